From an optimization exercise on the open Yosys and OpenROAD flow, aimed at small area; shortcuts taken in it are not production practice.
The RTL was checked by simulation tests, not by an equivalence proof against the original design.
Runs are listed by start time; runs that overlapped did not see each other's results, and the first one shown may already differ from the original design.
The series may have gaps, and a smaller design here may also do less where the tests do not look.
The clock port is modelled as an ideal driver; clocking choices that lean on that would not hold on a real chip.
Power and IR drop assume default switching activity.

==> flow/design.v <==
module clmul_top (
    input  wire         clk,
    input  wire [63:0]  a,
    input  wire [63:0]  b,
    output wire [127:0] p
);
reg  [63:0]  a_q;
reg  [63:0]  b_q;
reg  [127:0] p_q;
wire [127:0] prod;
Multiplier #(.n(64)) u_mul (
    .A(a_q),
    .B(b_q),
    .result(prod)
);
always @(posedge clk) begin
    a_q <= a;
    b_q <= b;
    p_q <= prod;
end
assign p = p_q;
endmodule

module Multiplier #(
    parameter n = 64
)(
    input wire signed [n-1:0] A,
    input wire signed [n-1:0] B,
    output reg signed [2*n-1:0] result
);
integer i, j;
always @(A or B) begin
    result = 0;
    for (i = 0; i < n; i = i + 1) begin
        for (j = 0; j < n; j = j + 1) begin
            if (i + j < 2*n) begin
                result[i + j] = result[i + j] + (A[i] & B[j]);
            end
        end
    end
end
endmodule
==> flow/run.sh <==
#!/bin/bash
# synth_recipe.tcl (not shown) runs the flow's synth.tcl, then flattens the netlist and writes it again
# the make line also repeats each setting of config.mk as NAME=value (left out here)
make -C /OpenROAD-flow-scripts/flow DESIGN_CONFIG=/design/flow/config.mk WORK_HOME=/design/flow/orfs CLKGATE_MAP_FILE= SYNTH_SCRIPT=/design/flow/synth_recipe.tcl finish
==> flow/config.mk <==
export PLATFORM = sky130hd
export DESIGN_NAME = clmul_top
export DESIGN_NICKNAME = clmul_top
export VERILOG_FILES = /design/flow/design.v
export SDC_FILE = /design/flow/constraint.sdc
export NUM_CORES = 4
export LEC_CHECK = 0
export CAP_MARGIN = 20
export CORE_MARGIN = 2
export CORE_UTILIZATION = 45
export SLEW_MARGIN = 20
==> flow/constraint.sdc <==
create_clock -name core_clock -period 5.0 [get_ports {clk}]
set_input_delay 1.0000 -clock core_clock [delete_from_list [all_inputs] [get_ports {clk}]]
set_output_delay 1.0000 -clock core_clock [all_outputs]
set_load 0.01 [all_outputs]
==> notes.md, run 1 <==
* Status: no timing/DRC/antenna violations
* Critical Path Slowest Stage Cell: dfxtp_4
* Total congestion overflow at 0
* Clk root buf: clkbuf_16
* WL final at 311.5 mm
* Slew headroom at 11.43%
* Row count at 137
* CTS Buffer Depth at 3
* Final worst path period need at 3305 ps
* Reg2Reg Capture Point: p_q[68]
* Area of the multi-input gates at 50150 um2
* RSZ-0062 raised after global routing: no
* CP most frequent cell: xnor2_1
* Seq/Total Area, Yosys at 8.118%
* Main area contributors after synthesis: xnor2_1 (43%), nand2_1 (24%), xor2_1 (13%), dfxtp_1 (8.1%), buf_6 (5.7%)
* Synthesized flop and latch total at 255
* Mean Syn Cell Area at 6.822 um2
* TNS Setup at 0 ps
* Initial core utilization at 45.23%
* Leading area contributor after synthesis: xnor2_1
* Syn Std Cell Area at 62880 um2
* Crit-path cells: buf_4 -> nand2_1 -> xor2_1 -> xnor2_1 -> xnor2_1 -> xnor2_1 -> xnor2_1 -> xnor2_1
* Final net count at 8980
* Routed Antenna Nets at 0
* Boundary Pins at 257
* Worst Setup EP: p_q[68]
* Worst Tran Pin Value at 1329 ps
* Hold_buf cts at 0
* Worst setup startpoint: b_q[31]
* Total CTS buffers at 41
* Max Clock Freq at 0.3025 GHz
* CP arrival at 3830 ps
* R2R cell count at 8
* Synth unique cells at 9
* Die Area at 142700 um2
* Setup CP Type: reg2reg
* Core Area at 139000 um2
* Mapped Cells at 9218
* Share of layout cells above drive strength 1 at 4.774%
* Final setup fails at 0
* Vias in the first global route at 61350
* CP top delay family: XOR/XNOR gates
* Final hold vios at 0
* PortBufs at 255
* Drt wl/cell at 28.92 um
* Gpl congestion at 0.9286
* Worst Path Required at 5530 ps
* Reg2reg start: b_q[31]
* Worst hold path type: in2reg
* Leak at 23.42 nW
* CP Buf/Inv Count at 1
* Yosys warning count at 2
* Via density at 6.005
* Post-cts sizing count at 0
* First-pass GRT wire length at 440.1 mm
* Post-route setup slack at 1695 ps
* Reg2Reg Setup Slack at 1690 ps
* Die width at 377.8 um
* Synth Net Count at 9347
* Clock sink count at 255
* CTS H-tree depth at 2
* CP max FO at 49
* Cell depth of the worst setup path at 8
* DRC at 0
* Initial DRC count at 12520
* Dpl ws at 1992 ps
* DP Wirelength at 163.7 mm
* Layout Area Growth over Synthesis at 1.643%
* Post-CTS Setup Bufs at 0
* Final period utilization at 66.11%
* Via count at 64670
* Pwr dens at 328.3 nW/um2
* Max Clock Skew at 63.32 ps
* Maxcap violations at 0
* Die height at 377.8 um
* Top-area cell type share of the netlist area at 42.57%
* First-pass iteration count of the detailed router at 6
* Worst skew pair latency at 700 ps
* Overall routing resource usage at 42.04%
* Register area at 5475 um2
* CP peak stage delay at 1130 ps
* Fill cell count at 14220
* CTS tree: done
* CP Launch Type: flip-flop
* Largest net degree at the start of global routing at 63
* Worst Setup End Kind: flip-flop
* Initial antenna violation count at 18
* Final slew viol count at 0
* Clock transition at path regs at 70 ps
* Worst vdd ir at 0.0003056 V
power by group:
part	total [mW]	switching, mW	internal (mW)
Clock	3.07	1.40	1.67
Combinational	13.6	6.74	6.82
Sequential	4.35	1.62	2.73
how the worst min path moves through the flow:
stage | startpoint | to | slack [ps] | cells after the start
floorplan | a_q[23] | p_q[32] | 1010 | 6
global placement | a_q[61] | p_q[110] | 1080 | 3
detailed placement | a_q[61] | p_q[110] | 1080 | 3
CTS | a[63] | a_q[63] | 740 | 1
global route | a[63] | a_q[63] | 750 | 1
finish | a[63] | a_q[63] | 730 | 1
layout make-up:
class / count / share of cell area (%)
antenna: 12 / 0.04698
clock buffer: 51 / 1.713
clock inverter: 22 / 0.3367
multi-input combinational: 8066 / 78.46
sequential: 255 / 8.566
tap: 1876 / 3.672
timing repair buffer: 487 / 7.208
cell usage after synthesis:
master and count:
dfxtp_1 255, buf_2 123, xor2_1 913, buf_4 453
nand2_1 4094, conb_1 1, and2_1 2, xnor2_1 3056
buf_6 321
logic make-up (layout without fill, tap and decap cells):
logic type	Yosys count	count (layout)	synth area share, %
buffers and inverters	897	560	12.14
other	1	13	0.005964
DFF	255	255	8.118
xor gates and xnor gates	3969	3969	55.28
and+or+nand+nor	4096	4096	24.46
flip-flops by register name, summed over array words and instances (netlist names):
signal,flops
a_q,64
p_q,127
b_q,64
cell usage in the layout, fill, tap and decap left out:
master,count
dfxtp_2,44
xor2_1,913
buf_4,207
diode_2,12
buf_12,25
inv_8,1
clkbuf_1,8
clkbuf_16,42
xnor2_1,3056
and2_1,2
clkinv_4,3
clkdlybuf4s50_1,255
clkbuf_8,1
clkinv_8,1
dfxtp_4,84
clkinv_1,1
inv_6,4
clkinv_2,5
conb_1,1
dfxtp_1,127
clkinvlp_4,5
bufinv_16,2
nand2_1,4094
metrics by stage:
stage,cell area [um2],cells,hold slack (ps),utilization (%),power [mW]
2_1_floorplan,62880,9218,1011,-,13.78
3_3_place_gp,62540,10680,1079,44.99,17.38
3_5_place_dp,62550,10680,1076,45.00,17.49
4_1_cts,63860,10760,744.4,45.94,20.62
5_1_grt,63890,10760,747.0,45.95,21.79
6_report,63920,10770,731.9,45.98,20.98
metal layers:
layer	global-route usage, %	vias to the layer above	part of all wire, %
met5	0	-	0.057
met4	27.85	28	8.9
met3	15.40	2339	18
met2	59.15	6961	38
met1	53.16	29240	35
li1	-	26100	-
## Run 2: large edit since run 1, in outline
flow/design.v: 42 -> 3884 lines; modules unchanged: 1
  Multiplier: edited, 19 -> 3861 lines, shown in part
==> module Multiplier, changes in run 2, first 68 of 3871 lines <==
@@ -4,16 +4,3858 @@
     input wire signed [n-1:0] A,
     input wire signed [n-1:0] B,
-    output reg signed [2*n-1:0] result
+    output wire signed [2*n-1:0] result
 );
-integer i, j;
-always @(A or B) begin
-    result = 0;
-    for (i = 0; i < n; i = i + 1) begin
-        for (j = 0; j < n; j = j + 1) begin
-            if (i + j < 2*n) begin
-                result[i + j] = result[i + j] + (A[i] & B[j]);
-            end
-        end
-    end
-end
+wire w128 = A[0] & B[0];
+wire w129 = A[0] & B[1];
+wire w130 = A[1] & B[0];
+wire w131 = w129 ^ w130;
+wire w132 = A[0] & B[2];
+wire w133 = A[1] & B[1];
+wire w134 = A[2] & B[0];
+wire w135 = w132 ^ w133;
+wire w136 = w135 ^ w134;
+wire w137 = A[0] & B[3];
+wire w138 = A[1] & B[2];
+wire w139 = A[2] & B[1];
+wire w140 = A[3] & B[0];
+wire w141 = w137 ^ w138;
+wire w142 = w139 ^ w140;
+wire w143 = w141 ^ w142;
+wire w144 = A[1] & B[3];
+wire w145 = A[2] & B[2];
+wire w146 = A[3] & B[1];
+wire w147 = w144 ^ w145;
+wire w148 = w147 ^ w146;
+wire w149 = A[2] & B[3];
+wire w150 = A[3] & B[2];
+wire w151 = w149 ^ w150;
+wire w152 = A[3] & B[3];
+wire w153 = A[4] & B[4];
+wire w154 = A[4] & B[5];
+wire w155 = A[5] & B[4];
+wire w156 = w154 ^ w155;
+wire w157 = A[4] & B[6];
+wire w158 = A[5] & B[5];
+wire w159 = A[6] & B[4];
+wire w160 = w157 ^ w158;
+wire w161 = w160 ^ w159;
+wire w162 = A[4] & B[7];
+wire w163 = A[5] & B[6];
+wire w164 = A[6] & B[5];
+wire w165 = A[7] & B[4];
+wire w166 = w162 ^ w163;
+wire w167 = w164 ^ w165;
+wire w168 = w166 ^ w167;
+wire w169 = A[5] & B[7];
+wire w170 = A[6] & B[6];
+wire w171 = A[7] & B[5];
+wire w172 = w169 ^ w170;
+wire w173 = w172 ^ w171;
+wire w174 = A[6] & B[7];
+wire w175 = A[7] & B[6];
+wire w176 = w174 ^ w175;
+wire w177 = A[7] & B[7];
+wire w178 = A[0] ^ A[4];
==> run 2 against run 1 <==
Compared with the run above:
- die area shrank 44%
- global-route usage is 5.3 points lower
- core utilization increased by 7.0 points
- setup slack got worse by 1400 ps
- highest routed layer unchanged
==> notes.md, run 2 <==
* Status: no timing/DRC/antenna violations
* R2R cell count at 11 (+3)
* Worst Setup End Kind: flip-flop
* Most used DFF post-synth: dfxtp_1
* Routed Antenna Nets at 0 (unchanged)
* Area of the multi-input gates at 28710 um2 (-43%)
* First-pass iteration count of the detailed router at 5 (-1)
* Hold_buf cts at 0 (unchanged)
* Reg2Reg Capture Point: p_q[62]
* Final setup fails at 0 (unchanged)
* CP arrival at 5250 ps (+1420 ps)
* Top-area cell type share of the netlist area at 43.30% (+0.73 points)
* Worst Path Required at 5500 ps (-30 ps)
* Clk root buf: clkbuf_16
* Initial antenna violation count at 3 (-15)
* CP max FO at 17 (-65%)
* Mean Syn Cell Area at 8.296 um2 (+22%)
* Row count at 101 (-26%)
* Top reg by flops: p_q
* Max Clock Freq at 0.2105 GHz (-30%)
* Final core occ at 52.99% (+7.0 points)
* Synth Net Count at 4323 (-54%)
* PortBufs at 255 (unchanged)
* Share of layout cells above drive strength 1 at 11.74% (+7.0 points)
* Die width at 282.1 um (-25%)
* Setup CP Type: reg2reg
* Via density at 5.211 (-13%)
* CTS tree: done
* Overall routing resource usage at 36.72% (-5.3 points)
* WL final at 149.0 mm (-52%)
* Maxcap violations at 0 (unchanged)
* Ant diodes at 0 (-12)
* Final period utilization at 95.01% (+29 points)
* Final hold vios at 0 (unchanged)
* Layout Area Growth over Synthesis at 16.05%
* Worst Setup EP: p_q[62]
* Initial DRC count at 3475 (-72%)
* Crit-path cells: nand2_1 -> xor2_1 -> xnor2_2 -> xnor2_1 -> xnor2_2 -> xnor2_1 -> xnor2_1 -> xnor2_1 -> xnor2_1 -> xnor2_1 -> xnor2_1
* CP peak stage delay at 910 ps (-220 ps)
* Main area contributors after synthesis: xnor2_1 (43%), dfxtp_1 (15%), nor2_1 (11%), xor2_1 (9.6%), xnor2_2 (8.6%)
* Initial core utilization at 45.66% (+0.42 points)
* Largest regs: p_q (127), a_q (64), b_q (64)
* Max reg flops at 127 (unchanged)
* Drt wl/cell at 26.54 um (-8.2%)
* Critical Path Slowest Stage Cell: dfxtp_1
* Worst Tran Pin Value at 1186 ps (-142.7 ps)
* Ys async rst share at 0% (unchanged)
* Highest-count cells in the layout ignoring fill and taps: xnor2_1 (1716), nor2_1 (993), xor2_1 (381)
* Worst hold path type: reg2reg
* Max Clock Skew at 34.65 ps (-28.67 ps)
* Clock transition at path regs at 70 ps (about the same)
* Largest net degree at the start of global routing at 18 (-71%)
* Vias in the first global route at 27500 (-55%)
* Leading area contributor after synthesis: xnor2_1
* Final net count at 4689 (-48%)
* Area post-placement at 39340 um2 (-37%)
* Via count at 29250 (-55%)
* Register area at 5105 um2 (-6.8%)
* Gpl congestion at 1.073 (+16%)
* First-pass GRT wire length at 206.0 mm (-53%)
* Die height at 282.1 um (-25%)
* CTS H-tree depth at 1 (-1)
* Reg2Reg Setup Slack at 250 ps (-1450 ps)
* Total congestion overflow at 0 (unchanged)
* Most common cell in the netlist: xnor2_1
* Post-synth top cells: xnor2_1 (1720), nor2_1 (993), xor2_1 (381)
* Total CTS buffers at 30 (-27%)
* Synthesized flop and latch total at 255 (unchanged)
* Final slew viol count at 0 (unchanged)
* Clock sink count at 255 (unchanged)
* Die Area at 79560 um2 (-44%)
* Syn Std Cell Area at 34790 um2 (-45%)
* TNS Setup at 0 ps (unchanged)
* Reg2reg start: b_q[0]
* Hold path start: a_q[63]
* CTS Buffer Depth at 3 (unchanged)
* DRC at 0 (unchanged)
* RSZ-0062 raised after global routing: no
* Final worst path period need at 4751 ps (+1445 ps)
* Slew headroom at 20.38% (+8.9 points)
* Worst skew pair latency at 640 ps (-60 ps)
* Mapped Cells at 4194 (-55%)
* Core Area at 76200 um2 (-45%)
* WHS at 740.0 ps (+8.048 ps)
* CP Launch Type: flip-flop
* Seq/Total Area, Yosys at 14.67% (+6.6 points)
* Commonest non-fill, non-tap cell in the layout: xnor2_1
* Fill cell count at 7293 (-49%)
* Yosys warning count at 1 (-1)
* Post-cts sizing count at 0 (unchanged)
* Worst setup startpoint: b_q[0]
* Post-synth EDFFs at 0 (unchanged)
* CP most frequent cell: xnor2_1
* Boundary Pins at 257 (unchanged)
* Synth unique cells at 37 (+28)
* Finished Cell Area at 40380 um2 (-37%)
* Post-CTS Setup Bufs at 0 (unchanged)
* DP Wirelength at 125.4 mm (-23%)
## run 2: cell count changes after synthesis, moves of 34 or more
cell	before	now
buf_4	453	79
buf_2	123	49
mux2_2	0	39
nor2_1	0	993
buf_6	321	12
nand2_1	4094	287
xnor2_2	0	185
xnor2_1	3056	1720
xnor2_4	0	34
xor2_1	913	381
## run 2: cell type report
| class | count | share of cell area [%] |
|---|---|---|
| Multi-Input combinational cell | 3788 | 71.12 |
| Inverter | 10 | 0.09297 |
| Tap cell | 1030 | 3.192 |
| Sequential cell | 255 | 12.64 |
| Timing Repair Buffer | 475 | 10.41 |
| Clock inverter | 19 | 0.5268 |
| Clock buffer | 36 | 2.017 |
## run 2: through the flow
stage / std cells / setup WS (ps)
finish: 5613 / 249.3
global route: 5613 / 191.8
CTS: 5612 / 330.6
detailed placement: 5557 / 341.4
global placement: 5557 / 376.4
floorplan: 4194 / 2134
## run 2: layer usage
layer  share of wire [%]  GRT usage [%]
met2                  42          54.93
met4                 5.9          18.51
met5              0.0094              0
met3                  10          6.410
met1                  42          50.53
## run 2: cells by family after synthesis
family / count (synthesis) / share of synthesized area [%]
XOR/XNOR: 2328 / 64.71
AND/OR/NAND/NOR: 1342 / 14.92
flip-flops: 255 / 14.67
buffers and inverters: 151 / 2.917
AO/OA/AOI/OAI: 76 / 1.446
multiplexers: 41 / 1.320
other: 1 / 0.01078
## run 2: worst min-delay path by stage
stage	slack (ps)	depth (start not counted)	end
4_1_cts	740	2	p_q[126]
3_3_place_gp	720	2	p_q[126]
2_1_floorplan	690	2	p_q[0]
5_1_grt	770	2	p_q[126]
6_report	740	2	p_q[126]
3_5_place_dp	730	2	p_q[126]
## run 2: critical path, delay by kind of cell, from the launching register on
family                    cells  cell delay (ps)
xor gates and xnor gates     10             3550
DFF                           1              910
and+or+nand+nor               1              150
Power of run 2 is not shown: default switching activity piles up to over one toggle a cycle in this logic, so the estimate is an artifact.
==> run 3: too many edits to list; what changed since run 2 <==
flow/design.v: 3884 -> 3802 lines; modules unchanged: 1
  Multiplier: edited, 3861 -> 3779 lines, shown in part
==> module Multiplier as of run 3, first 69 of 3779 lines <==
module Multiplier #(
    parameter n = 64
)(
    input wire signed [n-1:0] A,
    input wire signed [n-1:0] B,
    output wire signed [2*n-1:0] result
);
wire w128 = A[0] ^ A[32];
wire w129 = A[1] ^ A[33];
wire w130 = A[2] ^ A[34];
wire w131 = A[3] ^ A[35];
wire w132 = A[4] ^ A[36];
wire w133 = A[5] ^ A[37];
wire w134 = A[6] ^ A[38];
wire w135 = A[7] ^ A[39];
wire w136 = A[8] ^ A[40];
wire w137 = A[9] ^ A[41];
wire w138 = A[10] ^ A[42];
wire w139 = A[11] ^ A[43];
wire w140 = A[12] ^ A[44];
wire w141 = A[13] ^ A[45];
wire w142 = A[14] ^ A[46];
wire w143 = A[15] ^ A[47];
wire w144 = A[16] ^ A[48];
wire w145 = A[17] ^ A[49];
wire w146 = A[18] ^ A[50];
wire w147 = A[19] ^ A[51];
wire w148 = A[20] ^ A[52];
wire w149 = A[21] ^ A[53];
wire w150 = A[22] ^ A[54];
wire w151 = A[23] ^ A[55];
wire w152 = A[24] ^ A[56];
wire w153 = A[25] ^ A[57];
wire w154 = A[26] ^ A[58];
wire w155 = A[27] ^ A[59];
wire w156 = A[28] ^ A[60];
wire w157 = A[29] ^ A[61];
wire w158 = A[30] ^ A[62];
wire w159 = A[31] ^ A[63];
wire w160 = A[0] ^ A[16];
wire w161 = A[1] ^ A[17];
wire w162 = A[2] ^ A[18];
wire w163 = A[3] ^ A[19];
wire w164 = A[4] ^ A[20];
wire w165 = A[5] ^ A[21];
wire w166 = A[6] ^ A[22];
wire w167 = A[7] ^ A[23];
wire w168 = A[8] ^ A[24];
wire w169 = A[9] ^ A[25];
wire w170 = A[10] ^ A[26];
wire w171 = A[11] ^ A[27];
wire w172 = A[12] ^ A[28];
wire w173 = A[13] ^ A[29];
wire w174 = A[14] ^ A[30];
wire w175 = A[15] ^ A[31];
wire w176 = A[0] ^ A[8];
wire w177 = A[1] ^ A[9];
wire w178 = A[2] ^ A[10];
wire w179 = A[3] ^ A[11];
wire w180 = A[4] ^ A[12];
wire w181 = A[5] ^ A[13];
wire w182 = A[6] ^ A[14];
wire w183 = A[7] ^ A[15];
wire w184 = A[0] ^ A[4];
wire w185 = A[1] ^ A[5];
wire w186 = A[2] ^ A[6];
wire w187 = A[3] ^ A[7];
wire w188 = w176 ^ w180;
wire w189 = w177 ^ w181;
==> run 3 against run 2 <==
Compared with the run above:
- routed wire length shrank 1.8%
- register-to-register slack gained 40 ps
- count of clock-buffer cells in the layout grew 4
- critical path type unchanged
- critical endpoint is now p_q[64]
==> notes.md, run 3 <==
* Status: no timing/DRC/antenna violations
* Post-cts sizing count at 0 (unchanged)
* Hold_buf cts at 0 (unchanged)
* Most common cell in the netlist: xnor2_1
* Most used DFF post-synth: dfxtp_1
* Seq/Total Area, Yosys at 14.69% (+0.018 points)
* Max reg flops at 127 (unchanged)
* Overall routing resource usage at 35.94% (-0.78 points)
* Commonest non-fill, non-tap cell in the layout: xnor2_1
* Slew headroom at 24.14% (+3.8 points)
* Reg2Reg Capture Point: p_q[64]
* Crit-path cells: xnor2_1 -> nor2_1 -> xor2_1 -> xnor2_1 -> xnor2_1 -> xnor2_1 -> xnor2_2 -> xnor2_1 -> xnor2_1 -> xnor2_1 -> xnor2_1
* Hold path start: a_q[63]
* Fill cell count at 7314 (+0.29%)
* Final hold vios at 0 (unchanged)
* Routed Antenna Nets at 0 (unchanged)
* Row count at 101 (unchanged)
* Drt wl/cell at 26.49 um (-0.19%)
* Max Clock Skew at 24.88 ps (-9.775 ps)
* Setup CP Type: reg2reg
* R2R cell count at 11 (unchanged)
* Layout Area Growth over Synthesis at 15.22%
* Post-synth EDFFs at 0 (unchanged)
* Mapped Cells at 4126 (-1.6%)
* WL met1 at 60.62 mm (-2.7%)
* CTS tree: done
* Die height at 281.9 um (about the same)
* Synth Net Count at 4255 (-1.6%)
* Via density at 5.233 (+0.43%)
* CTS Buffer Depth at 3 (unchanged)
* Via count at 28890 (-1.2%)
* Boundary Pins at 257 (unchanged)
* Synth unique cells at 35 (-5.4%)
* DRC at 0 (unchanged)
* Post-CTS Setup Bufs at 0 (unchanged)
* Uppermost layer routed: met5
* Final worst path period need at 4710 ps (-40.92 ps)
* Worst Tran Pin Value at 1130 ps (-56.03 ps)
* Main area contributors after synthesis: xnor2_1 (43%), dfxtp_1 (15%), nor2_1 (11%), xor2_1 (9.2%), xnor2_2 (8.4%)
* DP Wirelength at 123.7 mm (-1.4%)
* WL met3 at 13.42 mm (-13%)
* Critical Path Slowest Stage Cell: xnor2_1
* First-pass GRT wire length at 202.3 mm (-1.8%)
* Met2 WL at 62.27 mm (-0.28%)
* Max Clock Freq at 0.2123 GHz (+0.87%)
* WL final at 146.3 mm (-1.8%)
* Reg2Reg Setup Slack at 290 ps (+40 ps)
* CP max FO at 8 (-9)
* Initial core utilization at 45.60% (-0.056 points)
* Initial antenna violation count at 2 (-1)
* Finished Cell Area at 40040 um2 (-0.84%)
* Total CTS buffers at 30 (unchanged)
* Clk root buf: clkbuf_16
* Hold path depth at 3 (+1)
* Final period utilization at 94.20% (-0.82 points)
* Largest net degree at the start of global routing at 15 (-3)
* Reg2reg start: b_q[49]
* Total congestion overflow at 0 (unchanged)
* Yosys warning count at 1 (unchanged)
* Maxcap violations at 0 (unchanged)
* Worst Setup End Kind: flip-flop
* Share of layout cells above drive strength 1 at 11.14% (-0.60 points)
* Area of the multi-input gates at 28550 um2 (-0.57%)
* CP Launch Type: flip-flop
* Ys async rst share at 0% (unchanged)
* Core Area at 76200 um2 (unchanged)
* Highest-count cells in the layout ignoring fill and taps: xnor2_1 (1707), nor2_1 (997), xor2_1 (365)
* Die Area at 79460 um2 (-0.12%)
* Gpl congestion at 1.058 (-1.4%)
* Top-area cell type share of the netlist area at 43.05% (-0.25 points)
* Worst hold path type: reg2reg
* CP most frequent cell: xnor2_1
* TNS Setup at 0 ps (unchanged)
* Worst skew pair latency at 630 ps (about the same)
* Largest regs: p_q (127), a_q (64), b_q (64)
* Syn Std Cell Area at 34750 um2 (-0.12%)
* Final setup fails at 0 (unchanged)
* Top reg by flops: p_q
* Worst Path Required at 5490 ps (about the same)
* Clock sink count at 255 (unchanged)
* Clock transition at path regs at 70 ps (about the same)
* WHS Endpoint: p_q[126]
* Register area at 5105 um2 (unchanged)
* Synthesized flop and latch total at 255 (unchanged)
* Mean Syn Cell Area at 8.422 um2 (+1.5%)
* Vias in the first global route at 27080 (-1.5%)
* Initial DRC count at 3759 (+8.2%)
* CP arrival at 5200 ps (-50 ps)
* Die width at 281.9 um (about the same)
* Final slew viol count at 0 (unchanged)
* PortBufs at 255 (unchanged)
* RSZ-0062 raised after global routing: no
* CTS H-tree depth at 1 (unchanged)
* First-pass iteration count of the detailed router at 5 (unchanged)
* Area post-placement at 38930 um2 (-1.0%)
* CP peak stage delay at 840 ps (-70 ps)
* Final net count at 4596 (-2.0%)
* Post-synth top cells: xnor2_1 (1708), nor2_1 (997), xor2_1 (365)
* Leading area contributor after synthesis: xnor2_1
[run 3: changes by cell type in the layout (fill, tap and decap cells not counted), sizes merged, moves of 5 or more]
cell    before   now
xor2       383   368
a22oi        8     2
buf        220   187
nand2b      23    16
nand2      287   278
mux2        39    23
xnor3        6    11
o21ai       13     5
a32oi        6     0
nor2       995  1000
[run 3: area by class of cell]
cell class	instances	share of cell area, %
inverter	11	0.1031
multi-input combinational	3727	71.31
clock buffer	40	2.147
antenna	1	0.006250
clock inverter	15	0.5844
tap	1030	3.219
sequential	255	12.75
timing repair buffer	442	9.881
[run 3: how the worst max path moves through the flow]
stage	from	to	depth (start not counted)
after floorplan	a_q[48]	p_q[63]	11
after global placement	b_q[49]	p_q[64]	11
after detailed placement	b_q[49]	p_q[64]	11
after CTS	b_q[49]	p_q[64]	11
after global routing	b_q[49]	p_q[64]	11
final	b_q[49]	p_q[64]	11
[run 3: kinds of logic (layout without fill, tap and decap cells)]
logic type,after synthesis,count (layout),synth area share [%]
other,1,2,0.01079
and+or+nand+nor,1329,1329,14.76
buffers and inverters,144,508,3.169
xor gates and xnor gates,2318,2318,65.56
muxes,25,25,0.8029
AOI/OAI and AO/OA,54,54,1.015
DFF,255,255,14.69
[run 3: routing by layer]
layer / global-route usage, % / up-vias
met5: 0 / -
met4: 20.20 / 2
met3: 5.991 / 378
met2: 54.43 / 1626
met1: 48.26 / 13730
li1: - / 13150
[run 3: through the flow]
stage | cells | util, % | hold WS (ps) | setup WS [ps]
finish | 5521 | 52.54 | 727.1 | 290.2
global route | 5520 | 52.54 | 752.7 | 255.4
CTS | 5520 | 52.53 | 728.0 | 81.34
detailed placement | 5465 | 51.09 | 705.9 | 98.69
global placement | 5465 | 51.09 | 699.9 | 60.65
floorplan | 4126 | - | 639.7 | 2110
[run 3: critical path, delay by kind of cell, from the launching register on]
kind          cells  cell delay, ps
flops             1             590
simple gates      1             130
xor+xnor         10            3840
Power of run 3 is left out for the same reason.
==> inputs of run 4 (changes only) <==
==> flow/flow/run.sh (new file) <==
#!/bin/bash
# Standard synthesis, then every gate set back to its smallest drive strength
# (the layout's timing repair upsizes only what it must), then the standard
# layout with the ports buffered by buf_1 cells.
set -euo pipefail
bash standard.sh synth > synth.log 2>&1
openroad -no_init -exit flow/downsize.tcl > downsize.log 2>&1
export BUFFER_PORTS_ARGS="-buffer_cell sky130_fd_sc_hd__buf_1"
bash standard.sh > layout.log 2>&1
==> flow/flow/downsize.tcl (new file) <==
# Set every combinational gate of the synthesized netlist to drive strength 1
# and remove the synthesis buffers. Registers keep their cells.
set res orfs/results/$::env(FLOW_PLATFORM)/clmul_top/base
read_liberty $::env(FLOW_HOME)/platforms/sky130hd/lib/sky130_fd_sc_hd__tt_025C_1v80.lib
read_db $res/1_synth.odb
set bufs {}
foreach inst [get_cells *] {
  set m [get_property $inst ref_name]
  if {[regexp {^sky130_fd_sc_hd__(buf|clkbuf)_\d+$} $m]} { lappend bufs $inst }
}
puts "removing [llength $bufs] buffers"
remove_buffers $bufs
set n 0
foreach inst [get_cells *] {
  set m [get_property $inst ref_name]
  if {[regexp {^(sky130_fd_sc_hd__\w+)_(\d+)$} $m -> base sz] && $sz > 1
      && ![string match *df* $base] && ![string match *conb* $base]} {
    set lc [get_lib_cells -quiet ${base}_1]
    if {$lc ne ""} {
      replace_cell $inst $lc
      incr n
    }
  }
}
puts "downsized $n cells"
write_db $res/1_synth.odb
==> flow/standard.sh (new file) <==
#!/bin/bash
# synth_recipe.tcl (not shown) runs the flow's synth.tcl, then flattens the netlist and writes it again
# the make line also repeats each setting of config.mk as NAME=value (left out here)
make -C /OpenROAD-flow-scripts/flow DESIGN_CONFIG=/design/flow/config.mk WORK_HOME=/design/flow/orfs CLKGATE_MAP_FILE= SYNTH_SCRIPT=/design/flow/synth_recipe.tcl "${@:-finish}"
removed: flow/run.sh
==> run 4 against run 3 <==
Compared with the run above:
- critical path type unchanged
- synthesized area shrank 9.7%
- largest cell class unchanged
- first-iteration DRC count shrank 6.8%
- sequential share of layout area rose by 1.3 points
==> notes.md, run 4 <==
* Status: no timing/DRC/antenna violations
* Final net count at 4666 (+1.5%)
* Met2 Use GR at 55.71% (+1.3 points)
* Via density at 5.225 (-0.15%)
* Total CTS buffers at 29 (-3.3%)
* Via count at 28690 (-0.71%)
* Final slew viol count at 0 (unchanged)
* Boundary Pins at 257 (unchanged)
* WL final at 136.9 mm (-6.4%)
* Vias in the first global route at 26730 (-1.3%)
* Clock sink count at 255 (unchanged)
* Max Clock Skew at 23.64 ps (-1.240 ps)
* Row count at 96 (-5.0%)
* Initial antenna violation count at 1 (-1)
* Core Area at 68830 um2 (-9.7%)
* Max Clock Freq at 0.2207 GHz (+3.9%)
* Top reg by flops: p_q
* Ant diodes at 0 (-1)
* DRC at 0 (unchanged)
* CP top delay family: XOR/XNOR gates
* Die height at 268.0 um (-4.9%)
* Setup CP Type: reg2reg
* CTS H-tree depth at 1 (unchanged)
* Final worst path period need at 4532 ps (-178.1 ps)
* CP Launch Type: flip-flop
* Share of layout cells above drive strength 1 at 6.778% (-4.4 points)
* CP peak stage delay at 950 ps (+110 ps)
* Total congestion overflow at 0 (unchanged)
* CP most frequent cell: xnor2_1
* CTS tree: done
* Worst Setup End Kind: flip-flop
* Clk root buf: clkbuf_16
* Syn Std Cell Area at 31370 um2 (-9.7%)
* Clock transition at path regs at 70 ps (about the same)
* Worst Tran Pin Value at 1170 ps (+40.40 ps)
* Gr busiest metal: met2
* Final period utilization at 90.63% (-3.6 points)
* Die width at 268.0 um (-4.9%)
* Final setup fails at 0 (unchanged)
* Post-CTS Setup Bufs at 0 (unchanged)
* Hold_buf cts at 0 (unchanged)
* CP max FO at 8 (unchanged)
* Crit-path cells: xnor2_1 -> nor2_1 -> xnor2_1 -> xnor2_1 -> xnor2_1 -> xnor2_1 -> xnor2_1 -> xnor2_1 -> buf_4 -> xnor2_1 -> xnor3_1
* Gpl congestion at 1.071 (+1.2%)
* PortBufs at 255 (unchanged)
* CP arrival at 5030 ps (-170 ps)
* Initial core utilization at 45.57% (about the same)
* Critical Path Slowest Stage Cell: xnor2_1
* Highest-count cells in the layout ignoring fill and taps: xnor2_1 (1938), nor2_1 (1000), xor2_1 (368)
* Overall routing resource usage at 37.19% (+1.2 points)
* RSZ-0062 raised after global routing: no
* Max reg flops at 127 (unchanged)
* Initial DRC count at 3503 (-6.8%)
* Worst Path Required at 5500 ps (about the same)
* CP Buf/Inv Count at 1 (+1)
* Met3 Resource Use GR at 5.929% (-0.062 points)
* Routed Antenna Nets at 0 (unchanged)
* Largest regs: p_q (127), a_q (64), b_q (64)
* First-pass GRT wire length at 191.1 mm (-5.6%)
* Mean Syn Cell Area at 7.855 um2 (-6.7%)
* Worst skew pair latency at 620 ps (about the same)
* Synth Net Count at 4122 (-3.1%)
* Worst hold path type: in2reg
* Slew headroom at 21.43% (-2.7 points)
* CTS Buffer Depth at 3 (unchanged)
* DP Wirelength at 114.2 mm (-7.6%)
* Final hold vios at 0 (unchanged)
* Post-cts sizing count at 0 (unchanged)
* Reg2Reg Setup Slack at 470 ps (+180 ps)
* Largest net degree at the start of global routing at 15 (unchanged)
* Drt wl/cell at 24.94 um (-5.9%)
* Maxcap violations at 0 (unchanged)
* Layout Area Growth over Synthesis at 15.97%
* Die Area at 71830 um2 (-9.6%)
* Mapped Cells at 3993 (-3.2%)
* First-pass iteration count of the detailed router at 5 (unchanged)
* TNS Setup at 0 ps (unchanged)
* Met1 Resource Use GR at 50.58% (+2.3 points)
* Commonest non-fill, non-tap cell in the layout: xnor2_1
* Yosys warning count at 1 (unchanged)
[run 4: worst reg2reg max path, cell delays in order (launching register included)]
cell and delay [ps]:
dfxtp_1 520, xnor2_1 950, nor2_1 120, xnor2_1 190
xnor2_1 680, xnor2_1 200, xnor2_1 560, xnor2_1 280
xnor2_1 290, buf_4 170, xnor2_1 140, xnor3_1 340
[run 4: area by class of cell]
cell class / instances / area (um2)
fillers: 6756 / 32450
repair buffers: 513 / 2894
multi-input cells: 3727 / 26220
clock inverters: 20 / 188.9
clock buffers: 33 / 760.7
well taps: 931 / 1165
inverters: 11 / 41.29
flip-flops and latches: 255 / 5105
[run 4: worst paths after layout]
path | from | end | cells after the start
setup reg to reg | b_q[30] | p_q[63] | 11
setup / recovery | b_q[30] | p_q[63] | 11
hold reg to reg | b_q[63] | p_q[126] | 2
hold / removal | a[35] | a_q[35] | 1
[run 4: metrics by stage]
step	std cells	instance area (um2)	setup slack [ps]	hold WS (ps)	util, %
finish	5490	36370	468.3	477.6	52.85
global route	5490	36370	439.8	463.1	52.85
CTS	5490	36370	685.1	448.4	52.85
detailed placement	5437	35430	692.2	715.5	51.47
global placement	5437	35430	707.0	715.8	51.47
floorplan	3993	31370	1694	607.9	-
[run 4: routing by layer]
layer | vias up | routed length (um)
met1 | 13290 | 56440
li1 | 13270 | -
met4 | 0 | 9586
met5 | - | 0
met2 | 1763 | 56870
met3 | 370 | 14010
Power of run 4 is left out for the same reason.
==> inputs of run 5 (changes only) <==
--- a/flow/config.mk
+++ b/flow/config.mk
@@ -9,3 +9,6 @@
 export CORE_MARGIN = 2
 export CORE_UTILIZATION = 45
+export CTS_BUF_LIST = sky130_fd_sc_hd__clkbuf_4
+export GPL_TIMING_DRIVEN = 0
+export SETUP_SLACK_MARGIN = 0.4
 export SLEW_MARGIN = 20
==> run 5 against run 4 <==
Compared with the run above:
- synthesized cell count unchanged
- still clean on timing, DRC and antenna
- critical path type unchanged
- global-route usage is 1.8 points lower
- largest cell class unchanged
- worst hold slack worse by 250 ps
- count of clock-buffer cells in the layout rose by 58
- non-clock buffer count down 251
==> notes.md, run 5 <==
* Status: no timing/DRC/antenna violations
* Worst Setup EP: p_q[66]
* Total CTS buffers at 66 (+130%)
* Reg2reg start: b_q[52]
* Overall routing resource usage at 35.44% (-1.8 points)
* Setup CP Type: reg2reg
* CTS tree: done
* DP Wirelength at 105.8 mm (-7.4%)
* Via count at 28120 (-2.0%)
* Initial antenna violation count at 3 (+2)
* Die height at 268.0 um (unchanged)
* DRC at 0 (unchanged)
* CP most frequent cell: xnor2_1
* Final worst path period need at 4797 ps (+265.8 ps)
* Largest regs: p_q (127), a_q (64), b_q (64)
* Core Area at 68830 um2 (unchanged)
* First-pass GRT wire length at 181.6 mm (-4.9%)
* Maxcap violations at 0 (unchanged)
* Met1 Resource Use GR at 46.61% (-4.0 points)
* Final period utilization at 95.95% (+5.3 points)
* Largest net degree at the start of global routing at 14 (-1)
* Initial core utilization at 45.57% (unchanged)
* CP Launch Type: flip-flop
* Die Area at 71830 um2 (unchanged)
* Share of layout cells above drive strength 1 at 4.607% (-2.2 points)
* Clock sink count at 255 (unchanged)
* CP arrival at 5490 ps (+460 ps)
* CP max FO at 9 (+1)
* Max Clock Skew at 45.22 ps (+21.58 ps)
* Met2 Use GR at 51.70% (-4.0 points)
* Hold path start: a[58]
* Max Clock Freq at 0.2084 GHz (-5.5%)
* RSZ-0062 raised after global routing: yes
* Total congestion overflow at 0 (unchanged)
* Crit-path cells: xnor2_1 -> xnor2_1 -> xnor2_1 -> nor2_1 -> xnor2_1 -> xnor2_1 -> xnor2_1 -> xnor2_1 -> xnor2_1 -> xnor2_1 -> xnor2_1
* Max reg flops at 127 (unchanged)
* Die width at 268.0 um (unchanged)
* Final net count at 4452 (-4.6%)
* Vias in the first global route at 26300 (-1.6%)
* Worst setup startpoint: b_q[52]
* Final hold vios at 0 (unchanged)
* Clk root buf: clkbuf_4
* Initial DRC count at 3103 (-11%)
* Mean Syn Cell Area at 7.855 um2 (unchanged)
* Row count at 96 (unchanged)
* R2R cell count at 11 (unchanged)
* Layout Area Growth over Synthesis at 11.99%
* Mapped Cells at 3993 (unchanged)
* Worst Setup End Kind: flip-flop
* Synth Net Count at 4122 (unchanged)
* CTS Buffer Depth at 3 (unchanged)
* Via density at 5.306 (+1.5%)
* Routed Antenna Nets at 0 (unchanged)
* Final core occ at 51.04% (-1.8 points)
* Reg2Reg Setup Slack at 200 ps (-270 ps)
* CP peak stage delay at 990 ps (+40 ps)
* Worst hold path type: in2reg
* Boundary Pins at 257 (unchanged)
* Commonest non-fill, non-tap cell in the layout: xnor2_1
* Final slew viol count at 0 (unchanged)
* PortBufs at 255 (unchanged)
* Worst skew pair latency at 860 ps (+240 ps)
* Reg2Reg Capture Point: p_q[66]
* Gpl congestion at 1.077 (+0.57%)
* Yosys warning count at 1 (unchanged)
* Critical Path Slowest Stage Cell: xnor2_1
* Highest-count cells in the layout ignoring fill and taps: xnor2_1 (1846), nor2_1 (1000), xor2_1 (366)
* Hold_buf cts at 0 (unchanged)
* First-pass iteration count of the detailed router at 6 (+1)
* Clock transition at path regs at 70 ps (about the same)
* Slew headroom at 22.33% (+0.90 points)
* Drt wl/cell at 24.56 um (-1.5%)
* Worst Path Required at 5700 ps (+200 ps)
* Top reg by flops: p_q
* CTS H-tree depth at 3 (+2)
* Final setup fails at 0 (unchanged)
* Met3 Resource Use GR at 8.036% (+2.1 points)
* WL final at 130.1 mm (-4.9%)
* Gr busiest metal: met2
* Worst Tran Pin Value at 1157 ps (-13.42 ps)
* Syn Std Cell Area at 31370 um2 (unchanged)
[run 5: cell count changes in the layout (fill, tap and decap cells not counted), moves of 3 or more]
cell,delta
clkinv_1,+10
xnor2_1,-92
clkinvlp_4,-4
clkbuf_16,-29
buf_6,+6
buf_4,-257
xnor2_2,+91
diode_2,+5
clkbuf_4,+91
inv_8,-3
clkinv_2,-6
[run 5: what timing repair did]
item                       CTS  global route
buffers inserted             0             0
setup endpoints to repair   18            14
gates resized for setup     23            42
[run 5: final cells by class]
type | count | area, um2
Sequential cell | 255 | 5107
Timing Repair Buffer | 262 | 1032
Clock inverter | 17 | 148.9
Antenna cell | 5 | 12.51
Fill cell | 6886 | 33700
Multi-Input combinational cell | 3727 | 26940
Inverter | 11 | 41.29
Tap cell | 931 | 1165
Clock buffer | 91 | 683.2
[run 5: worst max-delay path: cells and delay by family, from the launching register on]
kind / cells / cell delay, ps
xor gates and xnor gates: 10 / 3600
DFF: 1 / 780
and+or+nand+nor: 1 / 250
[run 5: per-layer routing]
layer  vias up  wire length (um)
li1      12900                 -
met1     13130             52250
met2      1657             53540
met3       427             14410
met4         2              9883
met5         -                53
[run 5: stage by stage]
stage	setup WS (ps)	hold slack (ps)	std cells	TNS, ps	cell area [um2]
global placement	-449.2	749.6	5179	-843.9	33490
finish	202.5	229.9	5299	0	35130
CTS	193.5	194.3	5294	0	34750
floorplan	1694	607.9	3993	0	31370
detailed placement	-212.6	754.5	5186	-659.6	33760
global route	322.4	205.4	5298	0	35120
[run 5: worst min path at each step]
stage / depth (start not counted) / endpoint / slack (ps)
6_report: 1 / a_q[58] / 230
2_1_floorplan: 2 / p_q[126] / 610
4_1_cts: 1 / b_q[31] / 190
5_1_grt: 1 / a_q[3] / 210
3_3_place_gp: 2 / p_q[126] / 750
3_5_place_dp: 2 / p_q[126] / 750
Power of run 5 is left out for the same reason.
==> inputs of run 6 (changes only) <==
==> flow/flow/run.sh (replaced) <==
#!/bin/bash
# Own flow: the standard synthesis script, except that the gates are mapped
# one to one onto sky130 cells (no ABC restructuring), inverters folded into
# XOR/XNOR gates, every gate at drive strength 1; then the standard layout
# with the ports buffered by buf_1 cells. Each tool's output goes to its own
# log here.
set -euo pipefail
W=$PWD
R=$W/orfs/results/$FLOW_PLATFORM/clmul_top/base
{ cat flow/synth_pre.tcl; sed '1s/-noshare /-noshare -noabc /' synth_recipe.tcl; } > my_synth.tcl
grep -q -- '-noshare -noabc' my_synth.tcl
sed "s#SYNTH_SCRIPT=[^ ]*#SYNTH_SCRIPT=$W/my_synth.tcl#" standard.sh > my_standard.sh
grep -q "SYNTH_SCRIPT=$W/my_synth.tcl" my_standard.sh
export FLOW_GATES_MAP=$W/flow/gates_map.v
bash my_standard.sh "$R/1_2_yosys.v" > synth.log 2>&1
python3 flow/absorb_inv.py "$R/1_2_yosys.v" "$W/absorbed.v" > absorb.log 2>&1
cp "$W/absorbed.v" "$R/1_2_yosys.v"
export BUFFER_PORTS_ARGS="-buffer_cell sky130_fd_sc_hd__buf_1"
bash my_standard.sh > layout.log 2>&1
==> flow/flow/absorb_inv.py (new file) <==
#!/usr/bin/env python3
"""Remove inverters from a mapped netlist by absorbing them into XOR/XNOR
gates: an inverter fed by an XOR/XNOR that drives nothing else flips that
gate (xor2 <-> xnor2); an inverter that drives only XOR/XNOR inputs flips
those gates instead. Usage: absorb_inv.py IN.v OUT.v"""
import re, sys
from collections import defaultdict

P = 'sky130_fd_sc_hd__'
FLIP = {P + 'xor2_1': (P + 'xnor2_1', 'Y'), P + 'xnor2_1': (P + 'xor2_1', 'X')}
OUTPIN = {P + 'xor2_1': 'X', P + 'xnor2_1': 'Y', P + 'inv_1': 'Y'}

src = open(sys.argv[1]).read()
inst_re = re.compile(r'^(\s*)(' + P + r'\w+)\s+(\S+)\s*\((.*?)\);\n', re.M | re.S)
pin_re = re.compile(r'\.(\w+)\(\s*((?:\\\S+ )|[^()\s]+)\s*\)')

cells = {}   # name -> [type, {pin: net}, span]
order = []
for m in inst_re.finditer(src):
    pins = dict((p, n.strip()) for p, n in pin_re.findall(m.group(4)))
    cells[m.group(3)] = [m.group(2), pins]
    order.append((m.start(), m.end(), m.group(3)))

rest = inst_re.sub('', src)
ext = set()
for line in re.findall(r'^\s*(?:input|output|inout|assign)\b[^;]*;', rest, re.M):
    for tok in re.findall(r'(\\\S+ |[A-Za-z_][\w$]*(?:\[\d+\])?)', line):
        ext.add(tok.strip())
def is_ext(n):
    return n in ext or n.split('[')[0] in ext

def build():
    drv = {}; loads = defaultdict(list)
    for c, (t, pins) in cells.items():
        for p, n in pins.items():
            if t in OUTPIN and p == OUTPIN[t] or (t not in OUTPIN and p in ('X', 'Y', 'Q', 'HI', 'LO', 'COUT', 'SUM')):
                drv[n] = (c, p)
            else:
                loads[n].append((c, p))
    return drv, loads

def flip(c):
    t, pins = cells[c]
    nt, nout = FLIP[t]
    out = pins.pop(OUTPIN[t])
    pins[nout] = out
    cells[c][0] = nt

removed = 0
changed = True
while changed:
    changed = False
    drv, loads = build()
    for c in list(cells):
        if c not in cells or cells[c][0] != P + 'inv_1': continue
        a = cells[c][1]['A']; y = cells[c][1]['Y']
        d = drv.get(a)
        # rule 1: driver is an XOR/XNOR whose only load is this inverter
        if d and cells[d[0]][0] in FLIP and len(loads[a]) == 1 and not is_ext(a):
            g = d[0]
            flip(g)
            cells[g][1][OUTPIN[cells[g][0]]] = y
            del cells[c]; removed += 1; changed = True
            break
        # rule 2: every load of the inverter is an XOR/XNOR input
        ls = loads[y]
        if ls and not is_ext(y) and all(cells[l][0] in FLIP and p in ('A', 'B') for l, p in ls):
            for l, p in ls:
                cells[l][1][p] = a
                flip(l)
            del cells[c]; removed += 1; changed = True
            break

def fmt(c):
    t, pins = cells[c]
    body = ',\n'.join('    .%s(%s)' % (p, n + (' ' if n.startswith('\\') else '')) for p, n in pins.items())
    return '  %s %s (\n%s\n  );\n' % (t, c, body)

out = []; pos = 0
for s, e, c in order:
    out.append(src[pos:s]); pos = e
    if c in cells: out.append(fmt(c))
out.append(src[pos:])
open(sys.argv[2], 'w').write(''.join(out))
left = sum(1 for t, _ in cells.values() if t == P + 'inv_1')
print('absorbed %d inverters, %d left' % (removed, left))
==> flow/flow/gates_map.v (new file) <==
// One sky130 cell per Yosys gate, no restructuring. AND and OR come out as
// NAND/NOR plus an inverter; absorb_inv.py later folds inverters into XORs.
module \$_NOT_ (input A, output Y);
  sky130_fd_sc_hd__inv_1 _TECHMAP_REPLACE_ (.A(A), .Y(Y));
endmodule
module \$_BUF_ (input A, output Y);
  sky130_fd_sc_hd__buf_1 _TECHMAP_REPLACE_ (.A(A), .X(Y));
endmodule
module \$_NAND_ (input A, B, output Y);
  sky130_fd_sc_hd__nand2_1 _TECHMAP_REPLACE_ (.A(A), .B(B), .Y(Y));
endmodule
module \$_NOR_ (input A, B, output Y);
  sky130_fd_sc_hd__nor2_1 _TECHMAP_REPLACE_ (.A(A), .B(B), .Y(Y));
endmodule
module \$_AND_ (input A, B, output Y);
  wire n;
  sky130_fd_sc_hd__nand2_1 g (.A(A), .B(B), .Y(n));
  sky130_fd_sc_hd__inv_1 i (.A(n), .Y(Y));
endmodule
module \$_OR_ (input A, B, output Y);
  wire n;
  sky130_fd_sc_hd__nor2_1 g (.A(A), .B(B), .Y(n));
  sky130_fd_sc_hd__inv_1 i (.A(n), .Y(Y));
endmodule
module \$_ANDNOT_ (input A, B, output Y);
  sky130_fd_sc_hd__and2b_1 _TECHMAP_REPLACE_ (.A_N(B), .B(A), .X(Y));
endmodule
module \$_ORNOT_ (input A, B, output Y);
  sky130_fd_sc_hd__or2b_1 _TECHMAP_REPLACE_ (.A(A), .B_N(B), .X(Y));
endmodule
module \$_XOR_ (input A, B, output Y);
  sky130_fd_sc_hd__xor2_1 _TECHMAP_REPLACE_ (.A(A), .B(B), .X(Y));
endmodule
module \$_XNOR_ (input A, B, output Y);
  sky130_fd_sc_hd__xnor2_1 _TECHMAP_REPLACE_ (.A(A), .B(B), .Y(Y));
endmodule
module \$_MUX_ (input A, B, S, output Y);
  sky130_fd_sc_hd__mux2_1 _TECHMAP_REPLACE_ (.A0(A), .A1(B), .S(S), .X(Y));
endmodule
==> flow/flow/synth_pre.tcl (new file) <==
# Prepended to synth_recipe.tcl: Yosys's synth runs without its own ABC pass,
# and ORFS's ABC mapping step is replaced by a one-to-one gate mapping, so the
# netlist keeps the gate structure the RTL spells out.
proc abc {args} {
  yosys techmap -map $::env(FLOW_GATES_MAP)
  yosys opt_clean
}
--- a/flow/config.mk
+++ b/flow/config.mk
@@ -10,5 +10,8 @@
 export CORE_UTILIZATION = 45
 export CTS_BUF_LIST = sky130_fd_sc_hd__clkbuf_4
+export CTS_CLUSTER_DIAMETER = 70
+export CTS_CLUSTER_SIZE = 10
 export GPL_TIMING_DRIVEN = 0
+export PLACE_DENSITY = 0.8
 export SETUP_SLACK_MARGIN = 0.4
 export SLEW_MARGIN = 20
removed: flow/flow/downsize.tcl
==> run 6 against run 5 <==
Compared with the run above:
- final area fell by 3.0%
- register-to-register slack improved by 20 ps
- highest routed layer unchanged
- critical path depth did not move
- non-clock buffer count fell by 5
- sequential cell count did not move
- worst hold slack improved by 15 ps
- critical endpoint is now p_q[63]
- die area fell by 2.6%
- routed wire length fell by 11%
- fmax rose by 0.51%
==> notes.md, run 6 <==
* CP max FO at 8 (-1)
* Synth Net Count at 4031 (-2.2%)
* Via density at 5.346 (+0.76%)
* Core Area at 67160 um2 (-2.4%)
* Initial DRC count at 3465 (+12%)
* CTS Buffer Depth at 3 (unchanged)
* Slew headroom at 20.64% (-1.7 points)
* CP Launch Type: flip-flop
* DRC at 0 (unchanged)
* Clk root buf: clkbuf_4
* First-pass GRT wire length at 165.6 mm (-8.8%)
* Total CTS buffers at 30 (-55%)
* Max Clock Freq at 0.2095 GHz (+0.51%)
* Share of layout cells above drive strength 1 at 5.434% (+0.83 points)
* Final setup fails at 0 (unchanged)
* Syn Std Cell Area at 30540 um2 (-2.6%)
* Die height at 264.5 um (-1.3%)
* TNS Setup at 0 ps (unchanged)
* First-pass iteration count of the detailed router at 6 (unchanged)
* Die Area at 69980 um2 (-2.6%)
* Largest net degree at the start of global routing at 15 (+1)
* CP peak stage delay at 690 ps (-300 ps)
* Mean Syn Cell Area at 7.828 um2 (-0.35%)
* Final period utilization at 95.47% (-0.48 points)
* Largest regs: p_q (127), a_q (64), b_q (64)
* Drt wl/cell at 22.76 um (-7.3%)
* CTS H-tree depth at 1 (-2)
* CTS tree: done
* Max Clock Skew at 77.90 ps (+32.68 ps)
* Initial core utilization at 45.48% (-0.092 points)
* Vias in the first global route at 25470 (-3.2%)
* Final worst path period need at 4773 ps (-24.19 ps)
* Top reg by flops: p_q
* Commonest non-fill, non-tap cell in the layout: xor2_1
* Final net count at 4319 (-3.0%)
* Crit-path cells: nand2_1 -> xor2_1 -> xor2_2 -> xor2_1 -> xor2_1 -> xor2_1 -> xor2_2 -> xor2_1 -> xor2_2 -> xor2_2 -> xor2_1
* Routed Antenna Nets at 0 (unchanged)
* WL final at 115.6 mm (-11%)
* Status: no timing/DRC/antenna violations
* PortBufs at 255 (unchanged)
* Worst Path Required at 5750 ps (+50 ps)
* Critical Path Slowest Stage Cell: dfxtp_1
* Setup CP Type: reg2reg
* Clock sink count at 255 (unchanged)
* Post-CTS Setup Bufs at 0 (unchanged)
* CP most frequent cell: xor2_1
* Fill cell count at 6404 (-7.0%)
* CP arrival at 5520 ps (+30 ps)
* Worst skew pair latency at 830 ps (-30 ps)
* Highest-count cells in the layout ignoring fill and taps: xor2_1 (1849), nand2_1 (1296), xnor2_1 (353)
* Maxcap violations at 0 (unchanged)
* Final slew viol count at 0 (unchanged)
* Die width at 264.5 um (-1.3%)
* Worst hold path type: in2reg
* Worst Setup End Kind: flip-flop
* Total congestion overflow at 0 (unchanged)
* DP Wirelength at 93.42 mm (-12%)
* Boundary Pins at 257 (unchanged)
* Gpl congestion at 1.092 (+1.4%)
* Layout Area Growth over Synthesis at 11.50%
* Overall routing resource usage at 31.82% (-3.6 points)
* Clock transition at path regs at 110 ps (+40 ps)
* RSZ-0062 raised after global routing: yes
* Max reg flops at 127 (unchanged)
* Via count at 27140 (-3.5%)
* Final hold vios at 0 (unchanged)
* Mapped Cells at 3902 (-2.3%)
* Worst Tran Pin Value at 1186 ps (+29.56 ps)
* Initial antenna violation count at 8 (+5)
* Yosys warning count at 1 (unchanged)
* Row count at 95 (-1.0%)
## run 6: path summary, 6_finish.rpt
kind         startpoint       to  slack [ps]  depth (start not counted)
max             b_q[63]  p_q[63]         230                         11
max reg2reg     b_q[63]  p_q[63]         230                         11
min reg2reg      a_q[0]   p_q[0]         800                          2
min               b[18]  b_q[18]         240                          1
## run 6: cell type report
| class | instances | area, um2 | share of cell area, % |
|---|---|---|---|
| antenna | 7 | 17.52 | 0.05143 |
| buffer | 1 | 7.507 | 0.02204 |
| clock buffer | 36 | 270.3 | 0.7936 |
| clock inverter | 2 | 12.51 | 0.03674 |
| inverter | 2 | 7.507 | 0.02204 |
| multi-input combinational | 3644 | 26520 | 77.88 |
| sequential | 255 | 5160 | 15.15 |
| tap | 873 | 1092 | 3.207 |
| timing repair buffer | 256 | 964.7 | 2.833 |
## run 6: critical path: cells and delay by family, from the launching register on
kind | cells | cell delay [ps]
xor gates and xnor gates | 10 | 3850
DFF | 1 | 690
and+or+nand+nor | 1 | 190
## run 6: per-layer routing
| layer | wire length [um] | GRT usage (%) |
|---|---|---|
| met4 | 7743 | 18.81 |
| met2 | 50190 | 48.53 |
| met3 | 14100 | 9.763 |
| met5 | 72 | 0.4158 |
| met1 | 43440 | 39.42 |
## run 6: repair_timing
| item | in CTS | in global routing |
|---|---|---|
| pin swaps | 0 | 0 |
| setup endpoints to repair | 13 | 34 |
| resized for setup | 35 | 155 |
| hold buffers | 0 | 0 |
## run 6: metrics by stage
step	hold WS [ps]	std cells	worst slack, ps	cell area, um2	util, %
finish	244.8	5076	226.7	34060	50.71
global route	165.4	5070	231.9	34040	50.69
CTS	150.7	5069	234.1	33140	49.35
detailed placement	839.5	5031	169.5	32600	48.54
global placement	825.4	5030	164.6	32590	48.53
floorplan	612.2	3902	1766	30540	-
Power of run 6 is left out for the same reason.
==> inputs of run 7 (changes only) <==
--- a/flow/config.mk
+++ b/flow/config.mk
@@ -8,5 +8,5 @@
 export CAP_MARGIN = 20
 export CORE_MARGIN = 2
-export CORE_UTILIZATION = 45
+export CORE_UTILIZATION = 60
 export CTS_BUF_LIST = sky130_fd_sc_hd__clkbuf_4
 export CTS_CLUSTER_DIAMETER = 70
==> run 7 against run 6 <==
Compared with the run above:
- still clean
- worst hold slack better by 22 ps
- first-iteration DRC count up 18%
- non-clock buffer count down 1
- core utilization up 16 points
- routed wire length down 3.8%
- register-to-register slack worse by 20 ps
==> notes.md, run 7 <==
* Max reg flops at 127 (unchanged)
* Finished Cell Area at 33380 um2 (-2.0%)
* CTS H-tree depth at 1 (unchanged)
* CP most frequent cell: xor2_1
* Total congestion overflow at 0 (unchanged)
* Top reg by flops: p_q
* Maxcap violations at 0 (unchanged)
* Worst Tran Pin Value at 1171 ps (-15.00 ps)
* Critical Path Slowest Stage Cell: xor2_1
* Yosys warning count at 1 (unchanged)
* Initial core utilization at 60.88% (+15 points)
* Row count at 82 (-14%)
* Crit-path cells: xor2_1 -> nand2_1 -> xor2_1 -> xor2_1 -> xor2_1 -> xor2_1 -> xor2_1 -> xor2_1 -> xor2_1
* CP Launch Type: flip-flop
* Total CTS buffers at 29 (-3.3%)
* Final hold vios at 0 (unchanged)
* Via density at 5.625 (+5.2%)
* Commonest non-fill, non-tap cell in the layout: xor2_1
* Max Clock Freq at 0.2085 GHz (-0.49%)
* Fill cell count at 4347 (-32%)
* Largest net degree at the start of global routing at 16 (+1)
* WL final at 111.2 mm (-3.8%)
* Clock transition at path regs at 110 ps (about the same)
* Area post-placement at 32340 um2 (-0.79%)
* Mapped Cells at 3902 (unchanged)
* DP Wirelength at 88.93 mm (-4.8%)
* Synth Net Count at 4031 (unchanged)
* Die width at 229.6 um (-13%)
* Status: no timing/DRC/antenna violations
* Via count at 27350 (+0.80%)
* Final setup fails at 0 (unchanged)
* Reg2reg start: a_q[2]
* WL met1 at 41.16 mm (-5.3%)
* Hold path start: a[18]
* RSZ-0062 raised after global routing: yes
* Slew headroom at 21.35% (+0.71 points)
* Drt wl/cell at 22.86 um (+0.43%)
* CTS tree: done
* Met2 WL at 46.17 mm (-8.0%)
* Gpl congestion at 1.112 (+1.8%)
* Mean Syn Cell Area at 7.828 um2 (unchanged)
* Worst setup startpoint: a_q[2]
* Core Area at 50170 um2 (-25%)
* Uppermost layer routed: met5
* Initial DRC count at 4094 (+18%)
* Max Clock Skew at 48.25 ps (-29.66 ps)
* Clock sink count at 255 (unchanged)
* CP Buf/Inv Count at 0 (unchanged)
* Area of the multi-input gates at 26210 um2 (-1.2%)
* Die height at 229.6 um (-13%)
* Highest-count cells in the layout ignoring fill and taps: xor2_1 (1890), nand2_1 (1296), xnor2_1 (354)
* First-pass GRT wire length at 161.2 mm (-2.6%)
* WL met3 at 14.17 mm (+0.49%)
* Register area at 5111 um2 (-0.95%)
* DRC at 0 (unchanged)
* Routed Antenna Nets at 0 (unchanged)
* Final slew viol count at 0 (unchanged)
* CP arrival at 5430 ps (-90 ps)
* Vias in the first global route at 25840 (+1.5%)
* Die Area at 52730 um2 (-25%)
* PortBufs at 255 (unchanged)
* Worst Path Required at 5630 ps (-120 ps)
* Layout Area Growth over Synthesis at 9.287%
* Worst hold path type: in2reg
* Final period utilization at 95.94% (+0.47 points)
* CP peak stage delay at 920 ps (+230 ps)
* Syn Std Cell Area at 30540 um2 (unchanged)
* Overall routing resource usage at 40.56% (+8.7 points)
* Largest regs: p_q (127), a_q (64), b_q (64)
* Final worst path period need at 4797 ps (+23.59 ps)
* Initial antenna violation count at 3 (-5)
* Worst Setup End Kind: flip-flop
* Hold_buf cts at 0 (unchanged)
* CTS Buffer Depth at 3 (unchanged)
* Setup CP Type: reg2reg
* Share of layout cells above drive strength 1 at 3.389% (-2.0 points)
* CP max FO at 8 (unchanged)
* Final net count at 4317 (-0.046%)
* First-pass iteration count of the detailed router at 15 (+9)
* TNS Setup at 0 ps (unchanged)
* Boundary Pins at 257 (unchanged)
* Clk root buf: clkbuf_4
* Worst skew pair latency at 810 ps (-20 ps)
* CP top delay family: XOR/XNOR gates
[run 7: final cells by class]
cell class / instances / area share (%)
multi-input cells: 3644 / 78.51
clock buffers: 31 / 0.6972
flip-flops and latches: 255 / 15.31
inverters: 2 / 0.02249
well taps: 672 / 2.519
clock inverters: 2 / 0.03748
plain buffers: 1 / 0.02249
repair buffers: 255 / 2.867
diodes: 1 / 0.007497
[run 7: worst register-to-register path: cells and delay by family (launching register included)]
| family | cells | cell delay [ps] |
|---|---|---|
| flip-flops | 1 | 730 |
| XOR/XNOR | 8 | 3760 |
| AND/OR/NAND/NOR | 1 | 130 |
[run 7: path summary, 6_finish.rpt]
check                                end  slack, ps  cells after the start
worst max register to register   p_q[59]        200                      9
worst min-delay path             a_q[18]        270                      1
worst min register to register  p_q[126]        900                      2
worst max-delay path             p_q[59]        200                      9
[run 7: per-layer routing]
metal	vias up	global-route usage, %
li1	12230	-
met1	12540	51.38
met2	2038	61.33
met3	543	9.973
met4	2	26.12
met5	-	0
[run 7: per-stage QoR]
| step | hold slack (ps) | worst slack [ps] | util (%) | cells |
|---|---|---|---|---|
| 4_1_cts | 184.4 | 397.8 | 65.18 | 4862 |
| 3_3_place_gp | 789.0 | 421.8 | 64.46 | 4829 |
| 6_report | 267.2 | 203.1 | 66.53 | 4863 |
| 3_5_place_dp | 800.5 | 394.2 | 64.46 | 4829 |
| 2_1_floorplan | 612.2 | 1766 | - | 3902 |
| 5_1_grt | 208.7 | 319.9 | 66.53 | 4863 |
[run 7: timing repair]
action	in CTS	in global routing
resized for setup	15	93
gates cloned	0	0
buffers inserted	0	0
endpoints found under the setup margin	5	36
Power of run 7 is left out for the same reason.
## Run 8: large edit since run 7, in outline
flow/design.v: 3802 -> 3802 lines; modules unchanged: 1
  Multiplier: edited, 3779 -> 3779 lines, shown in part
==> module Multiplier, changes in run 8, first 71 of 3491 lines <==
@@ -534,5 +534,5 @@
 wire w654 = A[2] & B[0];
 wire w655 = w652 ^ w653;
-wire w656 = w655 ^ w654;
+wire w656 = w654 ^ w655;
 wire w657 = A[0] & B[3];
 wire w658 = A[1] & B[2];
@@ -546,5 +546,5 @@
 wire w666 = A[3] & B[1];
 wire w667 = w664 ^ w665;
-wire w668 = w667 ^ w666;
+wire w668 = w666 ^ w667;
 wire w669 = A[2] & B[3];
 wire w670 = A[3] & B[2];
@@ -559,5 +559,5 @@
 wire w679 = w186 & w444;
 wire w680 = w677 ^ w678;
-wire w681 = w680 ^ w679;
+wire w681 = w679 ^ w680;
 wire w682 = w184 & w447;
 wire w683 = w185 & w446;
@@ -571,5 +571,5 @@
 wire w691 = w187 & w445;
 wire w692 = w689 ^ w690;
-wire w693 = w692 ^ w691;
+wire w693 = w691 ^ w692;
 wire w694 = w186 & w447;
 wire w695 = w187 & w446;
@@ -584,5 +584,5 @@
 wire w704 = A[6] & B[4];
 wire w705 = w702 ^ w703;
-wire w706 = w705 ^ w704;
+wire w706 = w704 ^ w705;
 wire w707 = A[4] & B[7];
 wire w708 = A[5] & B[6];
@@ -596,5 +596,5 @@
 wire w716 = A[7] & B[5];
 wire w717 = w714 ^ w715;
-wire w718 = w717 ^ w716;
+wire w718 = w716 ^ w717;
 wire w719 = A[6] & B[7];
 wire w720 = A[7] & B[6];
@@ -609,5 +609,5 @@
 wire w729 = w178 & w436;
 wire w730 = w727 ^ w728;
-wire w731 = w730 ^ w729;
+wire w731 = w729 ^ w730;
 wire w732 = w176 & w439;
 wire w733 = w177 & w438;
@@ -621,5 +621,5 @@
 wire w741 = w179 & w437;
 wire w742 = w739 ^ w740;
-wire w743 = w742 ^ w741;
+wire w743 = w741 ^ w742;
 wire w744 = w178 & w439;
 wire w745 = w179 & w438;
@@ -634,5 +634,5 @@
 wire w754 = w190 & w448;
 wire w755 = w752 ^ w753;
-wire w756 = w755 ^ w754;
+wire w756 = w754 ^ w755;
 wire w757 = w188 & w451;
 wire w758 = w189 & w450;
@@ -646,5 +646,5 @@
 wire w766 = w191 & w449;
 wire w767 = w764 ^ w765;
-wire w768 = w767 ^ w766;
+wire w768 = w766 ^ w767;
 wire w769 = w190 & w451;
 wire w770 = w191 & w450;
@@ -659,5 +659,5 @@
--- a/flow/config.mk
+++ b/flow/config.mk
@@ -14,4 +14,4 @@
 export GPL_TIMING_DRIVEN = 0
 export PLACE_DENSITY = 0.8
-export SETUP_SLACK_MARGIN = 0.4
+export SETUP_SLACK_MARGIN = 0.3
 export SLEW_MARGIN = 20
==> run 8 against run 7 <==
Compared with the run above:
- clock skew is 29 ps higher
- routed wire length rose by 1.9%
- fmax up 1.3%
- final area decreased by 0.41%
- synthesized cell count is the same
- die area is the same
- highest routed layer unchanged
- critical path depth increased by 2
- critical path type unchanged
- synthesized area unchanged
- setup slack better by 62 ps
==> notes.md, run 8 <==
* Met2 WL at 47.09 mm (+2.0%)
* PortBufs at 255 (unchanged)
* Status: no timing/DRC/antenna violations
* Largest regs: p_q (127), a_q (64), b_q (64)
* Worst hold path type: in2reg
* Top reg by flops: p_q
* Syn Std Cell Area at 30540 um2 (unchanged)
* Final setup fails at 0 (unchanged)
* Via density at 5.580 (-0.79%)
* DRC at 0 (unchanged)
* Initial DRC count at 3455 (-16%)
* Final hold vios at 0 (unchanged)
* Synth Net Count at 4031 (unchanged)
* First-pass iteration count of the detailed router at 8 (-7)
* Clock sink count at 255 (unchanged)
* Overall routing resource usage at 41.46% (+0.90 points)
* Crit-path cells: xor2_1 -> xor2_1 -> xor2_1 -> nand2_1 -> xor2_1 -> xor2_1 -> xor2_1 -> xor2_1 -> xor2_1 -> xor2_1 -> xor2_1
* Uppermost layer routed: met5
* WL met3 at 14.08 mm (-0.63%)
* Drt wl/cell at 23.29 um (+1.9%)
* Yosys warning count at 1 (unchanged)
* Worst Tran Pin Value at 1257 ps (+85.99 ps)
* Row count at 82 (unchanged)
* CP arrival at 5460 ps (+30 ps)
* CP most frequent cell: xor2_1
* Worst Path Required at 5730 ps (+100 ps)
* Boundary Pins at 257 (unchanged)
* CP Buf/Inv Count at 0 (unchanged)
* First-pass GRT wire length at 162.9 mm (+1.0%)
* Setup CP Type: reg2reg
* Highest-count cells in the layout ignoring fill and taps: xor2_1 (1994), nand2_1 (1296), xnor2_1 (285)
* Maxcap violations at 0 (unchanged)
* Routed Antenna Nets at 0 (unchanged)
* Clk root buf: clkbuf_4
* Core Area at 50170 um2 (unchanged)
* Vias in the first global route at 25500 (-1.3%)
* DP Wirelength at 91.26 mm (+2.6%)
* Die Area at 52730 um2 (unchanged)
* Final net count at 4318 (+0.023%)
* CP max FO at 8 (unchanged)
* Max Clock Freq at 0.2112 GHz (+1.3%)
* Clock transition at path regs at 110 ps (about the same)
* WL met1 at 43.67 mm (+6.1%)
* CTS tree: done
* Mapped Cells at 3902 (unchanged)
* CP Launch Type: flip-flop
* Max Clock Skew at 77.66 ps (+29.42 ps)
* Die width at 229.6 um (unchanged)
* Total CTS buffers at 30 (+3.4%)
* Hold_buf cts at 0 (unchanged)
* Total congestion overflow at 0 (unchanged)
* Max reg flops at 127 (unchanged)
* CP peak stage delay at 870 ps (-50 ps)
* Final slew viol count at 0 (unchanged)
* RSZ-0062 raised after global routing: yes
* CTS Buffer Depth at 3 (unchanged)
* TNS Setup at 0 ps (unchanged)
* Worst skew pair latency at 850 ps (+40 ps)
* Commonest non-fill, non-tap cell in the layout: xor2_1
* CP top delay family: XOR/XNOR gates
* Final worst path period need at 4734 ps (-62.42 ps)
* Initial core utilization at 60.88% (unchanged)
* Share of layout cells above drive strength 1 at 2.528% (-0.86 points)
* Fill cell count at 4487 (+3.2%)
* Via count at 27150 (-0.73%)
* Initial antenna violation count at 4 (+1)
* Worst Setup End Kind: flip-flop
* Critical Path Slowest Stage Cell: xor2_1
* Final period utilization at 94.69% (-1.2 points)
* Gpl congestion at 1.083 (-2.7%)
* WL final at 113.3 mm (+1.9%)
* Mean Syn Cell Area at 7.828 um2 (unchanged)
* Layout Area Growth over Synthesis at 8.844%
* CTS H-tree depth at 1 (unchanged)
* Die height at 229.6 um (unchanged)
* Largest net degree at the start of global routing at 16 (unchanged)
* Slew headroom at 15.89% (-5.5 points)
## run 8: metal layers
layer  vias up  global-route usage, %
met5         -                      0
met4         6                  25.93
met3       429                  11.79
met2      1840                  61.28
met1     12610                  52.97
li1      12270                      -
## run 8: layout make-up
type                    count  area [um2]  share of cell area [%]
clock inverters             5       100.1                  0.3011
multi-input cells        3644       25990                   78.18
clock buffers              31       232.7                  0.7000
diodes                      1       2.502                0.007527
inverters                   2       7.507                 0.02258
plain buffers               1       7.507                 0.02258
repair buffers            255       957.2                   2.879
flip-flops and latches    255        5106                   15.36
well taps                 672       840.8                   2.529
## run 8: worst paths after layout
kind	from	end	slack, ps	cells past startpoint
max	b_q[35]	p_q[63]	270	11
min	a[0]	a_q[0]	230	1
max reg2reg	b_q[35]	p_q[63]	270	11
min reg2reg	a_q[0]	p_q[0]	980	2
## run 8: what timing repair did
| action | 4_1_cts | 5_1_grt |
|---|---|---|
| buffers inserted | 0 | 0 |
| pin swaps | 0 | 0 |
| resized for setup | 12 | 56 |
| setup endpoints to repair | 5 | 10 |
## run 8: stage by stage
| step | worst slack, ps | cell area (um2) | hold slack (ps) | cells | util [%] |
|---|---|---|---|---|---|
| after floorplan | 1795 | 30540 | 614.9 | 3902 | - |
| after global placement | -325.5 | 32340 | 852.3 | 4829 | 64.46 |
| after detailed placement | -20.30 | 32360 | 853.5 | 4829 | 64.51 |
| after CTS | 180.4 | 32790 | 197.4 | 4865 | 65.35 |
| after global routing | 229.6 | 33250 | 203.4 | 4866 | 66.27 |
| final | 265.6 | 33250 | 233.3 | 4866 | 66.27 |
Power of run 8 is left out for the same reason.
==> inputs of run 9 (changes only) <==
--- a/flow/config.mk
+++ b/flow/config.mk
@@ -14,4 +14,4 @@
 export GPL_TIMING_DRIVEN = 0
 export PLACE_DENSITY = 0.8
-export SETUP_SLACK_MARGIN = 0.3
+export SETUP_SLACK_MARGIN = 0.4
 export SLEW_MARGIN = 20
==> run 9 against run 8 <==
Compared with the run above:
- still clean on timing, DRC and antenna
- via count fell by 0.21%
- register-to-register slack improved by 80 ps
- sequential cell count did not move
- count of clock-buffer cells in the layout did not move
- clock skew fell by 8.4 ps
- fmax rose by 1.8%
- synthesized area did not move
- largest cell class unchanged
==> notes.md, run 9 <==
* Status: no timing/DRC/antenna violations
* Worst skew pair latency at 840 ps (about the same)
* Mapped Cells at 3902 (unchanged)
* Post-cts sizing count at 28 (+16)
* Clock sink count at 255 (unchanged)
* Final setup fails at 0 (unchanged)
* Commonest non-fill, non-tap cell in the layout: xor2_1
* WL met3 at 14.26 mm (+1.3%)
* Die Area at 52730 um2 (unchanged)
* Top reg by flops: p_q
* Max Clock Skew at 69.24 ps (-8.422 ps)
* Via density at 5.569 (-0.21%)
* Overall routing resource usage at 41.64% (+0.18 points)
* Layout Area Growth over Synthesis at 9.053%
* Highest-count cells in the layout ignoring fill and taps: xor2_1 (1989), nand2_1 (1296), xnor2_1 (285)
* Final net count at 4318 (unchanged)
* Initial DRC count at 3654 (+5.8%)
* CP arrival at 5370 ps (-90 ps)
* Dpl ws at -20.30 ps (unchanged)
* Row count at 82 (unchanged)
* DRC at 0 (unchanged)
* CTS tree: done
* Worst Setup End Kind: flip-flop
* Die height at 229.6 um (unchanged)
* Initial antenna violation count at 2 (-2)
* Yosys warning count at 1 (unchanged)
* Worst Tran Pin Value at 1233 ps (-24.55 ps)
* Hold path depth at 1 (unchanged)
* Vias in the first global route at 25530 (+0.13%)
* Final slew viol count at 0 (unchanged)
* Core Area at 50170 um2 (unchanged)
* DP Wirelength at 91.26 mm (unchanged)
* WL final at 113.3 mm (unchanged)
* Max Clock Freq at 0.2150 GHz (+1.8%)
* Worst hold path type: in2reg
* Largest regs: p_q (127), a_q (64), b_q (64)
* Clk root buf: clkbuf_4
* Share of layout cells above drive strength 1 at 2.719% (+0.19 points)
* Maxcap violations at 0 (unchanged)
* WL met1 at 43.32 mm (-0.79%)
* Final worst path period need at 4650 ps (-84.19 ps)
* Syn Std Cell Area at 30540 um2 (unchanged)
* Post-CTS Setup Bufs at 0 (unchanged)
* Routed Antenna Nets at 0 (unchanged)
* CTS Buffer Depth at 3 (unchanged)
* Final hold vios at 0 (unchanged)
* Die width at 229.6 um (unchanged)
* Via count at 27100 (-0.21%)
* Worst Path Required at 5720 ps (about the same)
* CTS H-tree depth at 1 (unchanged)
* Total CTS buffers at 30 (unchanged)
* Synth Net Count at 4031 (unchanged)
* TNS Setup at 0 ps (unchanged)
* First-pass iteration count of the detailed router at 6 (-2)
* WHS at 248.3 ps (+15.02 ps)
* Setup CP Type: reg2reg
* Drt wl/cell at 23.29 um (unchanged)
* Mean Syn Cell Area at 7.828 um2 (unchanged)
* CP Launch Type: flip-flop
* Gpl congestion at 1.083 (unchanged)
* Final period utilization at 93.01% (-1.7 points)
* Boundary Pins at 257 (unchanged)
* Post-route setup slack at 349.7 ps (+84.19 ps)
* RSZ-0062 raised after global routing: yes
* Initial core utilization at 60.88% (unchanged)
* Clock transition at path regs at 120 ps (about the same)
* R2R cell count at 11 (unchanged)
* Uppermost layer routed: met5
* Max reg flops at 127 (unchanged)
* Met2 WL at 47.52 mm (+0.91%)
* Total congestion overflow at 0 (unchanged)
* PortBufs at 255 (unchanged)
* Largest net degree at the start of global routing at 16 (unchanged)
* Slew headroom at 17.54% (+1.6 points)
* First-pass GRT wire length at 163.5 mm (+0.39%)
* Hold_buf cts at 0 (unchanged)
* CP max FO at 8 (unchanged)
run 9: final timing paths:
kind / startpoint / to / slack (ps)
worst min register to register: a_q[0] / p_q[0] / 970
worst max register to register: b_q[35] / p_q[63] / 350
worst max-delay path: b_q[35] / p_q[63] / 350
worst min-delay path: a[0] / a_q[0] / 250
run 9: worst max-delay path: stages, from the launching register on:
cell	delay (ps)
dfxtp_1	680
xor2_1	830
xor2_1	570
xor2_1	490
nand2_1	130
xor2_1	200
xor2_1	400
xor2_1	280
xor2_1	390
xor2_1	220
xor2_1	200
xor2_1	140
run 9: per-layer routing:
layer  GRT usage, %  vias up
met5              0        -
met3          12.24      415
met2          61.84     1817
met4          25.20        2
met1          53.04    12610
li1               -    12260
run 9: final cells by class:
cell class	instances	area, um2
multi-input cells	3644	26050
fillers	4465	16860
flip-flops and latches	255	5110
repair buffers	255	957.2
well taps	672	840.8
clock buffers	31	232.7
clock inverters	5	100.1
plain buffers	1	7.507
inverters	2	7.507
diodes	1	2.502
run 9: stage by stage:
step	utilization [%]	std cells	cell area, um2
after floorplan	-	3902	30540
after global placement	64.46	4829	32340
after detailed placement	64.51	4829	32360
after CTS	65.59	4865	32910
after global routing	66.39	4866	33310
final	66.39	4866	33310
Power of run 9 is left out for the same reason.
==> inputs of run 10 (changes only) <==
--- a/flow/flow/run.sh
+++ b/flow/flow/run.sh
@@ -3,5 +3,5 @@
 # one to one onto sky130 cells (no ABC restructuring), inverters folded into
 # XOR/XNOR gates, every gate at drive strength 1; then the standard layout
-# with the ports buffered by buf_1 cells. Each tool's output goes to its own
+# with the ports buffered by buf_1 cells and no CTS dummy loads. Each tool's output goes to its own
 # log here.
 set -euo pipefail
@@ -17,3 +17,6 @@
 cp "$W/absorbed.v" "$R/1_2_yosys.v"
 export BUFFER_PORTS_ARGS="-buffer_cell sky130_fd_sc_hd__buf_1"
+# CTS as ORFS runs it with the settings in config.mk, but without the dummy
+# load cells that CTS adds to even out the leaf capacitances.
+export CTS_ARGS="-sink_clustering_enable -repair_clock_nets -sink_clustering_size 10 -sink_clustering_max_diameter 70 -buf_list sky130_fd_sc_hd__clkbuf_4 -dont_use_dummy_load"
 bash my_standard.sh > layout.log 2>&1
==> run 10 against run 9 <==
Compared with the run above:
- still clean
- fmax hardly changed
- final cell count decreased by 0.10%
- worst hold slack got worse by 4.3 ps
- largest cell class unchanged
==> notes.md, run 10 <==
* Max Clock Freq at 0.2152 GHz (about the same)
* Setup CP Type: reg2reg
* Vias in the first global route at 25590 (+0.23%)
* Largest regs: p_q (127), a_q (64), b_q (64)
* Total congestion overflow at 0 (unchanged)
* Max reg flops at 127 (unchanged)
* Fill cell count at 4437 (-0.63%)
* Register area at 5126 um2 (+0.32%)
* CP max FO at 8 (unchanged)
* Finished Cell Area at 33390 um2 (+0.25%)
* Worst Setup End Kind: flip-flop
* Worst hold path type: in2reg
* Die height at 229.6 um (unchanged)
* DP Wirelength at 91.26 mm (unchanged)
* TNS Setup at 0 ps (unchanged)
* Finished Layout Cells at 4861 (-0.10%)
* Area post-placement at 32360 um2 (unchanged)
* Final net count at 4318 (unchanged)
* Mapped Cells at 3902 (unchanged)
* Max Clock Skew at 115.0 ps (+45.78 ps)
* Die width at 229.6 um (unchanged)
* Worst skew pair latency at 840 ps (about the same)
* CP arrival at 5300 ps (-70 ps)
* WHS at 244.0 ps (-4.292 ps)
* Initial DRC count at 3640 (-0.38%)
* Gpl congestion at 1.083 (unchanged)
* Via density at 5.572 (about the same)
* Top reg by flops: p_q
* Boundary Pins at 257 (unchanged)
* PortBufs at 255 (unchanged)
* Reg2Reg Setup Slack at 350 ps (about the same)
* Slew headroom at 10.34% (-7.2 points)
* Drt wl/cell at 23.42 um (+0.57%)
* Final setup fails at 0 (unchanged)
* Final worst path period need at 4646 ps (-3.901 ps)
* Clock sink count at 255 (unchanged)
* Commonest non-fill, non-tap cell in the layout: xor2_1
* CP Launch Type: flip-flop
* RSZ-0062 raised after global routing: yes
* Highest-count cells in the layout ignoring fill and taps: xor2_1 (1972), nand2_1 (1296), xnor2_1 (285)
* Overall routing resource usage at 41.60% (about the same)
* CTS tree: done
* Die Area at 52730 um2 (unchanged)
* Placed insts at 4829 (unchanged)
* Yosys warning count at 1 (unchanged)
* Worst Path Required at 5660 ps (-60 ps)
* Synth Net Count at 4031 (unchanged)
* DRC at 0 (unchanged)
* Area of the multi-input gates at 26220 um2 (+0.66%)
* Layout Area Growth over Synthesis at 9.327%
* Largest net degree at the start of global routing at 16 (unchanged)
* Final slew viol count at 0 (unchanged)
* WL final at 113.9 mm (+0.47%)
* CTS H-tree depth at 1 (unchanged)
* Mean Syn Cell Area at 7.828 um2 (unchanged)
* Maxcap violations at 0 (unchanged)
* First-pass GRT wire length at 163.4 mm (about the same)
* Post-CTS Setup Bufs at 0 (unchanged)
* Routed Antenna Nets at 0 (unchanged)
* Hold_buf cts at 0 (unchanged)
* Total CTS buffers at 30 (unchanged)
* Initial antenna violation count at 2 (unchanged)
* Final period utilization at 92.93% (about the same)
* Syn Std Cell Area at 30540 um2 (unchanged)
* Core Area at 50170 um2 (unchanged)
* Worst Tran Pin Value at 1340 ps (+107.5 ps)
* Status: no timing/DRC/antenna violations
* Row count at 82 (unchanged)
* Clk root buf: clkbuf_4
* Share of layout cells above drive strength 1 at 3.296% (+0.58 points)
* CTS Buffer Depth at 3 (unchanged)
* First-pass iteration count of the detailed router at 6 (unchanged)
* Final hold vios at 0 (unchanged)
* Initial core utilization at 60.88% (unchanged)
* Clock transition at path regs at 110 ps (about the same)
* Via count at 27090 (-0.048%)
==> run 10: path summary, 6_finish.rpt <==
| path | depth (start not counted) | from | endpoint |
|---|---|---|---|
| hold / removal | 1 | a[14] | a_q[14] |
| setup reg to reg | 11 | a_q[31] | p_q[69] |
| setup / recovery | 11 | a_q[31] | p_q[69] |
| hold reg to reg | 2 | a_q[0] | p_q[0] |
==> run 10: final cells by class <==
cell class | instances | area share, %
Sequential cell | 255 | 15.35
Clock buffer | 30 | 0.6744
Buffer | 1 | 0.02248
Multi-Input combinational cell | 3644 | 78.53
Antenna cell | 2 | 0.01499
Timing Repair Buffer | 255 | 2.866
Tap cell | 672 | 2.518
Inverter | 2 | 0.02248
==> run 10: metal layers <==
| layer | routed length [um] | GRT usage (%) | vias to the layer above |
|---|---|---|---|
| li1 | - | - | 12250 |
| met1 | 43170 | 52.92 | 12450 |
| met2 | 47080 | 61.22 | 1908 |
| met3 | 14680 | 12.40 | 476 |
| met4 | 8926 | 26.30 | 2 |
| met5 | 13 | 0 | - |
==> run 10: stage by stage <==
| stage | setup WS (ps) | util, % |
|---|---|---|
| finish | 353.6 | 66.56 |
| global route | 314.0 | 66.55 |
| CTS | 163.0 | 65.44 |
| detailed placement | -20.30 | 64.51 |
| global placement | -325.5 | 64.46 |
| floorplan | 1795 | - |
==> run 10: worst max-delay path, cell delays in order (launching register included) <==
cell	delay, ps
dfxtp_1	860
nand2_1	180
xor2_1	220
xor2_1	250
xor2_1	270
xor2_1	420
xor2_1	240
xor2_1	780
xor2_1	230
xor2_1	550
xor2_1	310
xor2_1	170
==> run 10: what timing repair did <==
| item | in CTS | in global routing |
|---|---|---|
| endpoints found under the setup margin | 9 | 15 |
| resized for setup | 32 | 83 |
| pin swaps | 0 | 0 |
Power of run 10 is left out for the same reason.
==> inputs of run 11 (changes only) <==
--- a/flow/config.mk
+++ b/flow/config.mk
@@ -14,4 +14,4 @@
 export GPL_TIMING_DRIVEN = 0
 export PLACE_DENSITY = 0.8
-export SETUP_SLACK_MARGIN = 0.4
+export SETUP_SLACK_MARGIN = 0.2
 export SLEW_MARGIN = 20
==> run 11 against run 10 <==
Compared with the run above:
- core utilization fell by 0.89 points
- worst hold slack got worse by 10 ps
- non-clock buffer count did not move
- critical path depth did not move
- synthesized cell count did not move
- fmax fell by 5.4%
- register-to-register slack got worse by 270 ps
- via count barely moved
- global-route usage fell by 0.18 points
- synthesized area did not move
==> notes.md, run 11 <==
* CP peak stage delay at 860 ps (about the same)
* Max Clock Skew at 122.7 ps (+7.663 ps)
* Area post-placement at 32360 um2 (unchanged)
* CTS tree: done
* Drt wl/cell at 23.23 um (-0.83%)
* Final net count at 4318 (unchanged)
* Gpl congestion at 1.083 (unchanged)
* Final slew viol count at 0 (unchanged)
* CTS H-tree depth at 1 (unchanged)
* Finished Cell Area at 32950 um2 (-1.3%)
* Mapped Cells at 3902 (unchanged)
* Finished Layout Cells at 4860 (-0.021%)
* Clk root buf: clkbuf_4
* Clock transition at path regs at 120 ps (about the same)
* CP arrival at 5590 ps (+290 ps)
* Worst Tran Pin Value at 1254 ps (-85.99 ps)
* Placed insts at 4829 (unchanged)
* PortBufs at 255 (unchanged)
* Die Area at 52730 um2 (unchanged)
* Max reg flops at 127 (unchanged)
* Initial DRC count at 3480 (-4.4%)
* DP Wirelength at 91.26 mm (unchanged)
* Die height at 229.6 um (unchanged)
* Die width at 229.6 um (unchanged)
* Vias in the first global route at 25420 (-0.67%)
* First-pass iteration count of the detailed router at 9 (+3)
* Final worst path period need at 4914 ps (+267.7 ps)
* Largest regs: p_q (127), a_q (64), b_q (64)
* Boundary Pins at 257 (unchanged)
* Maxcap violations at 0 (unchanged)
* Yosys warning count at 1 (unchanged)
* CP most frequent cell: xor2_1
* Hold path depth at 1 (unchanged)
* Top reg by flops: p_q
* Reg2Reg Setup Slack at 90 ps (-270 ps)
* Routed Antenna Nets at 0 (unchanged)
* WHS Endpoint: a_q[0]
* Reg2Reg Capture Point: p_q[64]
* Share of layout cells above drive strength 1 at 1.935% (-1.4 points)
* Via density at 5.577 (about the same)
* Dpl ws at -20.30 ps (unchanged)
* Crit-path cells: xor2_1 -> nand2_1 -> xor2_1 -> xnor2_1 -> xor2_1 -> xor2_1 -> xor2_1 -> xor2_1 -> xor2_1 -> xor2_1 -> xor2_1
* Clock sink count at 255 (unchanged)
* Fill cell count at 4541 (+2.3%)
* Worst Setup End Kind: flip-flop
* Post-route setup slack at 85.95 ps (-267.7 ps)
* Commonest non-fill, non-tap cell in the layout: xor2_1
* CP Launch Type: flip-flop
* Final hold vios at 0 (unchanged)
* Via count at 27110 (+0.074%)
* Layout Area Growth over Synthesis at 7.861%
* Core Area at 50170 um2 (unchanged)
* Final setup fails at 0 (unchanged)
* Initial antenna violation count at 3 (+1)
* Initial core utilization at 60.88% (unchanged)
* Worst skew pair latency at 850 ps (about the same)
* Final period utilization at 98.28% (+5.4 points)
* Synth Net Count at 4031 (unchanged)
* R2R cell count at 11 (unchanged)
* Total congestion overflow at 0 (unchanged)
* Max Clock Freq at 0.2035 GHz (-5.4%)
* TNS Setup at 0 ps (unchanged)
* CP max FO at 8 (unchanged)
* Syn Std Cell Area at 30540 um2 (unchanged)
* Row count at 82 (unchanged)
* Critical Path Slowest Stage Cell: xor2_1
* Setup CP Type: reg2reg
* Hold_buf cts at 0 (unchanged)
* Hold path start: a[0]
* Worst hold path type: in2reg
* Overall routing resource usage at 41.42% (-0.18 points)
* Total CTS buffers at 30 (unchanged)
* Largest net degree at the start of global routing at 16 (unchanged)
* DRC at 0 (unchanged)
* WL final at 112.9 mm (-0.85%)
* Slew headroom at 16.09% (+5.8 points)
* Mean Syn Cell Area at 7.828 um2 (unchanged)
* First-pass GRT wire length at 162.7 mm (-0.44%)
* Reg2reg start: b_q[30]
* Status: no timing/DRC/antenna violations
* Worst Path Required at 5680 ps (+20 ps)
* Highest-count cells in the layout ignoring fill and taps: xor2_1 (2012), nand2_1 (1296), xnor2_1 (285)
* CTS Buffer Depth at 3 (unchanged)
* RSZ-0062 raised after global routing: yes
[run 11: changes by cell type in the layout (fill, tap and decap cells not counted)]
cell     delta
xor2_1     +40
xor2_2     -29
dfxtp_1    +17
dfxtp_2    -17
xor2_4     -11
diode_2     -1
[run 11: layout make-up]
class	instances	area, um2	area share (%)
inverter	2	7.507	0.02279
antenna	1	2.502	0.007596
sequential	255	5105	15.50
tap	672	840.8	2.552
timing repair buffer	255	957.2	2.905
buffer	1	7.507	0.02279
multi-input combinational	3644	25800	78.31
clock buffer	30	225.2	0.6836
[run 11: routing by layer]
metal,track usage (%),share of wire [%],up-vias
met5,0,0.012,-
met4,25.75,7.6,2
met3,11.74,12,450
met2,61.12,42,1828
met1,53.08,39,12550
li1,-,-,12280
[run 11: metrics by stage]
step                      util [%]  hold WS, ps
final                        65.67        234.0
after global routing         65.67        207.0
after CTS                    65.00        197.4
after detailed placement     64.51        853.5
after global placement       64.46        852.3
after floorplan                  -        614.9
[run 11: worst max-delay path, delay by kind of cell (launching register included)]
family | cells | cell delay [ps]
XOR/XNOR | 10 | 3870
flip-flops | 1 | 720
AND/OR/NAND/NOR | 1 | 160
[run 11: repair_timing]
item,4_1_cts,5_1_grt
buffers inserted,0,0
endpoints found under the setup margin,2,7
resized for setup,3,37
[run 11: how the worst max path moves through the flow]
stage / startpoint / end / slack [ps] / cells after the start
2_1_floorplan: b_q[3] / p_q[64] / 1790 / 12
3_3_place_gp: a_q[61] / p_q[64] / -330 / 11
3_5_place_dp: b_q[63] / p_q[64] / -20 / 11
4_1_cts: b_q[63] / p_q[64] / 160 / 11
5_1_grt: a_q[41] / p_q[64] / -2 / 12
6_report: b_q[30] / p_q[64] / 90 / 11
Power of run 11 is left out for the same reason.
==> inputs of run 12 (changes only) <==
==> flow/flow/run.sh (replaced) <==
#!/bin/bash
set -euo pipefail
W=$PWD
R=$W/orfs/results/$FLOW_PLATFORM/clmul_top/base
{ cat flow/synth_pre.tcl; sed '1s/-noshare /-noshare -noabc /' synth_recipe.tcl; } > my_synth.tcl
grep -q -- '-noshare -noabc' my_synth.tcl
sed "s#SYNTH_SCRIPT=[^ ]*#SYNTH_SCRIPT=$W/my_synth.tcl#" standard.sh > my_standard.sh
grep -q "SYNTH_SCRIPT=$W/my_synth.tcl" my_standard.sh
export FLOW_GATES_MAP=$W/flow/gates_map.v
bash my_standard.sh "$R/1_2_yosys.v" > synth.log 2>&1
python3 flow/absorb_inv.py "$R/1_2_yosys.v" "$W/absorbed.v" > absorb.log 2>&1
python3 flow/skew_clk.py "$W/absorbed.v" "$W/skewed.v" sky130_fd_sc_hd__clkbuf_2 > skew.log 2>&1
cp "$W/skewed.v" "$R/1_2_yosys.v"
export BUFFER_PORTS_ARGS="-buffer_cell sky130_fd_sc_hd__buf_1"
export CTS_ARGS="-sink_clustering_enable -repair_clock_nets -sink_clustering_size 8 -sink_clustering_max_diameter 70 -buf_list sky130_fd_sc_hd__clkbuf_8 -root_buf sky130_fd_sc_hd__clkbuf_16 -no_insertion_delay -dont_use_dummy_load"
bash my_standard.sh > layout.log 2>&1
==> flow/flow/skew_clk.py (new file) <==
#!/usr/bin/env python3
"""Clock the product registers (p_q) through one delay cell, so their clock
arrives a little after the operand registers' (a_q, b_q): useful skew for the
register-to-register paths through the multiplier. The paths from the inputs
and to the outputs are not helped by it (the output paths lose the skew).
Usage: skew_clk.py IN.v OUT.v CELL"""
import re, sys
src = open(sys.argv[1]).read()
cell = sys.argv[3]
pat = re.compile(r'(sky130_fd_sc_hd__dfxtp_\d+ \\p_q\[\d+\]\$_DFF_P_ \(\s*\.CLK\()clk(\))')
src, n = pat.subn(r'\1clk_skew\2', src)
assert n > 0
src, m = re.subn(r'^(\s*wire clk;\n)', r'\1  wire clk_skew;\n', src, count=1, flags=re.M)
assert m == 1
inst = '  %s clk_skew_dly (\n    .A(clk),\n    .X(clk_skew)\n  );\nendmodule' % cell
i = src.rindex('endmodule')
src = src[:i] + inst + src[i + len('endmodule'):]
open(sys.argv[2], 'w').write(src)
print('moved %d registers to the skewed clock through %s' % (n, cell))
--- a/flow/config.mk
+++ b/flow/config.mk
@@ -14,4 +14,4 @@
 export GPL_TIMING_DRIVEN = 0
 export PLACE_DENSITY = 0.8
-export SETUP_SLACK_MARGIN = 0.2
+export SETUP_SLACK_MARGIN = 0.3
 export SLEW_MARGIN = 20
==> run 12 against run 11 <==
Compared with the run above:
- worst hold slack lost 82 ps
- first-iteration DRC count grew 3.6%
- global-route usage grew 1.0 points
- synthesized area is essentially flat
- final area shrank 0.26%
- fmax grew 11%
- largest cell class unchanged
- sequential share of layout area is essentially flat
- critical endpoint is now p_q[63]
- die area is essentially flat
==> notes.md, run 12 <==
* Area of the multi-input gates at 25440 um2 (-1.4%)
* Largest regs: p_q (127), a_q (64), b_q (64)
* Initial antenna violation count at 1 (-2)
* Finished Layout Cells at 4865 (+0.10%)
* Final slew viol count at 0 (unchanged)
* Worst Path Required at 6030 ps (+350 ps)
* Highest-count cells in the layout ignoring fill and taps: xor2_1 (2060), nand2_1 (1296), xnor2_1 (285)
* Max Clock Freq at 0.2250 GHz (+11%)
* Slew headroom at 14.87% (-1.2 points)
* PortBufs at 255 (unchanged)
* Clock transition at path regs at 80 ps (-40 ps)
* Initial DRC count at 3607 (+3.6%)
* CTS tree: done
* Top reg by flops: p_q
* Final period utilization at 88.90% (-9.4 points)
* Final hold vios at 0 (unchanged)
* Worst hold path type: reg2reg
* CP Launch Type: flip-flop
* Layout Area Growth over Synthesis at 7.565%
* Fill cell count at 4528 (-0.29%)
* Drt wl/cell at 23.59 um (+1.6%)
* Final setup fails at 0 (unchanged)
* Ant diodes at 0 (-1)
* Via density at 5.587 (+0.18%)
* Mapped Cells at 3903 (+0.026%)
* Worst Tran Pin Value at 1273 ps (+18.36 ps)
* Yosys warning count at 1 (unchanged)
* WL final at 114.8 mm (+1.7%)
* Final net count at 4324 (+0.14%)
* Gpl congestion at 1.060 (-2.1%)
* Hold_buf cts at 0 (unchanged)
* Total congestion overflow at 0 (unchanged)
* Post-CTS Setup Bufs at 0 (unchanged)
* DRC at 0 (unchanged)
* RSZ-0062 raised after global routing: no
* Die height at 229.6 um (about the same)
* Mean Syn Cell Area at 7.827 um2 (about the same)
* First-pass iteration count of the detailed router at 7 (-2)
* Overall routing resource usage at 42.45% (+1.0 points)
* Vias in the first global route at 25650 (+0.88%)
* Initial core utilization at 60.89% (about the same)
* Maxcap violations at 0 (unchanged)
* Area post-placement at 32350 um2 (about the same)
* Syn Std Cell Area at 30550 um2 (about the same)
* Boundary Pins at 257 (unchanged)
* Commonest non-fill, non-tap cell in the layout: xor2_1
* CP arrival at 5470 ps (-120 ps)
* First-pass GRT wire length at 165.7 mm (+1.8%)
* Max reg flops at 127 (unchanged)
* Finished Cell Area at 32860 um2 (-0.26%)
* Die width at 229.6 um (about the same)
* Core Area at 50170 um2 (unchanged)
* DP Wirelength at 92.07 mm (+0.89%)
* Via count at 27180 (+0.29%)
* Post-cts sizing count at 0 (-3)
* Share of layout cells above drive strength 1 at 0.9301% (-1.0 points)
* Status: no timing/DRC/antenna violations
* Synth Net Count at 4032 (+0.025%)
* Worst Setup End Kind: flip-flop
* Die Area at 52740 um2 (about the same)
* Routed Antenna Nets at 0 (unchanged)
* Worst skew pair latency at 1140 ps (+290 ps)
* Row count at 82 (unchanged)
* Final worst path period need at 4445 ps (-468.9 ps)
* Placed insts at 4830 (+0.021%)
* CP max FO at 8 (unchanged)
* Setup CP Type: reg2reg
* Max Clock Skew at 782.4 ps (+659.8 ps)
* Register area at 5105 um2 (unchanged)
* Largest net degree at the start of global routing at 17 (+1)
## run 12: through the flow
step	setup WS [ps]	TNS, ps	utilization (%)	hold WS, ps
after CTS	853.8	0	65.47	104.0
after global routing	555.3	0	65.50	179.3
final	554.8	0	65.50	151.9
after floorplan	1795	0	-	614.9
after detailed placement	57.82	0	64.49	850.9
after global placement	-369.5	-475.3	64.47	837.4
## run 12: final timing paths
kind	from	to	slack, ps	depth (start not counted)
hold / removal	b_q[63]	p_q[126]	150	2
hold reg to reg	b_q[63]	p_q[126]	150	2
setup / recovery	b_q[20]	p_q[63]	550	11
setup reg to reg	b_q[20]	p_q[63]	550	11
## run 12: layer usage
layer	wire length, um	vias up	global-route usage, %
met4	7922	0	25.71
met5	0	-	0
met1	44530	12680	54.99
met2	48170	1775	62.77
met3	14160	406	11.29
li1	-	12320	-
## run 12: cell type report
cell class                 instances  area share (%)
multi-input combinational       3644           77.42
inverter                           2         0.02285
buffer                             2         0.03808
tap                              672           2.559
clock buffer                      34           1.493
sequential                       255           15.54
timing repair buffer             256           2.936
## run 12: worst max-delay path, stage by stage (launching register included)
cell,delay [ps]
dfxtp_1,810
xor2_1,1050
xor2_1,620
xor2_1,500
nand2_1,150
xor2_1,200
xor2_1,470
xor2_1,220
xor2_1,360
xor2_1,320
xor2_1,210
xor2_1,160
Power of run 12 is left out for the same reason.
==> inputs of run 13 (changes only) <==
--- a/flow/flow/run.sh
+++ b/flow/flow/run.sh
@@ -13,4 +13,4 @@
 cp "$W/skewed.v" "$R/1_2_yosys.v"
 export BUFFER_PORTS_ARGS="-buffer_cell sky130_fd_sc_hd__buf_1"
-export CTS_ARGS="-sink_clustering_enable -repair_clock_nets -sink_clustering_size 8 -sink_clustering_max_diameter 70 -buf_list sky130_fd_sc_hd__clkbuf_8 -root_buf sky130_fd_sc_hd__clkbuf_16 -no_insertion_delay -dont_use_dummy_load"
+export CTS_ARGS="-sink_clustering_enable -repair_clock_nets -sink_clustering_size 8 -sink_clustering_max_diameter 70 -buf_list {sky130_fd_sc_hd__clkbuf_4 sky130_fd_sc_hd__clkbuf_8} -sink_buffer_max_cap_derate 0.2 -root_buf sky130_fd_sc_hd__clkbuf_16 -no_insertion_delay -dont_use_dummy_load"
 bash my_standard.sh > layout.log 2>&1
==> run 13 against run 12 <==
Compared with the run above:
- still clean
- via count stayed put
- first-iteration DRC count stayed put
- global-route usage stayed put
- register-to-register slack hardly changed
- fmax stayed put
- critical endpoint unchanged
- highest routed layer unchanged
==> notes.md, run 13 <==
* Mapped Cells at 3903 (unchanged)
* Post-cts sizing count at 0 (unchanged)
* Layout Area Growth over Synthesis at 7.565% (unchanged)
* Top reg by flops: p_q
* Reg2reg start: b_q[20]
* Via count at 27180 (unchanged)
* Reg2Reg Setup Slack at 550 ps (about the same)
* DP Wirelength at 92.07 mm (unchanged)
* Vias in the first global route at 25650 (unchanged)
* Initial antenna violation count at 1 (unchanged)
* Max Clock Skew at 782.4 ps (unchanged)
* Core Area at 50170 um2 (unchanged)
* DRC at 0 (unchanged)
* Die height at 229.6 um (unchanged)
* Initial DRC count at 3607 (unchanged)
* R2R cell count at 11 (unchanged)
* Hold path start: b_q[63]
* Synth Net Count at 4032 (unchanged)
* Setup CP Type: reg2reg
* Final net count at 4324 (unchanged)
* CP arrival at 5470 ps (about the same)
* Final setup fails at 0 (unchanged)
* Clock transition at path regs at 80 ps (about the same)
* Max Clock Freq at 0.2250 GHz (unchanged)
* Highest-count cells in the layout ignoring fill and taps: xor2_1 (2060), nand2_1 (1296), xnor2_1 (285)
* Worst Setup End Kind: flip-flop
* Slew headroom at 14.87% (unchanged)
* Hold path depth at 2 (unchanged)
* Share of layout cells above drive strength 1 at 0.9301% (unchanged)
* Maxcap violations at 0 (unchanged)
* Reg2Reg Capture Point: p_q[63]
* Worst hold path type: reg2reg
* Worst Tran Pin Value at 1273 ps (unchanged)
* Row count at 82 (unchanged)
* CP Launch Type: flip-flop
* CTS tree: done
* First-pass GRT wire length at 165.7 mm (unchanged)
* Syn Std Cell Area at 30550 um2 (unchanged)
* Gpl congestion at 1.060 (unchanged)
* First-pass iteration count of the detailed router at 7 (unchanged)
* Overall routing resource usage at 42.45% (unchanged)
* Ant diodes at 0 (unchanged)
* Post-CTS Setup Bufs at 0 (unchanged)
* Die width at 229.6 um (unchanged)
* CP max FO at 8 (unchanged)
* Routed Antenna Nets at 0 (unchanged)
* Final hold vios at 0 (unchanged)
* Largest net degree at the start of global routing at 17 (unchanged)
* Final slew viol count at 0 (unchanged)
* RSZ-0062 raised after global routing: no
* Fill cell count at 4528 (unchanged)
* Drt wl/cell at 23.59 um (unchanged)
* PortBufs at 255 (unchanged)
* Mean Syn Cell Area at 7.827 um2 (unchanged)
* Final period utilization at 88.90% (unchanged)
* Hold_buf cts at 0 (unchanged)
* Largest regs: p_q (127), a_q (64), b_q (64)
* Die Area at 52740 um2 (unchanged)
* WL final at 114.8 mm (unchanged)
* Worst Path Required at 6030 ps (about the same)
* Via density at 5.587 (unchanged)
* Boundary Pins at 257 (unchanged)
* WHS Endpoint: p_q[126]
* Total congestion overflow at 0 (unchanged)
* Final worst path period need at 4445 ps (unchanged)
* Commonest non-fill, non-tap cell in the layout: xor2_1
* Status: no timing/DRC/antenna violations
* Initial core utilization at 60.89% (unchanged)
* Max reg flops at 127 (unchanged)
* Final core occ at 65.50% (unchanged)
* Worst skew pair latency at 1140 ps (about the same)
* Yosys warning count at 1 (unchanged)
[run 13: critical path: stages (launching register included)]
cell and delay [ps]:
dfxtp_1 810, xor2_1 1050, xor2_1 620, xor2_1 500, nand2_1 150, xor2_1 200, xor2_1 470, xor2_1 220
xor2_1 360, xor2_1 320, xor2_1 210, xor2_1 160
[run 13: worst max-delay path by stage]
stage	start	end	slack (ps)	cells past startpoint
floorplan	b_q[3]	p_q[64]	1790	12
global placement	a_q[61]	p_q[64]	-370	11
detailed placement	a_q[62]	p_q[64]	60	11
CTS	a_q[62]	p_q[64]	850	11
global route	a_q[22]	p_q[63]	560	11
finish	b_q[20]	p_q[63]	550	11
[run 13: cell type report]
class | instances | area (um2) | share of cell area, %
multi-input cells | 3644 | 25440 | 77.42
plain buffers | 2 | 12.51 | 0.03808
flip-flops and latches | 255 | 5105 | 15.54
clock buffers | 34 | 490.5 | 1.493
inverters | 2 | 7.507 | 0.02285
repair buffers | 256 | 964.7 | 2.936
well taps | 672 | 840.8 | 2.559
[run 13: through the flow]
stage	hold slack, ps	area [um2]	TNS (ps)	setup WS (ps)	std cells
after floorplan	614.9	30550	0	1795	3903
after global placement	837.4	32350	-475.3	-369.5	4830
after detailed placement	850.9	32350	0	57.82	4830
after CTS	104.0	32850	0	853.8	4864
after global routing	179.3	32860	0	555.3	4865
final	151.9	32860	0	554.8	4865
[run 13: layer usage]
metal / global-route usage [%] / vias up / wire length [um]
li1: - / 12320 / -
met1: 54.99 / 12680 / 44530
met2: 62.77 / 1775 / 48170
met3: 11.29 / 406 / 14160
met4: 25.71 / 0 / 7922
met5: 0 / - / 0
Power of run 13 is left out for the same reason.
==> inputs of run 14 (changes only) <==
--- a/flow/flow/run.sh
+++ b/flow/flow/run.sh
@@ -12,5 +12,7 @@
 python3 flow/skew_clk.py "$W/absorbed.v" "$W/skewed.v" sky130_fd_sc_hd__clkbuf_2 > skew.log 2>&1
 cp "$W/skewed.v" "$R/1_2_yosys.v"
+# All p[*] pins on the bottom edge (flow/pins.tcl).
+export PRE_IO_PLACEMENT_TCL=$W/flow/pins.tcl
 export BUFFER_PORTS_ARGS="-buffer_cell sky130_fd_sc_hd__buf_1"
-export CTS_ARGS="-sink_clustering_enable -repair_clock_nets -sink_clustering_size 8 -sink_clustering_max_diameter 70 -buf_list {sky130_fd_sc_hd__clkbuf_4 sky130_fd_sc_hd__clkbuf_8} -sink_buffer_max_cap_derate 0.2 -root_buf sky130_fd_sc_hd__clkbuf_16 -no_insertion_delay -dont_use_dummy_load"
+export CTS_ARGS="-sink_clustering_enable -repair_clock_nets -sink_clustering_size 8 -sink_clustering_max_diameter 70 -buf_list sky130_fd_sc_hd__clkbuf_8 -root_buf sky130_fd_sc_hd__clkbuf_16 -no_insertion_delay -dont_use_dummy_load"
 bash my_standard.sh > layout.log 2>&1
==> flow/flow/pins.tcl (new file) <==
set names {}
for {set i 0} {$i < 128} {incr i} { lappend names "p\[$i\]" }
set_io_pin_constraint -region bottom:* -pin_names $names
==> run 14 against run 13 <==
Compared with the run above:
- setup slack got worse by 390 ps
- highest routed layer is now met5
- fmax decreased by 8.1%
- final area increased by 0.96%
- clock skew decreased by 210 ps
- still clean
- synthesized area unchanged
- synthesized cell count unchanged
- count of clock-buffer cells in the layout unchanged
- die area unchanged
==> notes.md, run 14 <==
* Boundary Pins at 257 (unchanged)
* DRC at 0 (unchanged)
* WHS at 365.6 ps (+213.7 ps)
* DP Wirelength at 98.55 mm (+7.0%)
* Synth Net Count at 4032 (unchanged)
* R2R cell count at 10 (-1)
* Via count at 27520 (+1.2%)
* Setup CP Type: reg2reg
* Die width at 229.6 um (unchanged)
* Register area at 5105 um2 (unchanged)
* Via density at 5.656 (+1.2%)
* Slew headroom at 13.64% (-1.2 points)
* Highest-count cells in the layout ignoring fill and taps: xor2_1 (2019), nand2_1 (1296), xnor2_1 (284)
* Post-route setup slack at 164.3 ps (-390.5 ps)
* Initial antenna violation count at 1 (unchanged)
* Reg2reg start: a_q[31]
* Final net count at 4324 (unchanged)
* Final period utilization at 96.71% (+7.8 points)
* Mapped Cells at 3903 (unchanged)
* Largest net degree at the start of global routing at 17 (unchanged)
* PortBufs at 255 (unchanged)
* Ant diodes at 0 (unchanged)
* Worst Setup EP: p_q[64]
* Core Area at 50170 um2 (unchanged)
* Final slew viol count at 0 (unchanged)
* Area of the multi-input gates at 25750 um2 (+1.2%)
* Maxcap violations at 0 (unchanged)
* Worst Setup End Kind: flip-flop
* WL final at 121.9 mm (+6.2%)
* CP max FO at 8 (unchanged)
* Worst Tran Pin Value at 1291 ps (+18.36 ps)
* Commonest non-fill, non-tap cell in the layout: xor2_1
* Overall routing resource usage at 44.84% (+2.4 points)
* Clock transition at path regs at 70 ps (about the same)
* Row count at 82 (unchanged)
* CTS tree: done
* Final worst path period need at 4836 ps (+390.5 ps)
* Yosys warning count at 1 (unchanged)
* Fill cell count at 4452 (-1.7%)
* First-pass GRT wire length at 172.0 mm (+3.8%)
* Mean Syn Cell Area at 7.827 um2 (unchanged)
* Final core occ at 66.13% (+0.63 points)
* Worst hold path type: reg2reg
* Worst skew pair latency at 940 ps (-200 ps)
* Routed Antenna Nets at 0 (unchanged)
* Gpl congestion at 1.106 (+4.4%)
* RSZ-0062 raised after global routing: no
* Total congestion overflow at 0 (unchanged)
* First-pass iteration count of the detailed router at 9 (+2)
* CP arrival at 5690 ps (+220 ps)
* Drt wl/cell at 25.06 um (+6.2%)
* Final setup fails at 0 (unchanged)
* CP Launch Type: flip-flop
* Vias in the first global route at 25710 (+0.24%)
* Top reg by flops: p_q
* Initial DRC count at 3672 (+1.8%)
* Layout Area Growth over Synthesis at 8.597%
* Reg2Reg Capture Point: p_q[64]
* Share of layout cells above drive strength 1 at 1.932% (+1.0 points)
* Hold_buf cts at 0 (unchanged)
* Reg2Reg Setup Slack at 160 ps (-390 ps)
* Max reg flops at 127 (unchanged)
* Status: no timing/DRC/antenna violations
* Final hold vios at 0 (unchanged)
* Largest regs: p_q (127), a_q (64), b_q (64)
* Worst Path Required at 5850 ps (-180 ps)
* Max Clock Freq at 0.2068 GHz (-8.1%)
* Max Clock Skew at 576.4 ps (-206.0 ps)
* Initial core utilization at 60.89% (unchanged)
* Die Area at 52740 um2 (unchanged)
* Worst setup startpoint: a_q[31]
* Dpl ws at -509.6 ps (-567.5 ps)
* Die height at 229.6 um (unchanged)
* Syn Std Cell Area at 30550 um2 (unchanged)
==> run 14: area by class of cell <==
| type | count | share of cell area [%] |
|---|---|---|
| buffer | 2 | 0.03771 |
| clock buffer | 34 | 1.478 |
| inverter | 2 | 0.02263 |
| multi-input combinational | 3644 | 77.63 |
| sequential | 255 | 15.39 |
| tap | 672 | 2.534 |
| timing repair buffer | 256 | 2.908 |
==> run 14: repair_timing <==
| action | 4_1_cts | 5_1_grt |
|---|---|---|
| resized for setup | 5 | 0 |
| endpoints found under the setup margin | 2 | 0 |
| buffers inserted | 0 | 0 |
==> run 14: how the worst min path moves through the flow <==
stage / startpoint / endpoint / slack (ps) / cells past startpoint
final: b_q[0] / p_q[0] / 370 / 2
after global routing: b_q[0] / p_q[0] / 350 / 2
after CTS: b_q[0] / p_q[0] / 330 / 2
after detailed placement: a_q[0] / p_q[0] / 890 / 2
after global placement: a_q[1] / p_q[1] / 900 / 2
after floorplan: a_q[63] / p_q[126] / 610 / 2
==> run 14: through the flow <==
step	area, um2	setup TNS, ps	cells
6_report	33180	0	4865
5_1_grt	33180	0	4865
4_1_cts	33060	0	4864
3_5_place_dp	32540	-844.0	4830
3_3_place_gp	32350	-1124	4830
2_1_floorplan	30550	0	3903
==> run 14: critical path, cell delays in order (launching register included) <==
cell,delay [ps]
dfxtp_1,710
xor2_1,940
nand2_1,220
xnor2_2,690
xor2_1,220
xor2_1,800
xor2_1,230
xor2_1,720
xor2_1,230
xor2_1,360
xor2_1,170
==> run 14: per-layer routing <==
layer  global-route usage [%]  wire length, um  vias to the layer above
met5                    1.195               85                        -
met2                    69.12            52210                     1950
met4                    33.66            11190                        4
met3                    10.91            14350                      521
li1                         -                -                    12280
met1                    53.88            44100                    12760
Power of run 14 is left out for the same reason.
==> inputs of run 15 (changes only) <==
--- a/flow/flow/run.sh
+++ b/flow/flow/run.sh
@@ -12,6 +12,4 @@
 python3 flow/skew_clk.py "$W/absorbed.v" "$W/skewed.v" sky130_fd_sc_hd__clkbuf_2 > skew.log 2>&1
 cp "$W/skewed.v" "$R/1_2_yosys.v"
-# All p[*] pins on the bottom edge (flow/pins.tcl).
-export PRE_IO_PLACEMENT_TCL=$W/flow/pins.tcl
 export BUFFER_PORTS_ARGS="-buffer_cell sky130_fd_sc_hd__buf_1"
 export CTS_ARGS="-sink_clustering_enable -repair_clock_nets -sink_clustering_size 8 -sink_clustering_max_diameter 70 -buf_list sky130_fd_sc_hd__clkbuf_8 -root_buf sky130_fd_sc_hd__clkbuf_16 -no_insertion_delay -dont_use_dummy_load"
--- a/flow/config.mk
+++ b/flow/config.mk
@@ -8,10 +8,10 @@
 export CAP_MARGIN = 20
 export CORE_MARGIN = 2
-export CORE_UTILIZATION = 60
+export CORE_UTILIZATION = 66
 export CTS_BUF_LIST = sky130_fd_sc_hd__clkbuf_4
 export CTS_CLUSTER_DIAMETER = 70
 export CTS_CLUSTER_SIZE = 10
 export GPL_TIMING_DRIVEN = 0
-export PLACE_DENSITY = 0.8
+export PLACE_DENSITY = 0.86
 export SETUP_SLACK_MARGIN = 0.3
 export SLEW_MARGIN = 20
removed: flow/flow/pins.tcl
==> run 15 against run 14 <==
Compared with the run above:
- global-route usage up 0.38 points
- routed wire length down 9.4%
- final cell count down 1.5%
- critical path depth up 1
- sequential share of layout area up 0.20 points
- final area down 1.3%
- die area down 8.9%
- synthesized area unchanged
- count of clock-buffer cells in the layout unchanged
- non-clock buffer count down 1
- register-to-register slack better by 250 ps
- still clean
==> notes.md, run 15 <==
* Final setup fails at 0 (unchanged)
* Syn Std Cell Area at 30550 um2 (unchanged)
* Final period utilization at 91.71% (-5.0 points)
* Top reg by flops: p_q
* Reg2Reg Setup Slack at 410 ps (+250 ps)
* Commonest non-fill, non-tap cell in the layout: xor2_1
* TNS Setup at 0 ps (unchanged)
* Drt wl/cell at 23.05 um (-8.0%)
* Max Clock Freq at 0.2181 GHz (+5.4%)
* Final hold vios at 0 (unchanged)
* Final slew viol count at 0 (unchanged)
* Core Area at 45580 um2 (-9.2%)
* Reg2Reg Capture Point: p_q[64]
* Worst Tran Pin Value at 1300 ps (+9.124 ps)
* Max Clock Skew at 769.2 ps (+192.8 ps)
* WHS Endpoint: p_q[126]
* Initial DRC count at 3679 (+0.19%)
* Final worst path period need at 4586 ps (-249.9 ps)
* CP Launch Type: flip-flop
* Hold_buf cts at 0 (unchanged)
* WL final at 110.5 mm (-9.4%)
* Hold path depth at 2 (unchanged)
* Slew headroom at 13.03% (-0.61 points)
* Routed Antenna Nets at 0 (unchanged)
* Synth Net Count at 4032 (unchanged)
* First-pass iteration count of the detailed router at 6 (-3)
* Overall routing resource usage at 45.21% (+0.38 points)
* CP max FO at 8 (unchanged)
* Worst skew pair latency at 1120 ps (+180 ps)
* Fill cell count at 3816 (-14%)
* Worst Path Required at 5980 ps (+130 ps)
* Largest regs: p_q (127), a_q (64), b_q (64)
* Mapped Cells at 3903 (unchanged)
* CP arrival at 5570 ps (-120 ps)
* Initial core utilization at 67.03% (+6.1 points)
* Die Area at 48020 um2 (-8.9%)
* Largest net degree at the start of global routing at 17 (unchanged)
* Mean Syn Cell Area at 7.827 um2 (unchanged)
* Boundary Pins at 257 (unchanged)
* Die height at 219.1 um (-4.6%)
* Total congestion overflow at 0 (unchanged)
* Status: no timing/DRC/antenna violations
* RSZ-0062 raised after global routing: no
* Final net count at 4323 (-0.023%)
* Via density at 5.704 (+0.84%)
* Post-cts sizing count at 0 (-5)
* Die width at 219.1 um (-4.6%)
* Post-CTS Setup Bufs at 0 (unchanged)
* PortBufs at 255 (unchanged)
* Vias in the first global route at 25620 (-0.33%)
* R2R cell count at 11 (+1)
* Initial antenna violation count at 1 (unchanged)
* Maxcap violations at 0 (unchanged)
* Clock transition at path regs at 80 ps (about the same)
* Hold path start: a_q[63]
* CTS tree: done
* Worst Setup End Kind: flip-flop
* Reg2reg start: b_q[63]
* Layout Area Growth over Synthesis at 7.204%
* Highest-count cells in the layout ignoring fill and taps: xor2_1 (2061), nand2_1 (1296), xnor2_1 (286)
* Via count at 27340 (-0.65%)
* Yosys warning count at 1 (unchanged)
* Row count at 78 (-4.9%)
* Max reg flops at 127 (unchanged)
* Gpl congestion at 1.152 (+4.2%)
* Share of layout cells above drive strength 1 at 0.8588% (-1.1 points)
* Worst hold path type: reg2reg
* Setup CP Type: reg2reg
* First-pass GRT wire length at 160.5 mm (-6.7%)
* DP Wirelength at 89.19 mm (-9.5%)
* DRC at 0 (unchanged)
run 15: worst max-delay path: stages (launching register included):
cell and delay (ps):
dfxtp_1 610, nand2_1 120, xor2_1 190, xnor2_1 880
xor2_1 270, xor2_1 720, xor2_1 270, xor2_1 890
xor2_1 230, xor2_1 680, xor2_1 160, xor2_1 170
run 15: area by class of cell:
type                    count  area, um2  share of cell area [%]
repair buffers            255      957.2                   2.923
clock buffers              34      490.5                   1.498
diodes                      1      2.502                0.007641
multi-input cells        3644      25420                   77.63
flip-flops and latches    255       5105                   15.59
inverters                   2      7.507                 0.02292
plain buffers               2      12.51                 0.03820
well taps                 600      750.7                   2.292
run 15: routing by layer:
metal,vias up,wire (um),GRT usage [%]
met3,477,14660,13.61
met4,0,8668,30.29
li1,12310,-,-
met5,-,0,0
met2,2023,45630,66.27
met1,12530,41520,57.00
run 15: stage by stage:
step	cell area, um2	util, %	instances	hold WS, ps	setup slack [ps]
6_report	32750	71.86	4793	195.0	414.3
5_1_grt	32750	71.85	4792	162.6	465.4
4_1_cts	32750	71.85	4792	113.2	819.1
3_5_place_dp	32260	70.78	4758	853.5	78.04
3_3_place_gp	32260	70.78	4758	850.4	124.4
2_1_floorplan	30550	-	3903	614.9	1795
run 15: worst max path at each step:
stage	start	endpoint	slack, ps
6_report	b_q[63]	p_q[64]	410
5_1_grt	a_q[62]	p_q[64]	470
4_1_cts	a_q[61]	p_q[64]	820
3_5_place_dp	a_q[61]	p_q[64]	80
3_3_place_gp	a_q[62]	p_q[64]	120
2_1_floorplan	b_q[3]	p_q[64]	1790
Power of run 15 is left out for the same reason.
==> inputs of run 16 (changes only) <==
--- a/flow/flow/run.sh
+++ b/flow/flow/run.sh
@@ -13,4 +13,5 @@
 cp "$W/skewed.v" "$R/1_2_yosys.v"
 export BUFFER_PORTS_ARGS="-buffer_cell sky130_fd_sc_hd__buf_1"
-export CTS_ARGS="-sink_clustering_enable -repair_clock_nets -sink_clustering_size 8 -sink_clustering_max_diameter 70 -buf_list sky130_fd_sc_hd__clkbuf_8 -root_buf sky130_fd_sc_hd__clkbuf_16 -no_insertion_delay -dont_use_dummy_load"
+export CTS_ARGS="-sink_clustering_enable -repair_clock_nets -sink_clustering_size 8 -sink_clustering_max_diameter 70 -buf_list sky130_fd_sc_hd__clkbuf_4 -root_buf sky130_fd_sc_hd__clkbuf_16 -no_insertion_delay -dont_use_dummy_load"
+export POST_CTS_TCL=$W/flow/clk_slew.tcl
 bash my_standard.sh > layout.log 2>&1
==> flow/flow/clk_slew.tcl (new file) <==
set_propagated_clock [all_clocks]
estimate_parasitics -placement
set n 0
foreach inst [get_cells *] {
  if {[get_property $inst ref_name] ne "sky130_fd_sc_hd__clkbuf_4"} { continue }
  set pin [get_pins -of_objects $inst -filter "direction == output"]
  set s [get_property $pin slew_max]
  if {$s > 0.085} {
    replace_cell $inst [get_lib_cells sky130_fd_sc_hd__clkbuf_8]
    incr n
  }
}
puts "clk_slew.tcl: upsized $n clock buffers to clkbuf_8"
detailed_placement
check_placement -verbose
--- a/flow/config.mk
+++ b/flow/config.mk
@@ -8,10 +8,10 @@
 export CAP_MARGIN = 20
 export CORE_MARGIN = 2
-export CORE_UTILIZATION = 66
+export CORE_UTILIZATION = 60
 export CTS_BUF_LIST = sky130_fd_sc_hd__clkbuf_4
 export CTS_CLUSTER_DIAMETER = 70
 export CTS_CLUSTER_SIZE = 10
 export GPL_TIMING_DRIVEN = 0
-export PLACE_DENSITY = 0.86
+export PLACE_DENSITY = 0.8
 export SETUP_SLACK_MARGIN = 0.3
 export SLEW_MARGIN = 20
==> run 16 against run 15 <==
Compared with the run above:
- routed wire length up 3.9%
- largest cell class unchanged
- fmax increased by 4.1%
- synthesized area unchanged
- global-route usage fell by 2.8 points
- non-clock buffer count increased by 1
- critical path type unchanged
- critical endpoint is now p_q[63]
- via count fell by 0.50%
- register-to-register slack gained 180 ps
- critical path depth is the same
- core utilization fell by 6.5 points
==> notes.md, run 16 <==
* Status: no timing/DRC/antenna violations
* Share of layout cells above drive strength 1 at 0.9301% (+0.071 points)
* Final setup fails at 0 (unchanged)
* Slew headroom at 13.33% (+0.30 points)
* CP Launch Type: flip-flop
* Max Clock Freq at 0.2271 GHz (+4.1%)
* Yosys warning count at 1 (unchanged)
* Via count at 27200 (-0.50%)
* Final hold vios at 0 (unchanged)
* Clock transition at path regs at 80 ps (about the same)
* WHS at 162.8 ps (-32.19 ps)
* Final worst path period need at 4404 ps (-181.5 ps)
* DP Wirelength at 92.07 mm (+3.2%)
* Finished Layout Cells at 4866 (+1.5%)
* CP most frequent cell: xor2_1
* Overall routing resource usage at 42.40% (-2.8 points)
* CP peak stage delay at 1010 ps (+120 ps)
* DRC at 0 (unchanged)
* Final net count at 4324 (+0.023%)
* Initial core utilization at 60.89% (-6.1 points)
* Gpl congestion at 1.060 (-8.0%)
* Area post-placement at 32350 um2 (+0.30%)
* Initial antenna violation count at 1 (unchanged)
* Final period utilization at 88.09% (-3.6 points)
* Fill cell count at 4544 (+19%)
* Crit-path cells: xor2_1 -> xor2_1 -> xor2_1 -> nand2_1 -> xor2_1 -> xor2_1 -> xor2_1 -> xor2_1 -> xor2_1 -> xor2_1 -> xor2_1
* Highest-count cells in the layout ignoring fill and taps: xor2_1 (2060), nand2_1 (1296), xnor2_1 (285)
* Boundary Pins at 257 (unchanged)
* Worst Setup End Kind: flip-flop
* PortBufs at 255 (unchanged)
* Worst hold path type: reg2reg
* Worst Path Required at 6030 ps (+50 ps)
* Final slew viol count at 0 (unchanged)
* Synth Net Count at 4032 (unchanged)
* Die Area at 52740 um2 (+9.8%)
* Largest net degree at the start of global routing at 17 (unchanged)
* Max reg flops at 127 (unchanged)
* Setup CP Type: reg2reg
* Worst Tran Pin Value at 1296 ps (-4.476 ps)
* Syn Std Cell Area at 30550 um2 (unchanged)
* Via density at 5.590 (-2.0%)
* Worst skew pair latency at 1150 ps (+30 ps)
* Die height at 229.6 um (+4.8%)
* Area of the multi-input gates at 25440 um2 (about the same)
* Largest regs: p_q (127), a_q (64), b_q (64)
* Mean Syn Cell Area at 7.827 um2 (unchanged)
* Finished Cell Area at 32780 um2 (about the same)
* Die width at 229.6 um (+4.8%)
* Layout Area Growth over Synthesis at 7.307% (about the same)
* Row count at 82 (+5.1%)
* Mapped Cells at 3903 (unchanged)
* Core Area at 50170 um2 (+10%)
* Commonest non-fill, non-tap cell in the layout: xor2_1
* Maxcap violations at 0 (unchanged)
* WL final at 114.8 mm (+3.9%)
* First-pass GRT wire length at 165.5 mm (+3.1%)
* Routed Antenna Nets at 0 (unchanged)
* Placed insts at 4830 (+1.5%)
* Total congestion overflow at 0 (unchanged)
* Critical Path Slowest Stage Cell: xor2_1
* Vias in the first global route at 25590 (-0.13%)
* Drt wl/cell at 23.59 um (+2.4%)
* RSZ-0062 raised after global routing: no
* Register area at 5105 um2 (unchanged)
* Max Clock Skew at 793.8 ps (+24.64 ps)
* CTS tree: done
* Top reg by flops: p_q
* First-pass iteration count of the detailed router at 6 (unchanged)
* Initial DRC count at 3445 (-6.4%)
* CP max FO at 8 (unchanged)
* CP arrival at 5440 ps (-130 ps)
[run 16: final timing paths]
kind | from | end | slack [ps] | depth (start not counted)
worst max-delay path | b_q[20] | p_q[63] | 600 | 11
worst min-delay path | b_q[63] | p_q[126] | 160 | 2
worst max register to register | b_q[20] | p_q[63] | 600 | 11
worst min register to register | b_q[63] | p_q[126] | 160 | 2
[run 16: per-stage QoR]
stage | setup WS [ps] | TNS (ps) | util [%]
2_1_floorplan | 1795 | 0 | -
3_3_place_gp | -369.5 | -475.3 | 64.47
3_5_place_dp | 57.82 | 0 | 64.49
5_1_grt | 586.4 | 0 | 65.33
6_report | 595.7 | 0 | 65.34
[run 16: worst max-delay path, delay by kind of cell, from the launching register on]
kind	cells	cell delay (ps)
XOR/XNOR	10	4120
flip-flops	1	770
AND/OR/NAND/NOR	1	150
[run 16: final cells by class]
type	count	area share [%]
Multi-Input combinational cell	3644	77.60
Sequential cell	255	15.57
Timing Repair Buffer	256	2.943
Tap cell	672	2.565
Clock buffer	34	1.248
Buffer	2	0.03817
Inverter	2	0.02290
Antenna cell	1	0.007634
[run 16: metal layers]
layer | share of wire, % | track usage [%] | routed length [um] | vias to the layer above
met4 | 7.1 | 25.79 | 8171 | 0
met2 | 42 | 62.72 | 47790 | 1842
met3 | 12 | 10.64 | 14170 | 422
li1 | - | - | - | 12320
met5 | 0 | 0 | 0 | -
met1 | 39 | 55.26 | 44670 | 12610
Power of run 16 is left out for the same reason.

[separate check: timing with driven ports]
The results above use ideal ports. As a check the final layouts listed here were re-extracted and re-timed, cells and wires unchanged. Step 1: set_driving_cell puts a clkbuf_16 on clk and a buf_2 on each other input, an assumption about the parent block. Step 2, shift: input delay + t, output delay - t, t = (earliest + latest rising clock arrival at the registers) / 2. This alone moves slack from input paths to output paths. a / b / c = no drivers / after step 1 / after step 2; a / b = the first two.
run	t (ns)	setup WS [ns]	latest minus earliest clock arrival (ns)	worst slew at a driven data input, ns
run 1	0.753	1.695 / 1.695 / 1.695	0.071 / 0.070	0.11
run 2	0.684	0.249 / 0.249 / 0.249	0.035 / 0.035	0.05
run 3	0.689	0.290 / 0.290 / 0.290	0.028 / 0.027	0.05
run 4	0.670	0.468 / 0.468 / 0.468	0.024 / 0.024	0.04
run 5	0.905	0.203 / 0.203 / 0.203	0.046 / 0.045	0.05
run 6	0.853	0.227 / 0.227 / 0.227	0.083 / 0.082	0.05
run 7	0.847	0.203 / 0.203 / 0.203	0.049 / 0.049	0.05
run 8	0.864	0.266 / 0.266 / 0.266	0.078 / 0.078	0.04
run 9	0.851	0.350 / 0.350 / 0.350	0.069 / 0.069	0.04
run 10	0.832	0.354 / 0.354 / 0.354	0.116 / 0.115	0.04
run 11	0.839	0.086 / 0.086 / 0.086	0.123 / 0.123	0.04
run 12	0.801	0.555 / 0.555 / 0.555	0.783 / 0.782	0.04
run 13	0.801	0.555 / 0.555 / 0.555	0.783 / 0.782	0.04
run 14	0.702	0.164 / 0.164 / 0.164	0.577 / 0.577	0.04
run 15	0.783	0.414 / 0.414 / 0.414	0.773 / 0.773	0.04
run 16	0.803	0.596 / 0.596 / 0.596	0.794 / 0.794	0.04
Clock arrivals are far apart in 5 of these runs, so t is only a midpoint there and step 2 fits no single register.
